From an optimization exercise on the open Yosys and OpenROAD flow, aimed at small area, a short achievable clock period and few clock cycles; shortcuts taken in it are not production practice. The RTL was checked by simulation tests, not by an equivalence proof against the original design. Order is by start time. A run may have started before the one above it ended, and the first run may already hold edits. Not every run is shown, and edits may drop behaviour that the tests do not exercise. Power and IR drop assume default switching activity.

<file path="flow/run.sh">
#!/bin/bash
# synth_recipe.tcl (not shown) runs the flow's synth.tcl, then flattens the netlist and writes it again
# the make line also repeats each setting of config.mk as NAME=value (left out here)
make -C /OpenROAD-flow-scripts/flow DESIGN_CONFIG=/design/flow/config.mk WORK_HOME=/design/flow/orfs CLKGATE_MAP_FILE= SYNTH_SCRIPT=/design/flow/synth_recipe.tcl finish
</file>
<file path="flow/config.mk">
export PLATFORM = sky130hd
export DESIGN_NAME = CPU
export DESIGN_NICKNAME = CPU
export VERILOG_FILES = /design/flow/design.v
export SDC_FILE = /design/flow/constraint.sdc
export NUM_CORES = 4
export LEC_CHECK = 0
export CAP_MARGIN = 20
export CORE_MARGIN = 2
export CORE_UTILIZATION = 40
export SLEW_MARGIN = 20
</file>
<file path="flow/constraint.sdc">
create_clock -name core_clock -period 8.5 [get_ports {clk_i}]
set_input_delay 1.7000 -clock core_clock [delete_from_list [all_inputs] [get_ports {clk_i}]]
set_output_delay 1.7000 -clock core_clock [all_outputs]
set_load 0.01 [all_outputs]
</file>
<file path="flow/design.v">
`timescale 1ns/100ps
module PC(clk_i, rst_n_i, keep_i, pc_i, pc_o);
  input clk_i;
  input rst_n_i;
  input keep_i;
  input [32 - 1:0] pc_i;
  output reg [32 - 1:0] pc_o;
  always@(posedge clk_i)begin
    if(~rst_n_i)begin
	  pc_o <= 32'b0;
    end
    else if(keep_i)begin
      pc_o <= pc_o;
    end
    else begin
      pc_o <= pc_i;
    end	
  end
endmodule
`timescale 1ns/100ps
module adder(src1_i, src2_i, result_o);
  input [32 - 1:0] src1_i;
  input [32 - 1:0] src2_i;
  output [32 - 1:0] result_o;
  assign result_o = src1_i + src2_i;
endmodule
`timescale 1ns/100ps
module MUX_32(a, b, s, o);
  input [31:0] a;
  input [31:0] b;
  input s;
  output [31:0] o;
  assign o = (s)?b:a;
endmodule
`timescale 1ns/100ps
module MUX_pc(a, b, c, s, o);
  input [31:0] a;
  input [31:0] b;
  input [31:0] c;
  input [5:0] s;
  output [31:0] o;
  assign o = (s==6'b000100)?b:
             (s==6'b000010)?c:
			 a;
endmodule
`timescale 1ns/100ps
module IF_ID_reg(clk_i, rst_n_i, keep_d, next_addr_d, ins_d, flush_d, sign_extention_d,
                 next_addr_q, ins_q, sign_extention_q);
  input clk_i;
  input rst_n_i;
  input keep_d;
  input [32 - 1:0] next_addr_d;
  input [32 - 1:0] ins_d;
  input flush_d;
  input [32 - 1:0] sign_extention_d;
  output reg [32 - 1:0] next_addr_q;
  output reg [32 - 1:0] ins_q;
  output reg [32 - 1:0] sign_extention_q;
  always@(posedge clk_i)begin
    if(~rst_n_i)begin
      next_addr_q <= 32'b0;
	  ins_q <= {6'b000000, 26'b0}; 
	  sign_extention_q <= 32'd0;
    end
	else if(keep_d)begin
	  next_addr_q <= next_addr_q;
	  ins_q <= ins_q;
	  sign_extention_q <= sign_extention_q;
	end
	else if(flush_d)begin
      next_addr_q <= 32'b0;
	  ins_q <= {6'b000000, 26'b0}; 
	  sign_extention_q <= sign_extention_d;
    end
	else begin
	  next_addr_q <= next_addr_d;
	  ins_q <= ins_d;
	  sign_extention_q <= sign_extention_d;
	end
  end
endmodule
`timescale 1ns/100ps
module regfile(clk_i, rst_n_i, write_d, read_addr1_d, read_addr2_d, write_addr_d, write_data_d, read_data1_q, read_data2_q);
  input clk_i;
  input rst_n_i;
  input write_d;
  input [5 - 1:0] read_addr1_d;
  input [5 - 1:0] read_addr2_d;
  input [5 - 1:0] write_addr_d;
  input [32 - 1:0] write_data_d;
  output reg [32 - 1:0] read_data1_q;
  output reg [32 - 1:0] read_data2_q;
  reg [32 - 1:0] REGFILE [0:32 - 1];
  always@(posedge clk_i)begin
    if(~rst_n_i)
	    REGFILE[0] <= 32'b0;
	else if(write_d)
	  REGFILE[write_addr_d] <= write_data_d;
  end
  always@(*)begin
	read_data1_q = (write_d && write_addr_d==read_addr1_d) ? write_data_d : REGFILE[read_addr1_d];
	read_data2_q = (write_d && write_addr_d==read_addr2_d) ? write_data_d : REGFILE[read_addr2_d];
  end
endmodule
`timescale 1ns/100ps
module sign_extend(in_i, out_o);
  input [16 - 1:0] in_i;
  output [32 - 1:0] out_o;
  assign out_o = (in_i[15])?{16'b1111111111111111, in_i}
                           :{16'b0000000000000000, in_i};
endmodule
`timescale 1ns/100ps
module compare(data1_i, data2_i, equal_o);
  input [32 - 1:0] data1_i;
  input [32 - 1:0] data2_i;
  output equal_o;
  assign equal_o = (data1_i==data2_i)?1'b1:1'b0;
endmodule
`timescale 1ns/100ps
module MUX_8(a, b, s, o);
  input [7:0] a;
  input [7:0] b;
  input s;
  output [7:0] o;
  assign o = (s)?b:a;
endmodule
`timescale 1ns/100ps
module controller(opcode_i, equal_i, predic_incorrect, all_ctrl_o);
  input [6 - 1:0] opcode_i;
  input equal_i;
  output predic_incorrect;
  output [8 - 1:0] all_ctrl_o;
  reg RegWrite;
  reg MemtoReg;
  reg MemWrite;
  reg MemRead;
  reg ALUsrc;
  reg [2 - 1:0] ALUOp;
  reg RegDst;
  assign predic_incorrect = (~equal_i) & (opcode_i==6'b000100);
  assign all_ctrl_o = {RegWrite,
                       MemtoReg,
					   MemWrite,
					   MemRead,
					   ALUsrc,
					   ALUOp,
					   RegDst};
  always@(*)begin
	RegWrite = (opcode_i==6'b000000)?1'b1: 
	           (opcode_i==6'b100011)?1'b1: 
			   (opcode_i==6'b001000)?1'b1: 
			   1'b0; 
	MemtoReg = (opcode_i==6'b000000)?1'b1: 
	           (opcode_i==6'b100011)?1'b0: 
			   (opcode_i==6'b001000)?1'b1: 
			   1'b0; 
	MemWrite = (opcode_i==6'b101011)?1'b1: 
			   1'b0; 
	MemRead = (opcode_i==6'b100011)?1'b1: 
	          1'b0; 
	ALUsrc = (opcode_i==6'b000000)?1'b0: 
	         (opcode_i==6'b100011)?1'b1: 
			 (opcode_i==6'b101011)?1'b1: 
			 (opcode_i==6'b001000)?1'b1: 
			 1'b0; 
    ALUOp = (opcode_i==6'b000000)?2'b10: 
	        (opcode_i==6'b100011)?2'b00: 
			(opcode_i==6'b101011)?2'b00: 
			(opcode_i==6'b001000)?2'b00: 
			(opcode_i==6'b000100)?2'b01: 
			2'b11;
	RegDst = (opcode_i==6'b000000)?1'b1: 
	         (opcode_i==6'b100011)?1'b0: 
			 (opcode_i==6'b001000)?1'b0: 
			 1'b0; 
  end
endmodule
`timescale 1ns/100ps
module hazard_detection_unit(ID_rs_i, ID_rt_i, EX_rt_i, EX_mem_read_i,
                             pc_keep_o, IF_ID_keep_o, ID_EX_zero_o);
  input [5 - 1:0] ID_rs_i;
  input [5 - 1:0] ID_rt_i;
  input [5 - 1:0] EX_rt_i;
  input EX_mem_read_i;
  output reg pc_keep_o;
  output reg IF_ID_keep_o;
  output reg ID_EX_zero_o;
  always@(*)begin
    if((EX_mem_read_i && ((EX_rt_i==ID_rs_i) || (EX_rt_i==ID_rt_i))))begin
	  pc_keep_o = 1'b1;
	  IF_ID_keep_o = 1'b1;
	  ID_EX_zero_o = 1'b1;
	end
	else begin
	  pc_keep_o = 1'b0;
	  IF_ID_keep_o = 1'b0;
	  ID_EX_zero_o = 1'b0;
	end
  end
endmodule
`timescale 1ns/100ps
module ID_EX_reg (clk_i, rst_n_i, WB_ctrl_d, MEM_ctrl_d, EX_ctrl_d, data1_d, data2_d, extended_d, rt_d, rd_d,
                  WB_ctrl_q, MEM_ctrl_q, EX_ctrl_q,  data1_q, data2_q, extended_q, rt_q, rd_q);
  input clk_i;
  input rst_n_i;
  input [2-1:0] WB_ctrl_d;
  input [2-1:0] MEM_ctrl_d;
  input [4-1:0] EX_ctrl_d;
  input [32-1:0] data1_d;
  input [32-1:0] data2_d;
  input [32-1:0] extended_d;
  input [5-1:0] rt_d;
  input [5-1:0] rd_d;
  output reg [2-1:0] WB_ctrl_q;
  output reg [2-1:0] MEM_ctrl_q;
  output reg [4-1:0] EX_ctrl_q;
  output reg [32-1:0] data1_q;
  output reg [32-1:0] data2_q;
  output reg [32-1:0] extended_q;
  output reg [5-1:0] rt_q;
  output reg [5-1:0] rd_q;
  always@(posedge clk_i)begin
    if(~rst_n_i)begin
	  WB_ctrl_q <= 2'b0;
      MEM_ctrl_q <= 2'b0;
      EX_ctrl_q <= 4'b0;
      data1_q <= 32'b0;
      data2_q <= 32'b0;
      extended_q <= 32'b0;
      rt_q <= 5'b0;
      rd_q <= 5'b0;
	end
	else begin
	  WB_ctrl_q <= WB_ctrl_d;
      MEM_ctrl_q <= MEM_ctrl_d;
      EX_ctrl_q <= EX_ctrl_d;
      data1_q <= data1_d;
      data2_q <= data2_d;
      extended_q <= extended_d;
      rt_q <= rt_d;
      rd_q <= rd_d;
	end
  end
endmodule
`timescale 1ns/100ps
module MUX4_32(a, b, c, d, s, o);
  input [31:0] a;
  input [31:0] b;
  input [31:0] c;
  input [31:0] d;
  input [2:0] s;
  output [31:0] o;
  reg [31:0] o;
  always@(*)begin
    case(s)
      3'b000:  o = a;
	  3'b001:  o = b;
      3'b010:  o = c;
      3'b011:  o = d;
	  default:o = 32'b0;
    endcase	
  end
endmodule
`timescale 1ns/100ps
module ALU(src1_i, src2_i, ALU_control_i, result_o);
  input signed [32 - 1:0] src1_i;
  input signed [32 - 1:0] src2_i;
  input [4 - 1:0] ALU_control_i;
  output reg [32 - 1:0] result_o;
  always@(*)begin
    case(ALU_control_i)
      4'b0010:
	    result_o = src1_i + src2_i;
	  4'b0110:
	    result_o = src1_i - src2_i;
	  4'b0000:
	    result_o = src1_i & src2_i;
	  4'b0001:
	    result_o = src1_i | src2_i;
	  4'b0111:
        result_o = ((src1_i-src2_i)<0)?32'd1:32'b0;
	  4'b1000:
	    result_o = (src2_i << src1_i);
	  default:
	    result_o = 32'b0;
    endcase
  end
endmodule
`timescale 1ns/100ps
module ALUcontrol(func_i, ALUOp_i, ALU_control_o);
  input [6 - 1:0] func_i;
  input [2 - 1:0] ALUOp_i;
  output reg [4 - 1:0] ALU_control_o;
  always@(*)begin
      case(ALUOp_i)
	    2'b00: 
		  ALU_control_o = 4'b0010;
		2'b01: 
		  ALU_control_o = 4'b0110;
		2'b10:begin
          case(func_i)
		    6'b100000: 
			  ALU_control_o = 4'b0010;
			6'b100010: 
			  ALU_control_o = 4'b0110;
			6'b100100: 
			  ALU_control_o = 4'b0000;
			6'b100101: 
			  ALU_control_o = 4'b0001;
			6'b101010: 
			  ALU_control_o = 4'b0111;
			6'b010100: 
			  ALU_control_o = 4'b1000;
			default:
			  ALU_control_o = 4'b1111;
		  endcase
        end
        default:
          ALU_control_o = 4'b1111;		
	  endcase
  end
endmodule
`timescale 1ns/100ps
module MUX_5(a, b, s, o);
  input [4:0] a;
  input [4:0] b;
  input s;
  output [4:0] o;
  assign o = (s)?b:a;
endmodule
`timescale 1ns/100ps
module forwarding_unit(MEM_rd_i, EX_rd_i, ID_rs_i, ID_rt_i, MEM_reg_write_i, EX_reg_write_i, MEM_mem_read_i, forwardingA_o, forwardingB_o);
  input [5 - 1:0] MEM_rd_i;
  input [5 - 1:0] EX_rd_i;
  input [5 - 1:0] ID_rs_i;
  input [5 - 1:0] ID_rt_i;
  input MEM_reg_write_i;
  input EX_reg_write_i;
  input MEM_mem_read_i;
  output [2:0] forwardingA_o;
  output [2:0] forwardingB_o;
  assign RS_mem_hazard = (MEM_reg_write_i && MEM_rd_i!=5'b0 && (ID_rs_i==MEM_rd_i));
  assign RS_ex_hazard = (EX_reg_write_i && EX_rd_i!=5'b0 && (ID_rs_i==EX_rd_i));
  assign RS_wb_hazard = RS_mem_hazard && MEM_mem_read_i;
  assign RT_mem_hazard = (MEM_reg_write_i && MEM_rd_i!=5'b0 && (ID_rt_i==MEM_rd_i));
  assign RT_ex_hazard = (EX_reg_write_i && EX_rd_i!=5'b0 && (ID_rt_i==EX_rd_i));
  assign RT_wb_hazard = RT_mem_hazard && MEM_mem_read_i;
  assign forwardingA_o = (RS_ex_hazard)?3'b001:
						 (RS_wb_hazard)?3'b011:
                         (RS_mem_hazard)?3'b010:
						 3'b00;
  assign forwardingB_o = (RT_ex_hazard)?3'b001:
						 (RT_wb_hazard)?3'b011:
                         (RT_mem_hazard)?3'b010:
						 3'b00;
endmodule
`timescale 1ns/100ps
module EX_MEM_reg(clk_i, rst_n_i, MEM_ctrl_d, WB_ctrl_d, result_d, src2_d, rd_d,
                  MEM_ctrl_q, WB_ctrl_q, result_q, src2_q, rd_q);
  input clk_i;
  input rst_n_i;
  input [2-1:0]MEM_ctrl_d;
  input [2-1:0]WB_ctrl_d;
  input [32 - 1:0] result_d;
  input [32 - 1:0] src2_d;
  input [5 - 1:0] rd_d;
  output reg [2-1:0]MEM_ctrl_q;
  output reg [2-1:0]WB_ctrl_q;
  output reg [32 - 1:0] result_q;
  output reg [32 - 1:0] src2_q;
  output reg [5 - 1:0] rd_q;
  always@(posedge clk_i)begin
    if(~rst_n_i)begin
	  MEM_ctrl_q <= 2'b0;
	  WB_ctrl_q <= 2'b0;
	  result_q <= 32'b0;
	  src2_q <= 32'b0;
	  rd_q <= 5'b0;
	end
	else begin
	  MEM_ctrl_q <= MEM_ctrl_d;
	  WB_ctrl_q <= WB_ctrl_d;
	  result_q <= result_d;
	  src2_q <= src2_d;
	  rd_q <= rd_d;
	end
  end
endmodule
`timescale 1ns/100ps
module MEM_WB_reg(clk_i, rst_n_i,
                  WB_ctrl_d, read_data_d, result_d, rd_d,
                  WB_ctrl_q, read_data_q, result_q, rd_q);
  input clk_i;
  input rst_n_i;
  input [2 - 1:0] WB_ctrl_d;
  input [32 - 1:0] read_data_d;
  input [32 - 1:0] result_d;
  input [5 - 1:0] rd_d;
  output reg [2 - 1:0] WB_ctrl_q;
  output reg [32 - 1:0] read_data_q;
  output reg [32 - 1:0] result_q;
  output reg [5 - 1:0] rd_q;
  always@(posedge clk_i)begin
    if(~rst_n_i)begin
	  WB_ctrl_q <= 2'b0;
	  read_data_q <= 32'b0;
	  result_q <= 32'b0;
	  rd_q <= 5'b0;
	end
	else begin
	  WB_ctrl_q <= WB_ctrl_d;
	  read_data_q <= read_data_d;
	  result_q <= result_d;
	  rd_q <= rd_d;
	end
  end
endmodule
`timescale 1ns/100ps
module CPU(clk_i, rst_n_i, ins_i, pc_o, data_from_mem_i, MEM_ctrl_o, mem_write_addr_o, mem_write_data_o);
  input clk_i;
  input rst_n_i;
  input [32 - 1:0] ins_i;
  input [32 - 1:0] data_from_mem_i;
  output [32 - 1:0] pc_o; 
  output [2 - 1:0] MEM_ctrl_o; 
  output [32 - 1:0] mem_write_addr_o; 
  output [32 - 1:0] mem_write_data_o; 
  wire pc_keep;
  wire [32 - 1:0] correct_pc;
  wire [32 - 1:0] predict_pc;
  wire [32 - 1:0] new_pc;
  wire [32 - 1:0] next_addr_mem;
  wire [32 - 1:0] branch_addr;
  wire predic_incorrect;
  wire equal;
  wire IF_ID_keep;
  wire [32 - 1:0] IF_ID_addr;
  wire [32 - 1:0] IF_ID_ins;
  wire [2 - 1:0] EX_ctrl_WB;
  wire [2 - 1:0] MEM_ctrl_WB;
  wire [2 - 1:0] WB_ctrl_WB;
  wire [5 - 1:0] reg_write;
  wire [32 - 1:0] write_reg_data;
  wire [32 - 1:0] read_data1;
  wire [32 - 1:0] read_data2;
  wire [32 - 1:0] sign_extention_i;
  wire [32 - 1:0] sign_extention_o;
  wire [8 - 1:0] all_ctrl;
  wire ID_EX_zero_ctrl;
  wire [8 - 1:0] new_all_ctrl;
  wire [5 - 1:0] EX_rt;
  wire [5 - 1:0] EX_rd_new;
  wire [4 - 1:0] EX_ctrl;
  wire [32 - 1:0] EX_data_1;
  wire [32 - 1:0] EX_data_2;
  wire [32 - 1:0] EX_extention;
  wire [5 - 1:0] EX_rd;
  wire [3 - 1:0] forwardA;
  wire [3 - 1:0] forwardB;
  wire [32 - 1:0] after_forwardA;
  wire [32 - 1:0] after_forwardB;
  wire [32 - 1:0] ALU_src2_new;
  wire [4 - 1:0] alu_control;
  wire [32 - 1:0] ALU_result;
  wire [5 - 1:0] MEM_rd;
  wire [2 - 1:0] MEM_ctrl;
  wire [32 - 1:0] WB_data;
  wire [32 - 1:0] WB_result;
  PC PC(.clk_i  (clk_i),
        .rst_n_i(rst_n_i),
		.keep_i (pc_keep),
		.pc_i   (new_pc),
		.pc_o   (pc_o));
  adder adder0(.src1_i  (pc_o),
               .src2_i  (32'd1),
			   .result_o(next_addr_mem));
  MUX_32 MUX0(.a(next_addr_mem), 
              .b(IF_ID_addr), 
			  .s(predic_incorrect),
			  .o(correct_pc));
  sign_extend sign_extend(.in_i (ins_i[15:0]),
                          .out_o(sign_extention_i));
  adder adder1(.src1_i  (next_addr_mem),
               .src2_i  (sign_extention_i),
		       .result_o(predict_pc));
  MUX_pc MUX7(.a(correct_pc),
              .b(predict_pc), 
			  .c({next_addr_mem[31:28], 2'b00, ins_i[25:0]}), 
			  .s(predic_incorrect ? 6'b0 : ins_i[31:26]), 
			  .o(new_pc));
  IF_ID_reg IF_ID_reg(.clk_i           (clk_i),
                      .rst_n_i         (rst_n_i),
					  .keep_d          (IF_ID_keep),
					  .next_addr_d     (next_addr_mem),
					  .ins_d           (ins_i),
					  .flush_d         (predic_incorrect),
					  .sign_extention_d(sign_extention_i),
                      .next_addr_q     (IF_ID_addr),
					  .ins_q           (IF_ID_ins),
					  .sign_extention_q(sign_extention_o));
  regfile regfile(.clk_i       (clk_i),
                  .rst_n_i     (rst_n_i),
				  .write_d     (WB_ctrl_WB[1]),
				  .read_addr1_d(IF_ID_ins[25:21]),
				  .read_addr2_d(IF_ID_ins[20:16]),
				  .write_addr_d(reg_write),
				  .write_data_d(write_reg_data),
				  .read_data1_q(read_data1),
				  .read_data2_q(read_data2));
  MUX4_32 MUX2(.a(read_data1),
               .b(ALU_result),
			   .c(mem_write_addr_o),
			   .d(data_from_mem_i),
			   .s(forwardA),
			   .o(after_forwardA));
  MUX4_32 MUX3(.a(read_data2),
               .b(ALU_result),
			   .c(mem_write_addr_o),
			   .d(data_from_mem_i),
			   .s(forwardB),
			   .o(after_forwardB));
  compare compare(.data1_i(after_forwardA),
                  .data2_i(after_forwardB),
				  .equal_o(equal));
  MUX_8 MUX1(.a(all_ctrl),
             .b(8'b0),
			 .s(ID_EX_zero_ctrl),
			 .o(new_all_ctrl));
  controller controller(.opcode_i        (IF_ID_ins[31:26]),
						.equal_i         (equal),
						.predic_incorrect(predic_incorrect),
						.all_ctrl_o      (all_ctrl));
  hazard_detection_unit hazard_detection_unit(.ID_rs_i      (IF_ID_ins[25:21]),
                                              .ID_rt_i      (IF_ID_ins[20:16]),
											  .EX_rt_i      (EX_rt),
											  .EX_mem_read_i(MEM_ctrl[0]),
                                              .pc_keep_o    (pc_keep),
											  .IF_ID_keep_o (IF_ID_keep),
											  .ID_EX_zero_o (ID_EX_zero_ctrl));
  ID_EX_reg ID_EX_reg(.clk_i     (clk_i),
                      .rst_n_i   (rst_n_i),
					  .WB_ctrl_d (new_all_ctrl[7:6]),
					  .MEM_ctrl_d(new_all_ctrl[5:4]),
					  .EX_ctrl_d (new_all_ctrl[3:0]),
					  .data1_d   (after_forwardA),
					  .data2_d   (after_forwardB),
					  .extended_d(sign_extention_o),
					  .rt_d      (IF_ID_ins[20:16]),
					  .rd_d      (IF_ID_ins[15:11]),
                      .WB_ctrl_q (EX_ctrl_WB),
					  .MEM_ctrl_q(MEM_ctrl),
					  .EX_ctrl_q (EX_ctrl),
					  .data1_q   (EX_data_1),
					  .data2_q   (EX_data_2),
					  .extended_q(EX_extention),
					  .rt_q      (EX_rt),
					  .rd_q      (EX_rd));
  MUX_32 MUX4(.a(EX_data_2),
              .b(EX_extention),
			  .s(EX_ctrl[3]),
			  .o(ALU_src2_new));
  ALU ALU(.src1_i       (EX_data_1),
          .src2_i       (ALU_src2_new),
		  .ALU_control_i(alu_control),
		  .result_o     (ALU_result));
  ALUcontrol ALUcontrol(.func_i       (EX_extention[5:0]),
                        .ALUOp_i      (EX_ctrl[2:1]),
						.ALU_control_o(alu_control));
  MUX_5 MUX5(.a(EX_rt),
             .b(EX_rd),
			 .s(EX_ctrl[0]),
			 .o(EX_rd_new));
  forwarding_unit forwarding_unit(.MEM_rd_i       (MEM_rd),
                                  .EX_rd_i        (EX_rd_new),
								  .ID_rs_i        (IF_ID_ins[25:21]),
								  .ID_rt_i        (IF_ID_ins[20:16]),
								  .MEM_reg_write_i(MEM_ctrl_WB[1]),
								  .EX_reg_write_i (EX_ctrl_WB[1]),
								  .MEM_mem_read_i (MEM_ctrl_o[0]),
								  .forwardingA_o  (forwardA),
								  .forwardingB_o  (forwardB));
  EX_MEM_reg EX_MEM_reg(.clk_i     (clk_i),
                        .rst_n_i   (rst_n_i),
						.MEM_ctrl_d(MEM_ctrl),
						.WB_ctrl_d (EX_ctrl_WB),
						.result_d  (ALU_result),
						.src2_d    (EX_data_2),
						.rd_d      (EX_rd_new),
                        .MEM_ctrl_q(MEM_ctrl_o),
						.WB_ctrl_q (MEM_ctrl_WB),
						.result_q  (mem_write_addr_o),
						.src2_q    (mem_write_data_o),
						.rd_q      (MEM_rd));
  MEM_WB_reg MEM_WB_reg(.clk_i      (clk_i),
                        .rst_n_i    (rst_n_i),
                        .WB_ctrl_d  (MEM_ctrl_WB),
						.read_data_d(data_from_mem_i),
						.result_d   (mem_write_addr_o),
						.rd_d       (MEM_rd),
                        .WB_ctrl_q  (WB_ctrl_WB),
						.read_data_q(WB_data),
						.result_q   (WB_result),
						.rd_q       (reg_write));
  MUX_32 MUX6(.a(WB_data),
              .b(WB_result),
			  .s(WB_ctrl_WB[0]),
			  .o(write_reg_data));
endmodule
</file>
==> run summary, run 1 <==
setup bufs post-CTS=0; Initial DRT Pass Iterations=6; worst skew pair latency=between 0.8 and 0.9 ns; IO Pins=164; die height=431 µm; critical path required time=9.21 ns; Die ar.=about 190,000 µm²; count leader, synth=edfxtp_1; Synthesis Warnings=17; Tot GR Track Use=29.0%; setup TNS=0 ns; top post-synthesis cells by count=edfxtp_1, mux4_2, nor2_1, dfxtp_1, mux2i_1; remaining antenna violation count=0; arrival time at the worst endpoint=slightly above 8 ns; Clock Skew=0.0478 ns; DRC violations left=0; f_max=135 MHz; Hold Path Class=reg2reg; net switching power=0.00483 W; post-synth top area share=42.2%; HPWL after detailed placement=182 mm; Cell variety after synth=between 90 and 100; ys flop type=edfxtp_1; pwr/cell area=206 nW/µm²; Switching Share=28.5%; vias=53,200; clock power share=about 40%; RSZ-0062 raised after global routing=false; fillers=16,100; CTS clock-pin slew for the worst setup and hold paths=approximately 0.060 ns; Async SR Flop Fraction=0%; first-pass GRT wire length=387 mm; Hold Violations, Final=0; Iter 0 DRT Violations=6,756; Post-synth EDFFs=around 1,000; Final Hold Slack=0.435 ns; CTS tree=done; Crit. End Element=flip-flop; Slew HR=15.3%; status=timing/DRC/antenna clean; Pleak=between 20 and 25 nW; Sink Count=1,377; delay-heaviest family, CP=compound AO/OA/AOI/OAI gates; sequential share of the synthesized area=52.0%; root buffer cell=clkbuf_16; slowest stage delay, CP=0.70 ns; row cnt=156; CP bufs+invs=2; CTS Hold Buffers Added=0; type of origin of the critical path=flip-flop; Power Internal=between 0.01 and 0.015 W; post-synthesis net count=5,827; # Max-Cap Violations=0; Slew @ Worst Pin=1.26 ns; part of the power in registers=between 40% and 50%; FF+latch count, synth=1,377; peak supply drop=0.000208 V; IO buf count=163; grt total ovfl=0; Crit Path Max Fanout=27; nets@finish=5,911; Initial Util=40.3%; die width=431 µm; synthesized instance count=5,627; post-synth top area cell=edfxtp_1; largest net degree at the start of global routing=92; Total Power=0.0170 W; Tmin final=about 7.4 ns; critical-path cell list=buf_4 -> mux2i_1 -> inv_1 -> ha_1 -> fa_1 -> a211oi_1 -> o21ai_0 -> a2111o_1 -> a31oi_1 -> o32a_1 -> o311ai_1 -> a21boi_0 -> xnor2_1 -> a21oi_1 -> xnor2_1 -> a21oi_1 -> or3_1 -> nor3_1 -> nand3_4 -> a21oi_4 -> nand2_2 -> o31ai_1; Placed Cells=7,926; type of the worst setup path=reg2reg; core area=181,000 µm²; Routed WL per cell=33.4 µm; Combinational Power Share=15.9%; final WL=274 mm; initial antenna violation count=12; Synth area leaders=edfxtp_1, mux4_2, dfxtp_1, mux2i_1, ha_1; area grow syn2layout=13.3%; number of buffers created by CTS=about 150; Placer Congestion=0.982; Final Cycle Share=87.0%; H-tree depth=4; Vias/cell=6.48; mean post-synth cell area=~13 µm²; fraction of layout instances using a drive strength above 1=18.3%; mapped cell area=72,800 µm²; vias in the first global route=roughly 52,000; slowest cell on the critical path=dfxtp_2; post-CTS sizing=0; Final Setup Violations=0; Clock Tree Buf Depth=3; Post-Layout Cell Count=8,202; Slew Limit Fails=0
[sequential cells by signal, summed over array words and instances (netlist names), 16 cells and up, named ones only]
name	cells
regfile.REGFILE	1024
EX_MEM_reg.result_q	32
EX_MEM_reg.src2_q	32
ID_EX_reg.data1_q	32
ID_EX_reg.data2_q	32
IF_ID_reg.next_addr_q	32
MEM_WB_reg.read_data_q	32
MEM_WB_reg.result_q	32
PC.pc_o	32
IF_ID_reg.ins_q	21
ID_EX_reg.extended_q	16
IF_ID_reg.sign_extention_q	16
[routing by layer]
metal | global-route usage (%) | part of all wire, % | up-vias | wire (µm)
li1 | - | - | 22200 | -
met1 | 37.7 | 38 | 27200 | 105000
met2 | 46.1 | 46 | 3137 | 127000
met3 | 6.08 | 9.8 | 625 | 26800
met4 | 14.6 | 5.5 | 6 | 15100
met5 | 0 | 0.016 | - | 43
[cell families (layout without fill, tap and decap cells)]
| logic type | after synthesis | in the layout | share of synthesized area, % |
|---|---|---|---|
| DFF | 1377 | 1377 | 52.0 |
| buffers and inverters | 576 | 777 | 3.34 |
| other | 0 | 4 | 0 |
| xor gates and xnor gates | 137 | 137 | 1.65 |
| muxes | 894 | 894 | 20.9 |
| AOI/OAI and AO/OA | 1115 | 1115 | 10.5 |
| and+or+nand+nor | 1394 | 1394 | 9.33 |
| adders and majority gates | 134 | 134 | 2.33 |
[per-stage QoR]
| stage | area (µm²) | util [%] | worst slack [ns] |
|---|---|---|---|
| floorplan | 72800 | - | 1.96 |
| global placement | 77400 | 42.8 | 1.55 |
| detailed placement | 77400 | 42.8 | 1.31 |
| CTS | 82400 | 45.6 | 1.22 |
| global route | 82500 | 45.6 | 0.637 |
| finish | 82500 | 45.6 | 1.10 |
[power by group through the flow]
stage	clock, W	sequential [W]	combinational (W)
4_1_cts	0.00679	0.00753	0.00265
3_5_place_dp	0	0.00767	0.00263
3_3_place_gp	0	0.00767	0.00264
6_report	0.00673	0.00753	0.00271
2_1_floorplan	0	0.00752	0.00169
5_1_grt	0.00707	0.00754	0.00285
[layout by cell type (no fill, tap or decap), types with 26 or more instances in the layout]
cell | Yosys | layout
edfxtp_1 | 1024 | 1024
mux4_2 | 495 | 495
nor2_1 | 396 | 352
mux2i_1 | 352 | 352
dfxtp_1 | 353 | 338
nand2_1 | 323 | 318
a21oi_1 | 238 | 236
buf_4 | 20 | 170
and2_1 | 171 | 165
clkdlybuf4s50_1 | 0 | 162
o21ai_0 | 162 | 161
inv_1 | 159 | 158
clkbuf_16 | 0 | 155
ha_1 | 131 | 131
a22oi_1 | 115 | 115
nand3_1 | 106 | 106
a211oi_1 | 102 | 100
nor3_1 | 93 | 93
xnor2_1 | 76 | 76
xor2_1 | 61 | 61
nor2b_1 | 59 | 56
o22ai_1 | 49 | 49
o211ai_1 | 48 | 48
mux2_2 | 47 | 47
and3_1 | 44 | 44
nand4_1 | 41 | 41
nor2_4 | 0 | 40
o31ai_1 | 41 | 40
a22o_1 | 35 | 35
o221ai_1 | 34 | 34
nand2b_1 | 33 | 33
clkbuf_1 | 228 | 32
nor4_1 | 28 | 28
a221oi_1 | 27 | 27
or3_1 | 26 | 26
[cell type report]
class	instances	area, µm²	share of cell area [%]
sequential	1377	37900	45.9
multi-input combinational	3674	32900	39.9
clock buffer	198	4140	5.02
timing repair buffer	342	3090	3.75
tap	2370	2970	3.60
clock inverter	74	887	1.08
inverter	163	614	0.745
antenna	4	10.0	0.0121
[path summary, 6_finish.rpt]
kind         cells after the start  slack [ns]                   start                 endpoint
max reg2reg                     22        1.10  ID_EX_reg.EX_ctrl_q[3]              PC.pc_o[24]
min                              1        0.43  ID_EX_reg.WB_ctrl_q[0]  EX_MEM_reg.WB_ctrl_q[0]
max                             22        1.10  ID_EX_reg.EX_ctrl_q[3]              PC.pc_o[24]
min reg2reg                      1        0.43  ID_EX_reg.WB_ctrl_q[0]  EX_MEM_reg.WB_ctrl_q[0]
[worst reg2reg max path, cell delays in order (launching register included)]
cell and delay, ns:
dfxtp_2 0.70, buf_4 0.37, mux2i_1 0.32, inv_1 0.12, ha_1 0.25, fa_1 0.45
a211oi_1 0.27, o21ai_0 0.27, a2111o_1 0.52, a31oi_1 0.40, o32a_1 0.32, o311ai_1 0.29
a21boi_0 0.34, xnor2_1 0.14, a21oi_1 0.35, xnor2_1 0.16, a21oi_1 0.08, or3_1 0.32
nor3_1 0.31, nand3_4 0.27, a21oi_4 0.22, nand2_2 0.41, o31ai_1 0.42
==> run 2, diff against run 1 <==
==> flow/design.v (replaced) <==
`timescale 1ns/100ps
module CPU(clk_i, rst_n_i, ins_i, pc_o, data_from_mem_i, MEM_ctrl_o, mem_write_addr_o, mem_write_data_o);
  input clk_i;
  input rst_n_i;
  input [32 - 1:0] ins_i;
  input [32 - 1:0] data_from_mem_i;
  output [32 - 1:0] pc_o;
  output [2 - 1:0] MEM_ctrl_o;
  output [32 - 1:0] mem_write_addr_o;
  output [32 - 1:0] mem_write_data_o;
  integer i;
  reg  [31:0] pc;
  wire [31:0] pc1 = pc + 32'd1;
  wire [31:0] if_target = pc1 + {{16{ins_i[15]}}, ins_i[15:0]};
  wire if_beq = (ins_i[31:26] == 6'b000100);
  wire if_j   = (ins_i[31:26] == 6'b000010);
  wire        mispredict;
  wire [31:0] ex_fall;
  always @(posedge clk_i) begin
    if (~rst_n_i)        pc <= 32'd0;
    else if (mispredict) pc <= ex_fall;
    else if (if_beq)     pc <= if_target;
    else if (if_j)       pc <= {pc1[31:28], 2'b00, ins_i[25:0]};
    else                 pc <= pc1;
  end
  assign pc_o = pc;
  reg        id_valid;
  reg [31:0] id_ins;
  reg [31:0] id_pc1;
  reg [31:1] id_rs_oh;
  reg [31:1] id_rt_oh;
  always @(posedge clk_i) begin
    id_valid <= rst_n_i & ~mispredict;
    id_ins   <= ins_i;
    id_pc1   <= pc1;
    for (i = 1; i < 32; i = i + 1) begin
      id_rs_oh[i] <= (ins_i[25:21] == i);
      id_rt_oh[i] <= (ins_i[20:16] == i);
    end
  end
  wire [5:0] id_op   = id_ins[31:26];
  wire [4:0] id_rs   = id_ins[25:21];
  wire [4:0] id_rt   = id_ins[20:16];
  wire [4:0] id_rd   = id_ins[15:11];
  wire [5:0] id_fn   = id_ins[5:0];
  wire       is_r    = (id_op == 6'b000000);
  wire       is_addi = (id_op == 6'b001000);
  wire       is_lw   = (id_op == 6'b100011);
  wire       is_sw   = (id_op == 6'b101011);
  wire       is_beq  = (id_op == 6'b000100);
  wire       is_imm  = is_addi | is_lw | is_sw;
  wire       r_shl = ~id_fn[5];
  wire       r_slt = id_fn[5] & id_fn[3];
  wire       r_log = id_fn[5] & ~id_fn[3] & id_fn[2];
  wire       r_and = r_log & ~id_fn[0];
  wire       r_or  = r_log & id_fn[0];
  wire       r_sub = id_fn[5] & ~id_fn[3] & ~id_fn[2] & id_fn[1];
  wire       r_add = id_fn[5] & ~id_fn[3] & ~id_fn[2] & ~id_fn[1];
  wire [4:0] id_dest = is_r ? id_rd : id_rt;
  wire       id_rw   = (is_r | is_addi | is_lw) & (id_dest != 5'd0);
  wire       id_sub  = is_beq | (is_r & (r_sub | r_slt));
  reg [31:0] rf [1:31];
  reg [31:0] rf_a, rf_b;
  always @(*) begin
    rf_a = 32'd0;
    rf_b = 32'd0;
    for (i = 1; i < 32; i = i + 1) begin
      rf_a = rf_a | ({32{id_rs_oh[i]}} & rf[i]);
      rf_b = rf_b | ({32{id_rt_oh[i]}} & rf[i]);
    end
  end
  reg        ex_rw, ex_lw, ex_sw, ex_beq;
  reg        ex_add, ex_and, ex_or, ex_slt, ex_shl, ex_cin;
  reg  [4:0] ex_dest;
  reg [31:0] ex_a, ex_x, ex_b;
  wire [31:0] ex_res;
  wire fwd_a = ex_rw & (ex_dest == id_rs);
  wire fwd_b = ex_rw & (ex_dest == id_rt);
  wire [31:0] opa = fwd_a ? ex_res : rf_a;
  wire [31:0] opb = fwd_b ? ex_res : rf_b;
  wire id_go = id_valid & rst_n_i & ~mispredict;
  always @(posedge clk_i) begin
    ex_rw  <= id_go & id_rw;
    ex_lw  <= id_go & is_lw;
    ex_sw  <= id_go & is_sw;
    ex_beq <= id_go & is_beq;
    ex_add <= is_imm | (is_r & (r_add | r_sub));
    ex_and <= is_r & r_and;
    ex_or  <= is_r & r_or;
    ex_slt <= is_r & r_slt;
    ex_shl <= is_r & r_shl;
    ex_cin <= id_sub;
    ex_dest <= id_dest;
    ex_a <= opa;
    ex_x <= is_imm ? {{16{id_ins[15]}}, id_ins[15:0]} : (opb ^ {32{id_sub}});
    ex_b <= is_beq ? id_pc1 : opb;
  end
  wire [31:0] sum = ex_a + ex_x + {31'd0, ex_cin};
  wire [31:0] shl = (|ex_a[31:5]) ? 32'd0 : (ex_x << ex_a[4:0]);
  wire [31:0] alu = ({32{ex_add}} & sum)
                  | ({32{ex_and}} & (ex_a & ex_x))
                  | ({32{ex_or}}  & (ex_a | ex_x))
                  | ({32{ex_slt}} & {31'd0, sum[31]})
                  | ({32{ex_shl}} & shl);
  assign ex_res = ex_lw ? data_from_mem_i : alu;
  assign mispredict = ex_beq & (sum != 32'd0);
  assign ex_fall    = ex_b;
  always @(posedge clk_i) begin
    for (i = 1; i < 32; i = i + 1)
      if (ex_rw && ex_dest == i) rf[i] <= ex_res;
  end
  assign MEM_ctrl_o       = {ex_sw, ex_lw};
  assign mem_write_addr_o = sum;
  assign mem_write_data_o = ex_b;
endmodule
==> run 2 against run 1 <==
- still clean
- global-route usage grew 7.6 points
- clock skew shrank 0.0092 ns
- via count shrank 9.1%
- sequential share of layout area grew 8.4 points
- count of clock-buffer cells in the layout shrank 48
- non-clock buffer count shrank 32
- critical path depth shrank 13
- combinational power shrank 23%
- area after synthesis shrank 23%
- register-to-register slack gained 1.7 ns
- first-iteration DRC count grew 70%
- largest cell class unchanged
- highest routed layer unchanged
==> run summary, run 2 <==
net switching power=0.00403 W (-17%); ys flop type=edfxtp_1; nets@finish=4,645 (-21%); Die ar.=144,000 µm² (-23%); Synth area leaders=edfxtp_1, dfxtp_1, a221oi_1, a22o_1, a22oi_1; Tmin final=6.65 ns (-0.746 ns); # Max-Cap Violations=0 (unchanged); FF+latch count, synth=1,262 (-8.4%); delay-heaviest family, CP=compound AO/OA/AOI/OAI gates; initial antenna violation count=19 (+7); Async SR Flop Fraction=0% (unchanged); final WL=271 mm (-1.3%); Vias/cell=7.47 (+15%); Power Internal=0.0108 W (-11%); Iter 0 DRT Violations=11,500 (+70%); Clock Tree Buf Depth=3 (unchanged); reg2reg end=ex_x[24]; post-synthesis net count=4,517 (-22%); Placer Congestion=0.950 (-3.2%); RSZ-0062 raised after global routing=false; Tot GR Track Use=36.6% (+7.6 points); post-synth top area cell=edfxtp_1; mean post-synth cell area=12.9 µm² (about the same); Reg2Reg Setup Slack=2.84 ns (+1.74 ns); area grow syn2layout=15.5%; Crit Path Max Fanout=40 (+48%); vias=48,300 (-9.1%); H-tree depth=3 (-1); Sink Count=1,262 (-8.4%); Finished Core Util=46.6% (+0.93 points); synthesized instance count=4,351 (-23%); IO Pins=164 (unchanged); first-pass GRT wire length=362 mm (-6.4%); arrival time at the worst endpoint=4.95 ns (-3.16 ns); Pleak=22.2 nW (-11%); worst skew pair latency=0.78 ns (-0.04 ns); number of buffers created by CTS=121 (-21%); worst r2r src=ex_a[1]; Initial Util=40.3% (+0.046 points); root buffer cell=clkbuf_16; sequential share of the synthesized area=62.6% (+11 points); Final Setup Violations=0 (unchanged); row cnt=137 (-12%); die height=379 µm (-12%); CTS tree=done; DRC violations left=0 (unchanged); Hold Path Class=reg2reg; peak supply drop=0.000186 V (-11%); Clock Skew=0.0386 ns (-0.00921 ns); vias in the first global route=44,000 (-15%); Synthesis Warnings=2 (-15); Reg2Reg Depth=14 (-36%); clock power share=39.1% (-0.6 points); Final Cycle Share=78.3% (-8.8 points); Slew @ Worst Pin=1.30 ns (+0.0394 ns); critical path required time=6.80 ns (-2.41 ns); worst-case hold path end point=ex_b[19]; count leader, synth=edfxtp_1; largest net degree at the start of global routing=66 (-28%); CTS clock-pin slew for the worst setup and hold paths=0.07 ns (about the same); Crit. End Element=output port; remaining antenna violation count=0 (unchanged); type of origin of the critical path=flip-flop; slowest stage delay, CP=0.92 ns (+0.22 ns); HPWL after detailed placement=148 mm (-19%); Initial DRT Pass Iterations=12 (+6); Slew Limit Fails=0 (unchanged); CTS Hold Buffers Added=0 (unchanged); Combinational Power Share=14.1% (-1.8 points); post-synth top area share=53.0% (+11 points); largest reg by FF count=rf; slowest cell on the critical path=dfxtp_2; critical-path cell list=inv_1 -> fa_1 -> nand2b_1 -> a2111oi_0 -> o21a_1 -> o2111ai_1 -> a41o_1 -> a211oi_1 -> clkdlybuf4s50_1; die width=379 µm (-12%); post-CTS sizing=0 (unchanged); HP Start=id_pc1[19]; top post-synthesis cells by count=edfxtp_1, a221oi_1, a22o_1, dfxtp_1, a22oi_1; IO buf count=163 (unchanged); setup bufs post-CTS=0 (unchanged); status=timing/DRC/antenna clean; Routed WL per cell=41.8 µm (+25%); fraction of layout instances using a drive strength above 1=11.9% (-6.3 points); CP bufs+invs=2 (unchanged); setup TNS=0 ns (unchanged); core area=140,000 µm² (-23%); grt total ovfl=0 (unchanged); Post-synth EDFFs=992 (-3.1%); part of the power in registers=46.8% (+2.4 points); max FFs per register=992 (-3.1%); pwr/cell area=228 nW/µm² (+11%); mapped cell area=56,300 µm² (-23%); Min-Delay Path Depth=2 (+1); Hold Violations, Final=0 (unchanged); Switching Share=27.2% (-1.3 points); f_max=150 MHz (+11%); most frequent cells in the layout=edfxtp_1, a221oi_1, a22o_1, a22oi_1, dfxtp_1; Slew HR=13.3% (-2.0 points); Cell variety after synth=75 (-23%); type of the worst setup path=reg2out; commonest non-fill, non-tap cell in the layout=edfxtp_1
## run 2: how the worst max path moves through the flow
| stage | startpoint | end | cells past startpoint |
|---|---|---|---|
| 2_1_floorplan | ex_a[1] | ex_x[30] | 15 |
| 3_3_place_gp | ex_a[1] | mem_write_addr_o[30] | 9 |
| 3_5_place_dp | ex_a[1] | mem_write_addr_o[30] | 9 |
| 4_1_cts | ex_a[1] | mem_write_addr_o[30] | 9 |
| 5_1_grt | ex_a[1] | mem_write_addr_o[30] | 9 |
| 6_report | ex_a[1] | mem_write_addr_o[30] | 9 |
## run 2: cell families (layout without fill, tap and decap cells)
family                     Yosys count  in the layout  share of synthesized area [%]
AOI/OAI and AO/OA                 1489           1489                           20.5
DFF                               1262           1262                           62.6
other                                0             12                              0
adders and majority gates          100            100                           2.26
and+or+nand+nor                    866            866                           7.53
buffers and inverters              419            654                           2.86
xor gates and xnor gates           116            116                           1.81
muxes                               99             99                           2.43
## run 2: layout make-up
| cell class | instances | area [µm²] |
|---|---|---|
| fill | 12500 | 74600 |
| sequential | 1262 | 35300 |
| multi-input combinational | 2670 | 19900 |
| clock buffer | 150 | 3290 |
| timing repair buffer | 310 | 2740 |
| tap | 1876 | 2350 |
| clock inverter | 80 | 917 |
| inverter | 114 | 428 |
| antenna | 12 | 30.0 |
## run 2: metrics by stage
step / instance area [µm²] / std cells / hold WS, ns / setup slack [ns] / total power [W]
finish: 65000 / 6474 / 0.419 / 1.85 / 0.0148
global route: 64900 / 6462 / 0.444 / 1.63 / 0.0151
CTS: 64900 / 6461 / 0.424 / 1.86 / 0.0147
detailed placement: 60700 / 6231 / 0.410 / 2.68 / 0.00907
global placement: 60700 / 6231 / 0.411 / 2.71 / 0.00907
floorplan: 56300 / 4351 / 0.401 / 3.48 / 0.00810
## run 2: power groups by stage
stage / sequential, W / clock [W] / combinational, W
3_3_place_gp: 0.00706 / 0 / 0.00201
6_report: 0.00694 / 0.00580 / 0.00209
4_1_cts: 0.00693 / 0.00578 / 0.00202
3_5_place_dp: 0.00706 / 0 / 0.00201
2_1_floorplan: 0.00695 / 0 / 0.00115
5_1_grt: 0.00694 / 0.00601 / 0.00220
## run 2: routing by layer
metal / GRT usage, % / wire length, µm
met5: 0 / 185
met4: 23.9 / 23400
met3: 16.1 / 46700
met2: 52.6 / 110000
met1: 44.5 / 89900
## run 2: worst reg2reg max path, delay by kind of cell, from the launching register on
family | cells | cell delay (ns)
AO/OA/AOI/OAI | 8 | 2.93
XOR/XNOR | 2 | 0.40
adder cells (fa/ha/maj) | 1 | 0.52
buffers and inverters | 2 | 0.51
flip-flops | 1 | 0.92
AND/OR/NAND/NOR | 1 | 0.22
Testbench counts for the RTL of run 2, summed over its fixed seeds: cycles 112,812.
==> run 3, diff against run 2 <==
==> flow/design.v (replaced) <==
`timescale 1ns/100ps
module adder(a_i, b_i, c_i, s_o);
  input  [31:0] a_i;
  input  [31:0] b_i;
  input         c_i;
  output [31:0] s_o;
  reg [31:0] p, g, gn, pn;
  integer l, k, j;
  always @(*) begin
    p = a_i ^ b_i;
    g = a_i & b_i;
    g[0] = g[0] | (p[0] & c_i);    
    pn = p;
    for (l = 0; l < 5; l = l + 1) begin
      gn = g;
      for (k = 0; k < 32; k = k + 1)
        if ((k >> l) & 1) begin
          j = ((k >> l) << l) - 1;
          gn[k] = g[k] | (pn[k] & g[j]);
        end
      for (k = 31; k >= 0; k = k - 1)
        if ((k >> l) & 1) begin
          j = ((k >> l) << l) - 1;
          pn[k] = pn[k] & pn[j];
        end
      g = gn;
    end
  end
  assign s_o = p ^ {g[30:0], c_i};
endmodule
`timescale 1ns/100ps
module CPU(clk_i, rst_n_i, ins_i, pc_o, data_from_mem_i, MEM_ctrl_o, mem_write_addr_o, mem_write_data_o);
  input clk_i;
  input rst_n_i;
  input [32 - 1:0] ins_i;
  input [32 - 1:0] data_from_mem_i;
  output [32 - 1:0] pc_o;
  output [2 - 1:0] MEM_ctrl_o;
  output [32 - 1:0] mem_write_addr_o;
  output [32 - 1:0] mem_write_data_o;
  integer i;
  reg  [31:0] pc;
  wire [31:0] pc1 = pc + 32'd1;
  wire [31:0] if_target;
  adder target_adder(.a_i(pc1), .b_i({{16{ins_i[15]}}, ins_i[15:0]}), .c_i(1'b0), .s_o(if_target));
  wire if_beq = (ins_i[31:26] == 6'b000100);
  wire if_j   = (ins_i[31:26] == 6'b000010);
  wire        mispredict;
  reg  [31:0] id_pc1;
  always @(posedge clk_i) begin
    if (~rst_n_i)        pc <= 32'd0;
    else if (mispredict) pc <= id_pc1;
    else if (if_beq)     pc <= if_target;
    else if (if_j)       pc <= {pc1[31:28], 2'b00, ins_i[25:0]};
    else                 pc <= pc1;
  end
  assign pc_o = pc;
  reg        id_valid;
  wire [4:0] id_dest;
  wire       id_rw_go;
  reg [31:0] id_ins;
  reg [31:1] id_rs_oh;
  reg [31:1] id_rt_oh;
  reg  id_fwd_a, id_fwd_b;
  wire nx_fwd_a = id_rw_go & (id_dest == ins_i[25:21]);
  wire nx_fwd_b = id_rw_go & (id_dest == ins_i[20:16]);
  always @(posedge clk_i) begin
    id_valid <= rst_n_i & ~mispredict;
    id_ins   <= ins_i;
    id_pc1   <= pc1;
    id_fwd_a <= nx_fwd_a;
    id_fwd_b <= nx_fwd_b;
    for (i = 1; i < 32; i = i + 1) begin
      id_rs_oh[i] <= (ins_i[25:21] == i) & ~nx_fwd_a;
      id_rt_oh[i] <= (ins_i[20:16] == i) & ~nx_fwd_b;
    end
  end
  wire [5:0] id_op   = id_ins[31:26];
  wire [4:0] id_rs   = id_ins[25:21];
  wire [4:0] id_rt   = id_ins[20:16];
  wire [4:0] id_rd   = id_ins[15:11];
  wire [5:0] id_fn   = id_ins[5:0];
  wire       is_r    = (id_op == 6'b000000);
  wire       is_addi = (id_op == 6'b001000);
  wire       is_lw   = (id_op == 6'b100011);
  wire       is_sw   = (id_op == 6'b101011);
  wire       is_beq  = (id_op == 6'b000100);
  wire       is_imm  = is_addi | is_lw | is_sw;
  wire       id_go   = id_valid & rst_n_i;
  wire       r_shl = ~id_fn[5];
  wire       r_slt = id_fn[5] & id_fn[3];
  wire       r_log = id_fn[5] & ~id_fn[3] & id_fn[2];
  wire       r_and = r_log & ~id_fn[0];
  wire       r_or  = r_log & id_fn[0];
  wire       r_sub = id_fn[5] & ~id_fn[3] & ~id_fn[2] & id_fn[1];
  wire       r_add = id_fn[5] & ~id_fn[3] & ~id_fn[2] & ~id_fn[1];
  assign     id_dest = is_r ? id_rd : id_rt;
  wire       id_rw   = (is_r | is_addi | is_lw) & (id_dest != 5'd0);
  assign     id_rw_go = id_go & id_rw;
  wire       id_sub  = is_r & (r_sub | r_slt);
  wire       sel_add = is_imm | (is_r & (r_add | r_sub));
  wire       sel_and = is_r & r_and;
  wire       sel_or  = is_r & r_or;
  wire       sel_slt = is_r & r_slt;
  wire       sel_shl = is_r & r_shl;
  reg [31:0] rf [1:31];
  reg [31:0] rf_a, rf_b;
  always @(*) begin
    rf_a = 32'd0;
    rf_b = 32'd0;
    for (i = 1; i < 32; i = i + 1) begin
      rf_a = rf_a | ({32{id_rs_oh[i]}} & rf[i]);
      rf_b = rf_b | ({32{id_rt_oh[i]}} & rf[i]);
    end
  end
  reg        wb_rw, wb_lw, wb_sw;
  reg  [4:0] wb_dest;
  reg [31:0] wb_alu, wb_sd;
  wire [31:0] wb_res = wb_lw ? data_from_mem_i : wb_alu;
  wire [31:0] opa = rf_a | ({32{id_fwd_a}} & wb_res);
  wire [31:0] opb = rf_b | ({32{id_fwd_b}} & wb_res);
  wire [31:0] srcb = is_imm ? {{16{id_ins[15]}}, id_ins[15:0]} : opb;
  wire [31:0] sum;
  adder alu_adder(.a_i(opa), .b_i(srcb ^ {32{id_sub}}), .c_i(id_sub), .s_o(sum));
  wire [31:0] shl  = (|opa[31:5]) ? 32'd0 : (opb << opa[4:0]);
  wire [31:0] alu  = ({32{sel_add}} & sum)
                   | ({32{sel_and}} & (opa & opb))
                   | ({32{sel_or}}  & (opa | opb))
                   | ({32{sel_slt}} & {31'd0, sum[31]})
                   | ({32{sel_shl}} & shl);
  assign mispredict = id_valid & is_beq & (opa != opb);
  always @(posedge clk_i) begin
    wb_rw   <= id_rw_go;
    wb_lw   <= id_go & is_lw;
    wb_sw   <= id_go & is_sw;
    wb_dest <= id_dest;
    wb_alu  <= alu;
    wb_sd   <= opb;
  end
  always @(posedge clk_i) begin
    for (i = 1; i < 32; i = i + 1)
      if (wb_rw && wb_dest == i) rf[i] <= wb_res;
  end
  assign MEM_ctrl_o       = {wb_sw, wb_lw};
  assign mem_write_addr_o = wb_alu;
  assign mem_write_data_o = wb_sd;
endmodule
--- a/flow/config.mk
+++ b/flow/config.mk
@@ -10,2 +10,3 @@
 export CORE_UTILIZATION = 40
+export SETUP_SLACK_MARGIN = 5
 export SLEW_MARGIN = 20
==> run 3 against run 2 <==
- register-to-register slack gained 0.66 ns
- critical path type is now reg2reg
- area after synthesis shrank 3.3%
- largest cell class unchanged
- synthesized cell count shrank 6.4%
==> run summary, run 3 <==
die width=373 µm (-1.7%); f_max=200 MHz (+33%); vias=48,000 (-0.63%); critical path required time=9.20 ns (+2.40 ns); Reg2Reg Setup Slack=3.50 ns (+0.66 ns); post-synthesis net count=4,272 (-5.4%); mapped cell area=54,400 µm² (-3.3%); part of the power in registers=46.9% (about the same); Area after DPL=58,700 µm² (-3.2%); Crit Path Max Fanout=19 (-53%); RSZ-0062 raised after global routing=true; Initial Util=40.2% (-0.069 points); Clock Skew=0.0433 ns (+0.00474 ns); reg2reg end=wb_alu[28]; pwr/cell area=211 nW/µm² (-7.4%); Sink Count=1,220 (-3.3%); met3 Use GR=19.4% (+3.3 points); Cell variety after synth=81 (+8.0%); number of buffers created by CTS=119 (-1.7%); Routed WL per cell=44.8 µm (+7.3%); # Max-Cap Violations=0 (unchanged); clock power share=38.7% (-0.4 points); Top Usage Layer GRT=met2; nets@finish=4,634 (-0.24%); Slew HR=15.8% (+2.5 points); Slew Limit Fails=0 (unchanged); HPWL after detailed placement=154 mm (+4.3%); Slew @ Worst Pin=1.26 ns (-0.0368 ns); HP Start=id_pc1[12]; Setup crit start=id_rs_oh[7]; core area=135,000 µm² (-3.2%); most frequent cells in the layout=edfxtp_1, a22oi_1, buf_4, nand4_1, nor2_1; Clock Tree Buf Depth=3 (unchanged); post-synth top area share=54.8% (+1.8 points); Reg2Reg Depth=22 (+8); Hold Path Class=reg2reg; final WL=284 mm (+4.8%); grt total ovfl=0 (unchanged); peak supply drop=0.000189 V (+1.7%); type of origin of the critical path=flip-flop; met2 global-route usage=53.0% (+0.40 points); Pleak=23.1 nW (+4.0%); Synth area leaders=edfxtp_1, a22oi_1, dfxtp_1, ha_1, mux2i_1; largest reg by FF count=rf; synthesized instance count=4,071 (-6.4%); count leader, synth=edfxtp_1; net switching power=0.00377 W (-6.4%); Placer Congestion=1.02 (+7.8%); Post-synth EDFFs=992 (unchanged); vias in the first global route=44,100 (+0.27%); initial antenna violation count=15 (-4); largest net degree at the start of global routing=60 (-9.1%); Finished Core Util=49.2% (+2.6 points); area grow syn2layout=22.2%; Final Setup Violations=0 (unchanged); remaining antenna violation count=0 (unchanged); post-synth top area cell=edfxtp_1; fillers=11,700 (-6.4%); CTS Hold Buffers Added=0 (unchanged); met1 usage=47.3% (+2.8 points); CTS tree=done; first-pass GRT wire length=370 mm (+2.1%); IO Pins=164 (unchanged); Tot GR Track Use=38.6% (+2.0 points); crit path capture=wb_alu[28]; Switching Share=26.9% (-0.34 points); Total Power=0.0140 W (-5.2%); max FFs per register=992 (unchanged); Hold Violations, Final=0 (unchanged); IO buf count=163 (unchanged); commonest non-fill, non-tap cell in the layout=edfxtp_1; sequential share of the synthesized area=63.2% (+0.60 points); H-tree depth=3 (unchanged); worst skew pair latency=0.80 ns (+0.02 ns); Iter 0 DRT Violations=12,200 (+6.8%); row cnt=135 (-1.5%); Combinational Power Share=14.4% (+0.3 points); Async SR Flop Fraction=0% (unchanged); Tmin final=5.00 ns (-1.65 ns); worst r2r src=id_rs_oh[7]; status=timing/DRC/antenna clean; type of the worst setup path=reg2reg; DRC violations left=0 (unchanged); Power Internal=0.0103 W (-4.8%); mean post-synth cell area=13.4 µm² (+3.3%); post-route cell area=66,500 µm² (+2.3%); Synthesis Warnings=3 (+1); worst slack, placed=1.75 ns (-0.933 ns); top post-synthesis cells by count=edfxtp_1, a22oi_1, dfxtp_1, nand4_1, clkbuf_1; fraction of layout instances using a drive strength above 1=21.2% (+9.3 points); ys flop type=edfxtp_1; Vias/cell=7.60 (+1.7%); FF+latch count, synth=1,220 (-3.3%); CTS clock-pin slew for the worst setup and hold paths=0.07 ns (about the same); root buffer cell=clkbuf_16; Crit. End Element=flip-flop; setup TNS=0 ns (unchanged); die height=373 µm (-1.7%); arrival time at the worst endpoint=5.71 ns (+0.76 ns); Initial DRT Pass Iterations=13 (+1); final worst slack=3.50 ns (+1.65 ns); Die ar.=139,000 µm² (-3.3%); Final Cycle Share=58.9% (-19 points)
## run 3: cell count changes after synthesis, sizes merged, moves of 56 or more
cell / delta
o21ai: -56
clkbuf: -87
a21oi: -92
a22oi: +391
a221oi: -210
nor3: -63
buf: +60
a22o: -197
mux2i: +64
## run 3: layout make-up
cell class	instances	area, µm²	area share [%]
Multi-Input combinational cell	2475	20600	31.0
Sequential cell	1220	34600	52.0
Inverter	120	475	0.715
Clock inverter	72	649	0.977
Clock buffer	152	3270	4.92
Timing Repair inverter	2	10.0	0.0151
Tap cell	1781	2230	3.35
Timing Repair Buffer	495	4630	6.97
Antenna cell	7	17.5	0.0264
## run 3: through the flow
| stage | std cells | hold WS [ns] |
|---|---|---|
| 2_1_floorplan | 4071 | 0.450 |
| 3_3_place_gp | 5883 | 0.454 |
| 3_5_place_dp | 5883 | 0.462 |
| 4_1_cts | 6202 | 0.470 |
| 5_1_grt | 6317 | 0.486 |
| 6_report | 6324 | 0.465 |
## run 3: cells by family (layout without fill, tap and decap cells)
logic type,Yosys count,count (layout),synth area share [%]
compound gates,1318,1319,18.6
xor+xnor,118,118,1.90
fa+ha+maj,135,135,3.24
buf+inv,398,841,2.92
flops,1220,1220,63.2
mux,157,178,3.03
other cells,0,7,0
simple gates,725,725,7.10
## run 3: power by group through the flow
stage / clock [W] / sequential [W] / combinational (W)
3_3_place_gp: 0 / 0.00671 / 0.00152
2_1_floorplan: 0 / 0.00666 / 0.000915
3_5_place_dp: 0 / 0.00671 / 0.00152
5_1_grt: 0.00562 / 0.00658 / 0.00207
4_1_cts: 0.00540 / 0.00658 / 0.00168
6_report: 0.00544 / 0.00658 / 0.00202
## run 3: worst min-delay path by stage
stage | to | slack (ns) | cells after the start
after floorplan | pc[17] | 0.45 | 1
after global placement | pc[5] | 0.45 | 1
after detailed placement | pc[23] | 0.46 | 1
after CTS | pc[12] | 0.47 | 2
after global routing | pc[23] | 0.49 | 1
final | pc[12] | 0.46 | 2
## run 3: repair_timing
item | in CTS | in global routing
resized for setup | 213 | 318
cloned | 11 | 15
pin swaps | 65 | 110
endpoints found under the setup margin | 102 | 111
setup buffers | 84 | 99
## run 3: worst max-delay path, cell delays in order, from the launching register on
cell,delay (ns)
dfxtp_2,0.83
buf_6,0.48
a22oi_1,0.13
nand4_1,0.24
a2111oi_4,0.07
nand2_2,0.20
clkinv_4,0.11
nor2_1,0.13
a21oi_2,0.06
fa_2,0.40
nand2b_4,0.18
a21oi_4,0.22
o41ai_4,0.08
buf_4,0.17
a311o_1,0.32
a211oi_2,0.34
buf_4,0.19
o31ai_4,0.06
buf_6,0.13
a21oi_2,0.14
xor2_1,0.19
nand2_1,0.09
o2111ai_2,0.10
## run 3: per-layer routing
layer  vias up  wire length (µm)
met1     23100             91600
li1      17500                 -
met2      5722            110000
met3      1730             53300
met4        20             28200
met5         -               299
Testbench counts for the RTL of run 3, summed over its fixed seeds: cycles 107,105.
==> run 4, diff against run 3 <==
==> flow/design.v (replaced) <==
`timescale 1ns/100ps
module adder(a_i, b_i, c_i, s_o, c_o);
  parameter W = 32;
  input  [W-1:0] a_i;
  input  [W-1:0] b_i;
  input          c_i;
  output [W-1:0] s_o;
  output         c_o;
  reg [W-1:0] p, g, gn, pn;
  integer l, k, j;
  always @(*) begin
    p = a_i ^ b_i;
    g = a_i & b_i;
    g[0] = g[0] | (p[0] & c_i);    
    pn = p;
    for (l = 0; (1 << l) < W; l = l + 1) begin
      gn = g;
      for (k = 0; k < W; k = k + 1)
        if ((k >> l) & 1) begin
          j = ((k >> l) << l) - 1;
          gn[k] = g[k] | (pn[k] & g[j]);
        end
      for (k = W - 1; k >= 0; k = k - 1)
        if ((k >> l) & 1) begin
          j = ((k >> l) << l) - 1;
          pn[k] = pn[k] & pn[j];
        end
      g = gn;
    end
  end
  assign s_o = p ^ {g[W-2:0], c_i};
  assign c_o = g[W-1];
endmodule
`timescale 1ns/100ps
module CPU(clk_i, rst_n_i, ins_i, pc_o, data_from_mem_i, MEM_ctrl_o, mem_write_addr_o, mem_write_data_o);
  input clk_i;
  input rst_n_i;
  input [32 - 1:0] ins_i;
  input [32 - 1:0] data_from_mem_i;
  output [32 - 1:0] pc_o;
  output [2 - 1:0] MEM_ctrl_o;
  output [32 - 1:0] mem_write_addr_o;
  output [32 - 1:0] mem_write_data_o;
  integer i;
  reg        wb_rw, wb_lw, wb_sw;
  reg  [4:0] wb_dest;
  reg [31:0] wb_alu, wb_sd;
  wire [31:0] wb_res = wb_lw ? data_from_mem_i : wb_alu;
  reg [31:0] rf [1:31];
  reg  [31:0] pc;
  wire [31:0] pc1 = pc + 32'd1;
  wire [15:0] tgt_lo;
  wire        tgt_c;
  adder #(.W(16)) target_adder(.a_i(pc1[15:0]), .b_i(ins_i[15:0]), .c_i(1'b0), .s_o(tgt_lo), .c_o(tgt_c));
  wire [15:0] pc1_hi   = pc1[31:16];
  wire [15:0] pc1_hi_p = pc1_hi + 16'd1;
  wire [15:0] pc1_hi_m = ~((~pc1_hi) + 16'd1);
  wire [15:0] tgt_hi   = (tgt_c == ins_i[15]) ? pc1_hi : (tgt_c ? pc1_hi_p : pc1_hi_m);
  wire [31:0] if_target = {tgt_hi, tgt_lo};
  wire if_beq = (ins_i[31:26] == 6'b000100);
  wire if_j   = (ins_i[31:26] == 6'b000010);
  wire [4:0] if_rs = ins_i[25:21];
  wire [4:0] if_rt = ins_i[20:16];
  wire        mispredict;
  wire        stall;
  reg  [31:0] id_pc1;
  always @(posedge clk_i) begin
    if (~rst_n_i)        pc <= 32'd0;
    else if (mispredict) pc <= id_pc1;
    else if (stall)      pc <= pc;
    else if (if_beq)     pc <= if_target;
    else if (if_j)       pc <= {pc1[31:28], 2'b00, ins_i[25:0]};
    else                 pc <= pc1;
  end
  assign pc_o = pc;
  reg [31:0] rf_a, rf_b;
  always @(*) begin
    rf_a = 32'd0;
    rf_b = 32'd0;
    for (i = 1; i < 32; i = i + 1) begin
      rf_a = rf_a | ({32{if_rs == i}} & rf[i]);
      rf_b = rf_b | ({32{if_rt == i}} & rf[i]);
    end
  end
  wire byp_a = wb_rw & (wb_dest == if_rs);
  wire byp_b = wb_rw & (wb_dest == if_rt);
  wire [4:0] id_dest;
  wire       id_rw_go;
  wire nx_fwd_a = id_rw_go & (id_dest == if_rs);
  wire nx_fwd_b = id_rw_go & (id_dest == if_rt);
  wire id_lw_go;
  wire if_use_rt = (ins_i[31:26] == 6'b000000) | (ins_i[31:26] == 6'b101011) | if_beq;
  wire nx_lu = id_lw_go & ((nx_fwd_a & ~if_j) | (nx_fwd_b & if_use_rt));
  wire [5:0] if_op   = ins_i[31:26];
  wire [5:0] if_fn   = ins_i[5:0];
  wire       if_r    = (if_op == 6'b000000);
  wire       if_imm  = (if_op == 6'b001000) | (if_op == 6'b100011) | (if_op == 6'b101011);
  wire       f_slt   = if_fn[5] & if_fn[3];
  wire       f_log   = if_fn[5] & ~if_fn[3] & if_fn[2];
  wire       f_as    = if_fn[5] & ~if_fn[3] & ~if_fn[2];
  wire [6:0] if_ctl  = {if_imm,                           
                        if_r & (f_slt | (f_as & if_fn[1])),  
                        if_imm | (if_r & f_as),           
                        if_r & f_log & ~if_fn[0],         
                        if_r & f_log & if_fn[0],          
                        if_r & f_slt,                     
                        if_r & ~if_fn[5]};                
  reg        id_valid;
  reg  [6:0] id_ctl;
  reg [31:0] id_ins;
  reg [31:0] id_a, id_b;
  reg        id_fwd_a, id_fwd_b, id_lu;
  always @(posedge clk_i) begin
    id_valid <= rst_n_i & (stall | ~mispredict);
    if (stall) begin
      id_fwd_a <= 1'b0;
      id_fwd_b <= 1'b0;
      id_lu    <= 1'b0;
      id_a     <= id_fwd_a ? wb_res : id_a;
      id_b     <= id_fwd_b ? wb_res : id_b;
    end else begin
      id_ins   <= ins_i;
      id_ctl   <= if_ctl;
      id_pc1   <= pc1;
      id_fwd_a <= nx_fwd_a;
      id_fwd_b <= nx_fwd_b;
      id_lu    <= nx_lu;
      id_a     <= byp_a ? wb_res : rf_a;
      id_b     <= byp_b ? wb_res : rf_b;
    end
  end
  wire [5:0] id_op   = id_ins[31:26];
  wire [4:0] id_rt   = id_ins[20:16];
  wire [4:0] id_rd   = id_ins[15:11];
  wire [5:0] id_fn   = id_ins[5:0];
  wire       is_r    = (id_op == 6'b000000);
  wire       is_addi = (id_op == 6'b001000);
  wire       is_lw   = (id_op == 6'b100011);
  wire       is_sw   = (id_op == 6'b101011);
  wire       is_beq  = (id_op == 6'b000100);
  wire       is_imm  = is_addi | is_lw | is_sw;
  wire       id_go   = id_valid & rst_n_i;
  assign     id_dest  = is_r ? id_rd : id_rt;
  wire       id_rw    = (is_r | is_addi | is_lw) & (id_dest != 5'd0);
  assign     id_rw_go = id_go & id_rw;
  assign     id_lw_go = id_go & is_lw;
  assign     stall    = id_valid & id_lu;
  wire       b_imm    = id_ctl[6];
  wire       id_sub   = id_ctl[5];
  wire       sel_add  = id_ctl[4];
  wire       sel_and  = id_ctl[3];
  wire       sel_or   = id_ctl[2];
  wire       sel_slt  = id_ctl[1];
  wire       sel_shl  = id_ctl[0];
  wire [31:0] opa = id_fwd_a ? wb_alu : id_a;
  wire [31:0] opb = id_fwd_b ? wb_alu : id_b;
  wire [31:0] srcb = b_imm ? {{16{id_ins[15]}}, id_ins[15:0]} : opb;
  wire [31:0] sum;
  adder alu_adder(.a_i(opa), .b_i(srcb ^ {32{id_sub}}), .c_i(id_sub), .s_o(sum), .c_o());
  wire [31:0] shl  = (|opa[31:5]) ? 32'd0 : (opb << opa[4:0]);
  wire [31:0] alu  = ({32{sel_add}} & sum)
                   | ({32{sel_and}} & (opa & opb))
                   | ({32{sel_or}}  & (opa | opb))
                   | ({32{sel_slt}} & {31'd0, sum[31]})
                   | ({32{sel_shl}} & shl);
  assign mispredict = id_valid & ~id_lu & is_beq & (opa != opb);
  always @(posedge clk_i) begin
    wb_rw   <= id_rw_go & ~stall;
    wb_lw   <= id_lw_go & ~stall;
    wb_sw   <= id_go & is_sw & ~stall;
    wb_dest <= id_dest;
    wb_alu  <= alu;
    wb_sd   <= opb;
  end
  always @(posedge clk_i) begin
    for (i = 1; i < 32; i = i + 1)
      if (wb_rw && wb_dest == i) rf[i] <= wb_res;
  end
  assign MEM_ctrl_o       = {wb_sw, wb_lw};
  assign mem_write_addr_o = wb_alu;
  assign mem_write_data_o = wb_sd;
endmodule
==> run 4 against run 3 <==
- die area increased by 5.5%
- clock power increased by 12%
- largest power group unchanged
- critical path type unchanged
- area after synthesis increased by 5.6%
- clock skew down 0.0054 ns
- still clean
- first-iteration DRC count shrank 0.56%
- critical path depth is 8 lower
- sequential share of layout area is 1.6 points lower
- register-to-register slack gained 1.1 ns
- final cell count up 8.2%
- non-clock buffer count rose by 94
- fmax is 30% higher
- count of clock-buffer cells in the layout increased by 9
==> run summary, run 4 <==
Final Cycle Share=45.4% (-14 points); Sink Count=1,230 (+0.82%); type of origin of the critical path=flip-flop; Initial Util=40.1% (-0.12 points); worst r2r src=id_b[10]; DRC violations left=0 (unchanged); largest reg by FF count=rf; Routed WL per cell=42.0 µm (-6.3%); HPWL after detailed placement=153 mm (-0.51%); Cell variety after synth=80 (-1.2%); # Max-Cap Violations=0 (unchanged); number of buffers created by CTS=132 (+11%); pwr/cell area=209 nW/µm² (-1.1%); Async SR Flop Fraction=0% (unchanged); final WL=288 mm (+1.4%); largest net degree at the start of global routing=67 (+12%); met3 wire length=50.2 mm (-5.8%); mapped cell area=57,400 µm² (+5.6%); area grow syn2layout=24.5%; top post-synthesis cells by count=edfxtp_1, a22oi_1, nor2_1, clkbuf_1, a221oi_1; synthesized instance count=4,415 (+8.5%); slowest cell on the critical path=edfxtp_1; post-synth top area cell=edfxtp_1; RSZ-0062 raised after global routing=true; mean post-synth cell area=13.0 µm² (-2.6%); nets@finish=5,009 (+8.1%); HP Start=id_lu; Synthesis Warnings=4 (+1); met1 wire length=93.5 mm (+2.1%); fillers=12,100 (+3.3%); Synth area leaders=edfxtp_1, a22oi_1, a221oi_1, dfxtp_1, a22o_1; root buffer cell=clkbuf_16; part of the power in registers=45.8% (-1.1 points); grt total ovfl=0 (unchanged); Die ar.=147,000 µm² (+5.5%); Initial DRT Pass Iterations=14 (+1); top sig layer=met5; Placed Cells=6,300 (+7.1%); post-synthesis net count=4,602 (+7.7%); Clock Skew=0.0380 ns (-0.00536 ns); Clock Tree Buf Depth=3 (unchanged); ys flop type=edfxtp_1; die width=383 µm (+2.7%); row cnt=139 (+3.0%); Placer Congestion=0.978 (-4.5%); Slew Limit Fails=0 (unchanged); Final Hold Slack=0.497 ns (+0.0321 ns); post-synth top area share=58.7% (+3.9 points); max FFs per register=992 (unchanged); first-pass GRT wire length=384 mm (+3.9%); peak supply drop=0.000224 V (+18%); Slew HR=19.6% (+3.9 points); worst skew pair latency=0.82 ns (+0.02 ns); Final Setup Violations=0 (unchanged); Setup crit start=id_b[10]; setup TNS=0 ns (unchanged); slowest stage delay, CP=0.60 ns (-0.23 ns); clock power share=40.9% (+2.2 points); CTS clock-pin slew for the worst setup and hold paths=0.07 ns (about the same); IO Pins=164 (unchanged); Slew @ Worst Pin=1.21 ns (-0.0581 ns); sequential share of the synthesized area=62.4% (-0.74 points); Crit. End Element=flip-flop; Post-synth EDFFs=1,122 (+13%); Power Internal=0.0110 W (+7.0%); fraction of layout instances using a drive strength above 1=22.7% (+1.5 points); critical path required time=9.16 ns (-0.04 ns); type of the worst setup path=reg2reg; remaining antenna violation count=0 (unchanged); f_max=259 MHz (+30%); Post-Layout Cell Count=6,844 (+8.2%); final worst slack=4.64 ns (+1.15 ns); vias=51,200 (+6.6%); wire length on met2=114 mm (+3.4%); arrival time at the worst endpoint=4.52 ns (-1.19 ns); Pleak=24.6 nW (+6.5%); Tot GR Track Use=37.8% (-0.77 points); IO buf count=163 (unchanged); Tmin final=3.86 ns (-1.15 ns); net switching power=0.00395 W (+4.7%); die height=383 µm (+2.7%); core area=143,000 µm² (+5.9%); vias in the first global route=47,500 (+7.6%); Iter 0 DRT Violations=12,200 (-0.56%); Hold Violations, Final=0 (unchanged); Vias/cell=7.48 (-1.5%); most frequent cells in the layout=edfxtp_1, a22oi_1, buf_4, a22o_1, a221oi_1; initial antenna violation count=11 (-4); Hold Path Class=reg2reg; Combinational Power Share=13.3% (-1.1 points); critical-path cell list=mux2_4 -> mux2i_1 -> xnor2_1 -> ha_1 -> and3_4 -> or3b_4 -> o21a_4 -> o21ai_4 -> a21oi_4 -> fa_2 -> xor2_2 -> o221ai_2 -> a21oi_1 -> o21ai_1; Crit Path Max Fanout=3 (-16); worst slack, placed=3.08 ns (+1.33 ns); FF+latch count, synth=1,230 (+0.82%); status=timing/DRC/antenna clean; H-tree depth=4 (+1); Total Power=0.0149 W (+6.4%); CTS tree=done; commonest non-fill, non-tap cell in the layout=edfxtp_1; Switching Share=26.4% (-0.43 points); CTS Hold Buffers Added=0 (unchanged); count leader, synth=edfxtp_1
-- run 4: final cells by class --
type,instances,area (µm²),share of cell area [%]
clock inverters,83,1070,1.50
flip-flops and latches,1230,36000,50.4
multi-input cells,2750,22400,31.3
well taps,1903,2380,3.33
inverters,119,482,0.674
repair buffers,589,5650,7.91
diodes,9,22.5,0.0315
clock buffers,161,3460,4.84
-- run 4: power by group through the flow --
stage / clock network (W) / registers [W] / logic [W]
finish: 0.00611 / 0.00685 / 0.00199
global route: 0.00632 / 0.00684 / 0.00207
CTS: 0.00609 / 0.00682 / 0.00175
detailed placement: 0 / 0.00696 / 0.00151
global placement: 0 / 0.00696 / 0.00150
floorplan: 0 / 0.00688 / 0.000918
-- run 4: cell families (layout without fill, tap and decap cells) --
family / Yosys count / in the layout / share of synthesized area [%]
AOI/OAI and AO/OA: 1442 / 1442 / 19.2
xor gates and xnor gates: 107 / 107 / 1.66
adders and majority gates: 121 / 121 / 2.75
buffers and inverters: 437 / 952 / 2.92
DFF: 1230 / 1230 / 62.4
muxes: 170 / 170 / 3.07
other: 0 / 9 / 0
and+or+nand+nor: 908 / 910 / 7.96
-- run 4: path summary, 6_finish.rpt --
check	end	slack [ns]	depth (start not counted)
min	wb_lw	0.50	1
max	wb_alu[17]	4.64	14
min reg2reg	wb_lw	0.50	1
max reg2reg	wb_alu[17]	4.64	14
-- run 4: metrics by stage --
| stage | cell area (µm²) | util [%] |
|---|---|---|
| after global placement | 62200 | 43.4 |
| final | 71500 | 50.0 |
| after global routing | 71500 | 50.0 |
| after floorplan | 57800 | - |
| after CTS | 70000 | 48.9 |
| after detailed placement | 62200 | 43.4 |
-- run 4: timing repair --
item	CTS	global route
resized for setup	444	211
buffers inserted	194	86
endpoints found under the setup margin	193	116
pin swaps	125	87
cloned	11	0
-- run 4: metal layers --
layer  vias up  global-route usage, %
li1      19000                      -
met1     24400                   45.2
met2      5899                   53.5
met3      1920                   17.3
met4        19                   27.0
met5         -                   2.25
-- run 4: critical path: cells and delay by family (launching register included) --
| kind | cells | cell delay [ns] |
|---|---|---|
| multiplexers | 2 | 0.53 |
| AND/OR/NAND/NOR | 2 | 0.58 |
| flip-flops | 1 | 0.60 |
| XOR/XNOR | 2 | 0.29 |
| AO/OA/AOI/OAI | 6 | 0.98 |
| adder cells (fa/ha/maj) | 2 | 0.75 |
Testbench counts for the RTL of run 4, summed over its fixed seeds: cycles 112,057.
==> run 5, diff against run 4 <==
--- a/flow/config.mk
+++ b/flow/config.mk
@@ -9,4 +9,5 @@
 export CORE_MARGIN = 2
-export CORE_UTILIZATION = 40
+export CORE_UTILIZATION = 30
 export SETUP_SLACK_MARGIN = 5
 export SLEW_MARGIN = 20
+export TNS_END_PERCENT = 5
==> run 5 against run 4 <==
- worst hold slack improved by 0.0047 ns
- area after synthesis did not move
- register-to-register slack got worse by 0.13 ns
- fmax fell by 3.2%
- sequential power barely moved
- combinational power fell by 12%
- synthesized cell count did not move
- clock skew rose by 0.0064 ns
- die area rose by 33%
- sequential cell count did not move
- clock power fell by 1%
- critical path type unchanged
- critical endpoint is now pc[18]
==> run summary, run 5 <==
status=timing/DRC/antenna clean; Routed WL per cell=38.4 µm (-8.5%); slowest cell on the critical path=edfxtp_1; worst skew pair latency=0.80 ns (-0.02 ns); Reg2Reg Depth=11 (-3); Storage cell area=35,900 µm² (-0.40%); Post-synth EDFFs=1,122 (unchanged); WP depth=11 (-3); Final Hold Slack=0.502 ns (+0.00471 ns); type of origin of the critical path=flip-flop; Tot GR Track Use=27.8% (-10 points); top post-synthesis cells by count=edfxtp_1, a22oi_1, nor2_1, clkbuf_1, a221oi_1; HPWL after detailed placement=156 mm (+1.8%); largest reg by FF count=rf; IO buf count=163 (unchanged); delay-heaviest family, CP=simple AND/OR/NAND/NOR gates; Sink Count=1,230 (unchanged); die width=442 µm (+15%); CP bufs+invs=1 (+1); IO Pins=164 (unchanged); ys flop type=edfxtp_1; HP Start=pc[9]; f_max=251 MHz (-3.2%); Initial DRT Pass Iterations=20 (+6); slowest stage delay, CP=0.56 ns (-0.04 ns); post-synth top area share=58.7% (unchanged); Post-Layout Cell Count=7,332 (+7.1%); Slew HR=23.9% (+4.3 points); Clock Tree Buf Depth=3 (unchanged); type of the worst setup path=reg2reg; first-pass GRT wire length=378 mm (-1.8%); Async SR Flop Fraction=0% (unchanged); pwr/cell area=209 nW/µm² (+0.26%); Crit Path Max Fanout=16 (+13); Tmin final=3.98 ns (+0.127 ns); peak supply drop=0.000214 V (-4.3%); final WL=282 mm (-2.0%); commonest non-fill, non-tap cell in the layout=edfxtp_1; Pleak=23.4 nW (-5.1%); fillers=18,000 (+49%); # Max-Cap Violations=0 (unchanged); CTS clock-pin slew for the worst setup and hold paths=0.06 ns (about the same); vias=49,800 (-2.7%); arrival time at the worst endpoint=4.62 ns (+0.10 ns); largest net degree at the start of global routing=72 (+7.5%); nets@finish=4,902 (-2.1%); Final Setup Violations=0 (unchanged); Placed Cells=6,918 (+9.8%); CTS tree=done; Clock Skew=0.0444 ns (+0.00636 ns); H-tree depth=4 (unchanged); Iter 0 DRT Violations=12,700 (+4.5%); Vias/cell=6.80 (-9.2%); Min-Delay Path Depth=2 (+1); mapped cell area=57,400 µm² (unchanged); fraction of layout instances using a drive strength above 1=17.8% (-5.0 points); Hold Violations, Final=0 (unchanged); synthesized instance count=4,415 (unchanged); grt total ovfl=0 (unchanged); Finished Core Util=36.8% (-13 points); area grow syn2layout=21.7%; post-route cell area=69,900 µm² (-2.3%); die height=442 µm (+15%); Area after DPL=63,000 µm² (+1.3%); critical path required time=9.14 ns (-0.02 ns); count leader, synth=edfxtp_1; Top cell by count, worst path=nor2_1; row cnt=160 (+15%); remaining antenna violation count=0 (unchanged); setup TNS=0 ns (unchanged); area of the multi-input gates=21,600 µm² (-3.7%); most frequent cells in the layout=edfxtp_1, a22oi_1, buf_4, a221oi_1, a22o_1; core area=190,000 µm² (+33%); DRC violations left=0 (unchanged); initial antenna violation count=10 (-1); Slew @ Worst Pin=1.14 ns (-0.0645 ns); Synthesis Warnings=4 (unchanged); post-synthesis net count=4,602 (unchanged); FF+latch count, synth=1,230 (unchanged); Die ar.=195,000 µm² (+33%); Placer Congestion=0.978 (unchanged); RSZ-0062 raised after global routing=true; critical-path cell list=mux2i_1 -> ha_1 -> nor4_2 -> nand4_1 -> nor2_4 -> nor2_1 -> buf_4 -> a221o_1 -> a21oi_1 -> a2bb2oi_1 -> nor2_1; Hold Path Class=reg2reg; worst r2r src=id_a[16]; vias in the first global route=46,300 (-2.6%); sequential share of the synthesized area=62.4% (unchanged); Crit. End Element=flip-flop; Synth area leaders=edfxtp_1, a22oi_1, a221oi_1, dfxtp_1, a22o_1; root buffer cell=clkbuf_16; Cell variety after synth=80 (unchanged); number of buffers created by CTS=131 (-0.76%); Setup crit start=id_a[16]; mean post-synth cell area=13.0 µm² (unchanged); post-synth top area cell=edfxtp_1; Slew Limit Fails=0 (unchanged); max FFs per register=992 (unchanged); CTS Hold Buffers Added=0 (unchanged); Initial Util=30.2% (-9.9 points); Final Cycle Share=46.8% (+1.5 points)
==> run 5: cell count changes in the layout (fill, tap and decap cells not counted), moves of 16 or more <==
cell and change:
buf_4 -50, buf_6 -33, dfxtp_1 +46, dfxtp_4 -34, buf_12 -16, o21ai_0 +24, clkdlybuf4s50_1 +40, dlygate4sd2_1 -25
==> run 5: metrics by stage <==
step | setup slack, ns | power [W]
3_3_place_gp | 3.01 | 0.00846
6_report | 4.52 | 0.0146
5_1_grt | 4.49 | 0.0149
4_1_cts | 4.65 | 0.0145
3_5_place_dp | 3.01 | 0.00846
2_1_floorplan | 4.38 | 0.00778
==> run 5: path summary, 6_finish.rpt <==
check / endpoint / slack, ns
worst max-delay path: pc[18] / 4.52
worst min register to register: pc[9] / 0.50
worst min-delay path: pc[9] / 0.50
worst max register to register: pc[18] / 4.52
==> run 5: final cells by class <==
| class | instances | area share [%] |
|---|---|---|
| inverters | 119 | 0.662 |
| well taps | 2511 | 4.49 |
| diodes | 5 | 0.0179 |
| repair buffers | 483 | 6.24 |
| clock inverters | 76 | 1.41 |
| flip-flops and latches | 1230 | 51.4 |
| multi-input cells | 2750 | 30.9 |
| clock buffers | 158 | 4.95 |
==> run 5: where the power goes <==
part / switching [W] / internal [W]
Clock: 0.00251 / 0.00353
Combinational: 0.00110 / 0.000657
Sequential: 0.000147 / 0.00670
Total: 0.00376 / 0.0109
==> run 5: kinds of logic after synthesis <==
logic type	share of synthesized area (%)
AND/OR/NAND/NOR	7.96
XOR/XNOR	1.66
buffers and inverters	2.92
adder cells (fa/ha/maj)	2.75
flip-flops	62.4
multiplexers	3.07
AO/OA/AOI/OAI	19.2
==> run 5: metal layers <==
layer | part of all wire (%) | vias up | GRT usage (%)
met1 | 34 | 23700 | 33.4
met3 | 17 | 1747 | 12.4
met5 | 0.081 | - | 0.440
met4 | 9.0 | 16 | 18.3
met2 | 41 | 5597 | 40.0
li1 | - | 18700 | -
==> run 5: worst reg2reg max path, cell delays in order (launching register included) <==
cell	delay, ns
edfxtp_1	0.56
mux2i_1	0.50
ha_1	0.36
nor4_2	0.45
nand4_1	0.39
nor2_4	0.36
nor2_1	0.14
buf_4	0.26
a221o_1	0.35
a21oi_1	0.22
a2bb2oi_1	0.20
nor2_1	0.05
==> run 5: timing repair <==
action,in CTS,in global routing
cloned,7,0
gates resized for setup,211,88
setup buffers,105,63
pin swaps,69,44
endpoints found under the setup margin,185,178
==> run 6, diff against run 5 <==
==> flow/design.v (replaced) <==
`timescale 1ns/100ps
module adder(a_i, b_i, c_i, s_o, c_o);
  parameter W = 32;
  input  [W-1:0] a_i;
  input  [W-1:0] b_i;
  input          c_i;
  output [W-1:0] s_o;
  output         c_o;
  reg [W-1:0] p, g, gn, pn;
  integer l, k, j;
  always @(*) begin
    p = a_i ^ b_i;
    g = a_i & b_i;
    g[0] = g[0] | (p[0] & c_i);    
    pn = p;
    for (l = 0; (1 << l) < W; l = l + 1) begin
      gn = g;
      for (k = 0; k < W; k = k + 1)
        if ((k >> l) & 1) begin
          j = ((k >> l) << l) - 1;
          gn[k] = g[k] | (pn[k] & g[j]);
        end
      for (k = W - 1; k >= 0; k = k - 1)
        if ((k >> l) & 1) begin
          j = ((k >> l) << l) - 1;
          pn[k] = pn[k] & pn[j];
        end
      g = gn;
    end
  end
  assign s_o = p ^ {g[W-2:0], c_i};
  assign c_o = g[W-1];
endmodule
`timescale 1ns/100ps
module CPU(clk_i, rst_n_i, ins_i, pc_o, data_from_mem_i, MEM_ctrl_o, mem_write_addr_o, mem_write_data_o);
  input clk_i;
  input rst_n_i;
  input [32 - 1:0] ins_i;
  input [32 - 1:0] data_from_mem_i;
  output [32 - 1:0] pc_o;
  output [2 - 1:0] MEM_ctrl_o;
  output [32 - 1:0] mem_write_addr_o;
  output [32 - 1:0] mem_write_data_o;
  integer i;
  reg        wb_rw, wb_lw, wb_sw;
  reg  [4:0] wb_dest;
  reg [31:0] wb_alu, wb_sd;
  wire [31:0] wb_res = wb_lw ? data_from_mem_i : wb_alu;
  reg [31:0] rf [1:31];
  wire        mispredict;
  wire        stall;
  reg  [31:0] pc;
  wire [31:0] pc1 = pc + 32'd1;
  wire [15:0] tgt_lo;
  wire        tgt_c;
  adder #(.W(16)) target_adder(.a_i(pc1[15:0]), .b_i(ins_i[15:0]), .c_i(1'b0), .s_o(tgt_lo), .c_o(tgt_c));
  wire [15:0] pc1_hi   = pc1[31:16];
  wire [15:0] pc1_hi_p = pc1_hi + 16'd1;
  wire [15:0] pc1_hi_m = ~((~pc1_hi) + 16'd1);
  wire [15:0] tgt_hi   = (tgt_c == ins_i[15]) ? pc1_hi : (tgt_c ? pc1_hi_p : pc1_hi_m);
  wire [31:0] if_target = {tgt_hi, tgt_lo};
  wire if_beq = (ins_i[31:26] == 6'b000100);
  wire if_j   = (ins_i[31:26] == 6'b000010);
  reg  [31:0] id_c;    
  always @(posedge clk_i) begin
    if (~rst_n_i)        pc <= 32'd0;
    else if (mispredict) pc <= id_c;
    else if (stall)      pc <= pc;
    else if (if_beq)     pc <= if_target;
    else if (if_j)       pc <= {pc1[31:28], 2'b00, ins_i[25:0]};
    else                 pc <= pc1;
  end
  assign pc_o = pc;
  reg        id_valid;
  reg [31:0] id_ins;
  wire [31:0] s_ins = stall ? id_ins : ins_i;
  wire [5:0]  s_op  = s_ins[31:26];
  wire [5:0]  s_fn  = s_ins[5:0];
  wire [4:0]  s_rs  = s_ins[25:21];
  wire [4:0]  s_rt  = s_ins[20:16];
  wire        s_r   = (s_op == 6'b000000);
  wire        s_beq = (s_op == 6'b000100);
  wire        s_imm = (s_op == 6'b001000) | (s_op == 6'b100011) | (s_op == 6'b101011);
  wire        f_slt = s_fn[5] & s_fn[3];
  wire        f_log = s_fn[5] & ~s_fn[3] & s_fn[2];
  wire        f_as  = s_fn[5] & ~s_fn[3] & ~s_fn[2];
  wire        s_sub = s_r & (f_slt | (f_as & s_fn[1]));
  wire [5:0]  s_ctl = {s_sub,                     
                       s_imm | (s_r & f_as),      
                       s_r & f_log & ~s_fn[0],    
                       s_r & f_log & s_fn[0],     
                       s_r & f_slt,               
                       s_r & ~s_fn[5]};           
  reg [31:0] rf_a, rf_b;
  always @(*) begin
    rf_a = 32'd0;
    rf_b = 32'd0;
    for (i = 1; i < 32; i = i + 1) begin
      rf_a = rf_a | ({32{s_rs == i}} & rf[i]);
      rf_b = rf_b | ({32{s_rt == i}} & rf[i]);
    end
  end
  wire byp_a = wb_rw & (wb_dest == s_rs);
  wire byp_b = wb_rw & (wb_dest == s_rt);
  wire [31:0] val_a = byp_a ? wb_res : rf_a;
  wire [31:0] val_b = byp_b ? wb_res : rf_b;
  wire [4:0] id_dest;
  wire       id_rw_go, id_lw_go;
  wire nx_fwd_a  = id_rw_go & (id_dest == ins_i[25:21]);
  wire nx_fwd_b  = id_rw_go & (id_dest == ins_i[20:16]);
  wire if_use_rt = (ins_i[31:26] == 6'b000000) | (ins_i[31:26] == 6'b101011) | if_beq;
  wire nx_lu     = id_lw_go & ((nx_fwd_a & ~if_j) | (nx_fwd_b & if_use_rt));
  reg  [5:0] id_ctl;
  reg [31:0] id_a, id_bx;
  reg        id_fwd_a, id_fwd_b, id_fwd_bx, id_lu;
  always @(posedge clk_i) begin
    id_valid  <= rst_n_i & (stall | ~mispredict);
    id_ins    <= s_ins;
    id_ctl    <= s_ctl;
    id_lu     <= ~stall & nx_lu;
    id_fwd_a  <= ~stall & nx_fwd_a;
    id_fwd_b  <= ~stall & nx_fwd_b;
    id_fwd_bx <= ~stall & nx_fwd_b & ~s_imm;
    id_a      <= val_a;
    id_bx     <= (s_imm ? {{16{s_ins[15]}}, s_ins[15:0]} : val_b) ^ {32{s_sub}};
    if (s_beq) begin
      if (~stall) id_c <= pc1;
    end else
      id_c <= val_b;
  end
  wire [5:0] id_op   = id_ins[31:26];
  wire [4:0] id_rt   = id_ins[20:16];
  wire [4:0] id_rd   = id_ins[15:11];
  wire       is_r    = (id_op == 6'b000000);
  wire       is_addi = (id_op == 6'b001000);
  wire       is_lw   = (id_op == 6'b100011);
  wire       is_sw   = (id_op == 6'b101011);
  wire       is_beq  = (id_op == 6'b000100);
  wire       id_go   = id_valid & rst_n_i;
  assign     id_dest  = is_r ? id_rd : id_rt;
  wire       id_rw    = (is_r | is_addi | is_lw) & (id_dest != 5'd0);
  assign     id_rw_go = id_go & id_rw;
  assign     id_lw_go = id_go & is_lw;
  assign     stall    = id_valid & id_lu;
  wire       id_sub   = id_ctl[5];
  wire       sel_add  = id_ctl[4];
  wire       sel_and  = id_ctl[3];
  wire       sel_or   = id_ctl[2];
  wire       sel_slt  = id_ctl[1];
  wire       sel_shl  = id_ctl[0];
  wire [31:0] opa  = id_fwd_a ? wb_alu : id_a;
  wire [31:0] srcb = id_fwd_bx ? (wb_alu ^ {32{id_sub}}) : id_bx;
  wire [31:0] sum;
  adder alu_adder(.a_i(opa), .b_i(srcb), .c_i(id_sub), .s_o(sum), .c_o());
  wire [31:0] shl  = (|opa[31:5]) ? 32'd0 : (srcb << opa[4:0]);
  wire [31:0] alu  = ({32{sel_add}} & sum)
                   | ({32{sel_and}} & (opa & srcb))
                   | ({32{sel_or}}  & (opa | srcb))
                   | ({32{sel_slt}} & {31'd0, sum[31]})
                   | ({32{sel_shl}} & shl);
  assign mispredict = id_valid & ~id_lu & is_beq & (opa != srcb);
  always @(posedge clk_i) begin
    wb_rw   <= id_rw_go & ~stall;
    wb_lw   <= id_lw_go & ~stall;
    wb_sw   <= id_go & is_sw & ~stall;
    wb_dest <= id_dest;
    wb_alu  <= alu;
    wb_sd   <= id_fwd_b ? wb_alu : id_c;
  end
  always @(posedge clk_i) begin
    for (i = 1; i < 32; i = i + 1)
      if (wb_rw && wb_dest == i) rf[i] <= wb_res;
  end
  assign MEM_ctrl_o       = {wb_sw, wb_lw};
  assign mem_write_addr_o = wb_alu;
  assign mem_write_data_o = wb_sd;
endmodule
--- a/flow/config.mk
+++ b/flow/config.mk
@@ -10,2 +10,4 @@
 export CORE_UTILIZATION = 30
+export CTS_BUF_LIST = sky130_fd_sc_hd__clkbuf_8
+export CTS_CLUSTER_SIZE = 24
 export SETUP_SLACK_MARGIN = 5
==> run 6 against run 5 <==
- largest cell class unchanged
- sequential power is essentially flat
- critical endpoint is now id_c[22]
- die area rose by 1.8%
- critical path depth unchanged
- sequential share of layout area is 2.9 points lower
- via count up 8.5%
- combinational power increased by 12%
- first-iteration DRC count rose by 4.8%
- area after synthesis is 1.8% higher
- largest power group unchanged
- wire length up 12%
- worst hold slack worse by 0.064 ns
- clock power down 14%
==> run summary, run 6 <==
critical path required time=9.27 ns (+0.13 ns); Tot GR Track Use=30.3% (+2.6 points); core area=194,000 µm² (+2.2%); met3 wire length=53.2 mm (+12%); sequential share of the synthesized area=59.8% (-2.6 points); Setup crit start=ins_i[20]; Synth Area in Adders=2.12% (-0.64 points); first-pass GRT wire length=417 mm (+10%); Placer Congestion=0.989 (+1.2%); Sink Count=1,235 (+0.41%); CTS clock-pin slew for the worst setup and hold paths=0.06 ns (about the same); worst skew pair latency=1.01 ns (+0.21 ns); top sig layer=met5; Hold Path Class=reg2reg; Synthesis Warnings=4 (unchanged); Pleak=25.2 nW (+8.1%); vias in the first global route=50,100 (+8.2%); Vias/cell=6.79 (about the same); IO buf count=163 (unchanged); largest net degree at the start of global routing=58 (-19%); post-synthesis net count=4,930 (+7.1%); number of buffers created by CTS=198 (+51%); post-synth top area cell=edfxtp_1; grt total ovfl=0 (unchanged); RSZ-0062 raised after global routing=true; top post-synthesis cells by count=edfxtp_1, a22oi_1, nand2_1, nor2_1, dfxtp_1; initial antenna violation count=31 (+21); CTS tree=done; H-tree depth=4 (unchanged); main combinational cell family by area after synthesis=compound AO/OA/AOI/OAI gates; Crit. End Element=flip-flop; Final Setup Violations=0 (unchanged); mapped cell area=58,500 µm² (+1.8%); Reg2Reg Depth=16 (+5); remaining antenna violation count=0 (unchanged); Area after DPL=63,800 µm² (+1.3%); # Max-Cap Violations=0 (unchanged); Slew HR=14.6% (-9.3 points); pwr/cell area=194 nW/µm² (-7.3%); worst r2r src=id_ctl[5]; Final Cycle Share=47.9% (+1.0 points); root buffer cell=clkbuf_8; wire length on met2=126 mm (+10%); type of the worst setup path=in2reg; f_max=246 MHz (-2.1%); peak supply drop=0.000162 V (-24%); die width=445 µm (+0.90%); type of origin of the critical path=primary input; ys flop type=edfxtp_1; met1 wire length=103 mm (+8.5%); Die ar.=198,000 µm² (+1.8%); CTS Hold Buffers Added=0 (unchanged); vias=54,100 (+8.5%); IO Pins=164 (unchanged); post-synth top area share=52.6% (-6.1 points); Slew @ Worst Pin=1.28 ns (+0.137 ns); die height=445 µm (+0.90%); Iter 0 DRT Violations=13,300 (+4.8%); row cnt=162 (+1.3%); crit path capture=id_c[22]; status=timing/DRC/antenna clean; nets@finish=5,385 (+9.9%); FF+latch count, synth=1,235 (+0.41%); Reg2Reg Setup Slack=4.57 ns (+0.05 ns); compound-gate portion of the synthesized area=18.6% (-0.58 points); Slew Limit Fails=0 (unchanged); fraction of layout instances using a drive strength above 1=22.1% (+4.4 points); reg2reg end=pc[26]; most frequent cells in the layout=edfxtp_1, a22oi_1, buf_4, nand2_1, clkbuf_8; synthesized instance count=4,771 (+8.1%); Clock Tree Buf Depth=3 (unchanged); arrival time at the worst endpoint=4.83 ns (+0.21 ns); Post-synth EDFFs=1,024 (-8.7%); final WL=315 mm (+12%); count leader, synth=edfxtp_1; mean post-synth cell area=12.3 µm² (-5.8%); Cell variety after synth=103 (+29%); setup TNS=0 ns (unchanged); Clock Skew=0.0841 ns (+0.0397 ns); Tmin final=4.07 ns (+0.0860 ns); Initial Util=30.1% (-0.12 points); Initial DRT Pass Iterations=14 (-30%); Synth area leaders=edfxtp_1, a22oi_1, dfxtp_1, mux2i_1, nand2_1; XOR/XNOR Fraction of Synth Area=1.85% (+0.19 points); commonest non-fill, non-tap cell in the layout=edfxtp_1; Crit Path Max Fanout=21 (+5); DRC violations left=0 (unchanged); HPWL after detailed placement=180 mm (+15%); multiplexer share of the synthesized area=4.50% (+1.4 points); Async SR Flop Fraction=0% (unchanged); Hold Violations, Final=0 (unchanged); post-synthesis simple-gate area fraction=9.63% (+1.7 points); Routed WL per cell=39.5 µm (+2.9%); area grow syn2layout=23.6%; max FFs per register=992 (unchanged); largest reg by FF count=rf; HP Start=id_ins[8]; post-route cell area=72,300 µm² (+3.4%)
==> run 6: per-stage QoR <==
step | cells | worst slack, ns | util (%) | total power [W] | hold WS, ns
after floorplan | 4771 | 4.55 | - | 0.00781 | 0.411
after global placement | 7297 | 2.25 | 32.8 | 0.00857 | 0.421
after detailed placement | 7299 | 2.19 | 32.8 | 0.00858 | 0.427
after CTS | 7899 | 4.51 | 36.8 | 0.0139 | 0.440
after global routing | 7941 | 4.51 | 37.2 | 0.0143 | 0.472
final | 7962 | 4.43 | 37.2 | 0.0140 | 0.438
==> run 6: final cells by class <==
| cell class | count | area, µm² |
|---|---|---|
| antenna | 28 | 70.1 |
| clock buffer | 215 | 2960 |
| clock inverter | 151 | 985 |
| fill | 18500 | 122000 |
| inverter | 121 | 478 |
| multi-input combinational | 3082 | 23800 |
| sequential | 1235 | 35100 |
| tap | 2542 | 3180 |
| timing repair buffer | 588 | 5740 |
==> run 6: cells by family (layout without fill, tap and decap cells) <==
kind of cell / count (synthesis) / count (layout)
fa+ha+maj: 93 / 93
mux: 249 / 249
flops: 1235 / 1235
xor+xnor: 122 / 122
compound gates: 1463 / 1463
buf+inv: 468 / 1075
other cells: 0 / 28
simple gates: 1141 / 1155
==> run 6: worst min path at each step <==
stage | endpoint | slack (ns) | cells past startpoint
2_1_floorplan | id_ins[10] | 0.41 | 2
3_3_place_gp | id_ins[8] | 0.42 | 2
6_report | id_ins[8] | 0.44 | 2
4_1_cts | id_ins[8] | 0.44 | 2
5_1_grt | id_ins[10] | 0.47 | 2
3_5_place_dp | id_ins[8] | 0.43 | 2
==> run 6: per-layer routing <==
layer,GRT usage [%],vias up
met3,14.1,1989
met1,35.2,25800
met5,1.07,-
li1,-,20100
met2,43.4,6152
met4,23.0,35
==> run 6: report_power, final <==
| part | internal, W | switching [W] | total [W] |
|---|---|---|---|
| clock | 0.00259 | 0.00264 | 0.00522 |
| combinational | 0.000735 | 0.00125 | 0.00198 |
| sequential | 0.00667 | 0.000165 | 0.00683 |
==> run 6: worst max-delay path, stage by stage <==
cell             delay, ns
clkdlybuf4s15_2       0.31
a21oi_4               0.32
buf_4                 0.39
and3_4                0.64
buf_4                 0.37
a22o_1                0.19
a221oi_1              0.05
and4_1                0.19
a31oi_2               0.40
nand2_1               0.12
o21ai_0               0.10
==> run 6: what timing repair did <==
| action | 4_1_cts | 5_1_grt |
|---|---|---|
| resized for setup | 374 | 70 |
| gates cloned | 19 | 2 |
| pin swaps | 82 | 26 |
| buffers inserted | 215 | 33 |
| setup endpoints to repair | 281 | 253 |
Testbench counts for the RTL of run 6, summed over its fixed seeds: cycles 112,057.
==> run 7, diff against run 6 <==
==> flow/design.v: back to that of run 4 <==
==> flow/flow/run.sh (new file) <==
#!/bin/bash
# The standard layout, with the ports buffered by a plain buffer cell
# instead of the delay cell buffer_ports picks by default.
set -euo pipefail
export BUFFER_PORTS_ARGS="-buffer_cell sky130_fd_sc_hd__buf_2"
bash standard.sh > standard_flow.log 2>&1
==> flow/standard.sh (new file) <==
#!/bin/bash
# synth_recipe.tcl (not shown) runs the flow's synth.tcl, then flattens the netlist and writes it again
# the make line also repeats each setting of config.mk as NAME=value (left out here)
make -C /OpenROAD-flow-scripts/flow DESIGN_CONFIG=/design/flow/config.mk WORK_HOME=/design/flow/orfs CLKGATE_MAP_FILE= SYNTH_SCRIPT=/design/flow/synth_recipe.tcl "${@:-finish}"
--- a/flow/config.mk
+++ b/flow/config.mk
@@ -10,4 +10,2 @@
 export CORE_UTILIZATION = 30
-export CTS_BUF_LIST = sky130_fd_sc_hd__clkbuf_8
-export CTS_CLUSTER_SIZE = 24
 export SETUP_SLACK_MARGIN = 5
removed: flow/run.sh
==> run 7 against run 6 <==
- clock power rose by 12%
- worst hold slack improved by 0.064 ns
- clock skew fell by 0.040 ns
- critical path depth fell by 1
- count of clock-buffer cells in the layout fell by 55
- first-iteration DRC count fell by 6.1%
- via count fell by 8.1%
- setup slack got worse by 0.079 ns
- highest routed layer unchanged
- core utilization fell by 0.98 points
==> run summary, run 7 <==
type of origin of the critical path=primary input; Routed WL per cell=38.2 µm (-3.3%); row cnt=160 (-1.2%); Crit Path Max Fanout=13 (-38%); Hold Violations, Final=0 (unchanged); Initial DRT Pass Iterations=15 (+1); CTS Hold Buffers Added=0 (unchanged); die width=442 µm (-0.89%); final WL=280 mm (-11%); most frequent cells in the layout=edfxtp_1, a22oi_1, buf_4, a221oi_1, a22o_1; first-pass GRT wire length=373 mm (-10%); CTS tree=done; root buffer cell=clkbuf_16; nets@finish=4,893 (-9.1%); Top cell by count, worst path=buf_4; Placed Cells=6,910 (-5.3%); RSZ-0062 raised after global routing=true; Tmin final=4.15 ns (+0.0791 ns); Iter 0 DRT Violations=12,500 (-6.1%); clock power share=40.7% (+3.5 points); vias=49,700 (-8.1%); CP bufs+invs=3 (unchanged); CTS clock-pin slew for the worst setup and hold paths=0.06 ns (about the same); type of the worst setup path=in2reg; slowest stage delay, CP=0.57 ns (-0.07 ns); post-synth top area cell=edfxtp_1; sequential share of the synthesized area=62.4% (+2.6 points); # Max-Cap Violations=0 (unchanged); Area after DPL=62,100 µm² (-2.7%); Tot GR Track Use=27.4% (-2.9 points); Synthesis Warnings=4 (unchanged); delay-heaviest family, CP=simple AND/OR/NAND/NOR gates; H-tree depth=4 (unchanged); DRC violations left=0 (unchanged); post-synthesis net count=4,602 (-6.7%); Hold Path Class=reg2reg; Slew @ Worst Pin=1.22 ns (-0.0559 ns); IO buf count=163 (unchanged); top post-synthesis cells by count=edfxtp_1, a22oi_1, nor2_1, clkbuf_1, a221oi_1; critical path required time=9.12 ns (-0.15 ns); remaining antenna violation count=0 (unchanged); worst slack, placed=3.14 ns (+0.948 ns); mean post-synth cell area=13.0 µm² (+6.1%); fraction of layout instances using a drive strength above 1=20.9% (-1.2 points); synthesized instance count=4,415 (-7.5%); number of buffers created by CTS=132 (-33%); peak supply drop=0.000164 V (+1.3%); worst skew pair latency=0.81 ns (-0.20 ns); status=timing/DRC/antenna clean; arrival time at the worst endpoint=4.77 ns (-0.06 ns); Clock Tree Buf Depth=3 (unchanged); largest reg by FF count=rf; count leader, synth=edfxtp_1; slowest cell on the critical path=nor2_4; Final Hold Slack=0.502 ns (+0.0637 ns); post-synth top area share=58.7% (+6.1 points); FF+latch count, synth=1,230 (-0.40%); IO Pins=164 (unchanged); Cell variety after synth=80 (-22%); Combinational Power Share=12.0% (-2.1 points); area grow syn2layout=19.9%; mapped cell area=57,400 µm² (-1.8%); Crit. End Element=flip-flop; die height=442 µm (-0.89%); Async SR Flop Fraction=0% (unchanged); part of the power in registers=47.3% (-1.4 points); Placer Congestion=0.998 (+0.88%); Final Cycle Share=48.8% (+0.93 points); Vias/cell=6.78 (-0.13%); setup TNS=0 ns (unchanged); Post-Layout Cell Count=7,323 (-8.0%); Slew Limit Fails=0 (unchanged); initial antenna violation count=7 (-77%); Synth area leaders=edfxtp_1, a22oi_1, a221oi_1, dfxtp_1, a22o_1; Power Internal=0.0105 W (+5.2%); HPWL after detailed placement=155 mm (-14%); Post-synth EDFFs=1,122 (+9.6%); Clock Skew=0.0445 ns (-0.0396 ns); critical-path cell list=buf_2 -> or3_1 -> nor2_4 -> buf_4 -> buf_4 -> a22o_1 -> a221oi_1 -> nand4_1 -> nor3_1 -> a21oi_1; post-route cell area=68,900 µm² (-4.7%); Pleak=23.4 nW (-7.3%); largest net degree at the start of global routing=65 (+12%); Initial Util=30.2% (+0.12 points); pwr/cell area=209 nW/µm² (+7.7%); vias in the first global route=45,800 (-8.6%); Die ar.=195,000 µm² (-1.8%); ys flop type=edfxtp_1; max FFs per register=992 (unchanged); core area=190,000 µm² (-2.2%); commonest non-fill, non-tap cell in the layout=edfxtp_1; Final Setup Violations=0 (unchanged); Sink Count=1,230 (-0.40%); net switching power=0.00390 W (-3.8%); Slew HR=18.6% (+3.9 points); grt total ovfl=0 (unchanged); final worst slack=4.35 ns (-0.0791 ns); Switching Share=27.0% (-1.8 points); f_max=241 MHz (-1.9%)
run 7: cell types whose count changed after synthesis, sizes merged, moves of 98 or more:
cell / delta
a221oi: +167
nand2: -200
a22oi: -330
edfxtp: +98
a22o: +151
buf: -139
clkbuf: +110
dfxtp: -103
run 7: area by class of cell:
class                      instances  area (µm²)
multi-input combinational       2751       21500
clock inverter                    78         903
antenna                            2        5.00
tap                             2511        3140
sequential                      1230       35900
clock buffer                     160        3440
fill                           18100      121000
inverter                         119         477
timing repair buffer             472        3480
run 7: per-stage QoR:
| step | util [%] | total power (W) |
|---|---|---|
| after global placement | 32.6 | 0.00840 |
| after CTS | 35.7 | 0.0143 |
| after detailed placement | 32.6 | 0.00841 |
| after global routing | 36.2 | 0.0147 |
| after floorplan | - | 0.00778 |
| final | 36.2 | 0.0144 |
run 7: what timing repair did:
action	4_1_cts	5_1_grt
setup buffers	83	81
pin swaps	45	52
gates cloned	7	2
gates resized for setup	147	85
endpoints found under the setup margin	130	124
run 7: cells by family after synthesis:
group	after synthesis	synth area share (%)
muxes	170	3.07
and+or+nand+nor	908	7.96
xor gates and xnor gates	107	1.66
AOI/OAI and AO/OA	1442	19.2
buffers and inverters	437	2.92
adders and majority gates	121	2.75
DFF	1230	62.4
run 7: layer usage:
| metal | share of wire, % | global-route usage (%) | wire length [µm] |
|---|---|---|---|
| met3 | 17 | 12.4 | 47200 |
| met1 | 33 | 32.7 | 92800 |
| met2 | 41 | 39.7 | 114000 |
| met5 | 0.14 | 0.367 | 381 |
| met4 | 9.1 | 17.9 | 25400 |
run 7: worst min-delay path, delay by kind of cell (launching register included):
kind | cells | cell delay (ns)
and+or+nand+nor | 1 | 0.06
AOI/OAI and AO/OA | 1 | 0.05
DFF | 1 | 0.36
run 7: worst paths after layout:
check        startpoint          to  slack [ns]  cells past startpoint
max           ins_i[24]    id_a[20]        4.35                     10
min               pc[6]       pc[6]        0.50                      2
max reg2reg    id_fwd_b  wb_alu[16]        4.62                     15
min reg2reg       pc[6]       pc[6]        0.50                      2
run 7: power groups by stage:
| stage | Sequential [W] | Combinational [W] | Clock (W) |
|---|---|---|---|
| global placement | 0.00693 | 0.00147 | 0 |
| CTS | 0.00681 | 0.00160 | 0.00585 |
| finish | 0.00682 | 0.00172 | 0.00586 |
| detailed placement | 0.00693 | 0.00148 | 0 |
| global route | 0.00682 | 0.00181 | 0.00609 |
| floorplan | 0.00687 | 0.000908 | 0 |
Testbench counts for the RTL of run 7, summed over its fixed seeds: cycles 112,057.
==> run 8, diff against run 7 <==
==> flow/run.sh (new file) <==
#!/bin/bash
# synth_recipe.tcl (not shown) runs the flow's synth.tcl, then flattens the netlist and writes it again
# the make line also repeats each setting of config.mk as NAME=value (left out here)
make -C /OpenROAD-flow-scripts/flow DESIGN_CONFIG=/design/flow/config.mk WORK_HOME=/design/flow/orfs CLKGATE_MAP_FILE= SYNTH_SCRIPT=/design/flow/synth_recipe.tcl finish
--- a/flow/config.mk
+++ b/flow/config.mk
@@ -10,2 +10,4 @@
 export CORE_UTILIZATION = 30
+export CTS_CLUSTER_DIAMETER = 100
+export CTS_CLUSTER_SIZE = 24
 export SETUP_SLACK_MARGIN = 5
removed: flow/flow/run.sh
removed: flow/standard.sh
==> run 8 against run 7 <==
- sequential cell count unchanged
- die area unchanged
- critical path depth up 2
- highest routed layer unchanged
- setup slack better by 0.22 ns
- core utilization down 0.95 points
- still clean on timing, DRC and antenna
- first-iteration DRC count down 1.3%
- fmax up 5.7%
- synthesized cell count unchanged
- area after synthesis unchanged
- largest power group unchanged
- register-to-register slack worse by 0.04 ns
- wire length about the same
- final cell count down 1.9%
==> run summary, run 8 <==
Post-synth EDFFs=1,122 (unchanged); # Max-Cap Violations=0 (unchanged); vias=49,600 (-0.093%); ys flop type=edfxtp_1; compound-gate portion of the synthesized area=19.2% (unchanged); post-synthesis simple-gate area fraction=7.96% (unchanged); H-tree depth=2 (-2); Synth Area in Adders=2.75% (unchanged); row cnt=160 (unchanged); Min-Delay Path Depth=2 (unchanged); Reg2Reg Depth=12 (-3); die height=442 µm (unchanged); remaining antenna violation count=0 (unchanged); first-pass GRT wire length=375 mm (+0.35%); Top cell by count, worst path=nor2_1; Hold Path Class=reg2reg; largest reg by FF count=rf; core area=190,000 µm² (unchanged); DRC violations left=0 (unchanged); clock power share=27.7% (-13 points); fraction of layout instances using a drive strength above 1=15.7% (-5.2 points); Clock Skew=0.0236 ns (-0.0209 ns); number of buffers created by CTS=59 (-55%); vias in the first global route=45,600 (-0.40%); arrival time at the worst endpoint=4.53 ns (-0.24 ns); peak supply drop=0.000180 V (+9.3%); status=timing/DRC/antenna clean; mean post-synth cell area=13.0 µm² (unchanged); largest net degree at the start of global routing=72 (+11%); post-route cell area=67,100 µm² (-2.6%); Crit Path Max Fanout=16 (+3); multiplexer share of the synthesized area=3.07% (unchanged); IO buf count=163 (unchanged); Die ar.=195,000 µm² (unchanged); post-synthesis net count=4,602 (unchanged); Crit. End Element=flip-flop; Initial Util=30.2% (unchanged); critical-path cell list=buf_12 -> mux2i_1 -> ha_1 -> nor4_2 -> nand4_1 -> nor2_4 -> nor2_1 -> buf_4 -> a221o_1 -> a21oi_1 -> a2bb2oi_1 -> nor2_1; post-synth top area cell=edfxtp_1; Switching Share=27.1% (+0.10 points); CTS tree=done; synthesized instance count=4,415 (unchanged); Power Internal=0.00867 W (-18%); part of the power in registers=57.4% (+10 points); Placer Congestion=0.978 (-2.0%); FF+latch count, synth=1,230 (unchanged); pwr/cell area=177 nW/µm² (-15%); Initial DRT Pass Iterations=22 (+7); max FFs per register=992 (unchanged); commonest non-fill, non-tap cell in the layout=edfxtp_1; type of origin of the critical path=flip-flop; Slew HR=22.7% (+4.2 points); CTS clock-pin slew for the worst setup and hold paths=0.10 ns (+0.04 ns); Sink Count=1,230 (unchanged); setup TNS=0 ns (unchanged); Post-Layout Cell Count=7,184 (-1.9%); Synthesis Warnings=4 (unchanged); count leader, synth=edfxtp_1; Pleak=22.0 nW (-5.9%); Final Cycle Share=46.2% (-2.6 points); Routed WL per cell=39.0 µm (+1.9%); Slew Limit Fails=0 (unchanged); most frequent cells in the layout=edfxtp_1, a22oi_1, buf_4, a221oi_1, a22o_1; type of the worst setup path=reg2reg; IO Pins=164 (unchanged); slowest stage delay, CP=0.47 ns (-0.10 ns); area grow syn2layout=16.8%; Iter 0 DRT Violations=12,300 (-1.3%); worst skew pair latency=0.75 ns (-0.06 ns); Area after DPL=63,000 µm² (+1.5%); Final Setup Violations=0 (unchanged); root buffer cell=clkbuf_16; initial antenna violation count=7 (unchanged); Slew @ Worst Pin=1.16 ns (-0.0627 ns); HPWL after detailed placement=156 mm (+0.62%); Cell variety after synth=80 (unchanged); grt total ovfl=0 (unchanged); Vias/cell=6.91 (+1.8%); die width=442 µm (unchanged); main combinational cell family by area after synthesis=compound AO/OA/AOI/OAI gates; slowest cell on the critical path=mux2i_1; critical path required time=9.11 ns (about the same); Clock Tree Buf Depth=3 (unchanged); top post-synthesis cells by count=edfxtp_1, a22oi_1, nor2_1, clkbuf_1, a221oi_1; final WL=280 mm (about the same); net switching power=0.00323 W (-17%); Tmin final=3.92 ns (-0.223 ns); Total Power=0.0119 W (-17%); f_max=255 MHz (+5.7%); CTS Hold Buffers Added=0 (unchanged); Async SR Flop Fraction=0% (unchanged); Synth area leaders=edfxtp_1, a22oi_1, a221oi_1, dfxtp_1, a22o_1; RSZ-0062 raised after global routing=true; Combinational Power Share=14.9% (+2.9 points); mapped cell area=57,400 µm² (unchanged); nets@finish=4,836 (-1.2%); XOR/XNOR Fraction of Synth Area=1.66% (unchanged); post-synth top area share=58.7% (unchanged); Placed Cells=6,918 (+0.12%); Hold Violations, Final=0 (unchanged); sequential share of the synthesized area=62.4% (unchanged); Tot GR Track Use=27.5% (+0.10 points)
run 8: cell counts after synthesis:
Identical to the previous run, type by type.
run 8: area by class of cell:
| class | instances | area (µm²) |
|---|---|---|
| Fill cell | 18200 | 123000 |
| Sequential cell | 1230 | 35900 |
| Multi-Input combinational cell | 2750 | 21500 |
| Timing Repair Buffer | 489 | 4370 |
| Tap cell | 2511 | 3140 |
| Clock buffer | 70 | 1560 |
| Inverter | 119 | 463 |
| Clock inverter | 9 | 97.6 |
| Antenna cell | 6 | 15.0 |
run 8: cells by family (layout without fill, tap and decap cells):
logic type,after synthesis,count (layout)
other,0,6
AND/OR/NAND/NOR,908,910
buffers and inverters,437,687
multiplexers,170,170
AO/OA/AOI/OAI,1442,1442
adder cells (fa/ha/maj),121,121
flip-flops,1230,1230
XOR/XNOR,107,107
run 8: timing repair:
action	4_1_cts	5_1_grt
setup buffers	110	65
pin swaps	74	42
endpoints found under the setup margin	183	176
resized for setup	207	93
cloned	6	0
run 8: power groups by stage:
stage	Sequential [W]	Clock, W	Combinational, W
after detailed placement	0.00695	0	0.00151
after global routing	0.00683	0.00347	0.00185
after CTS	0.00682	0.00328	0.00166
after global placement	0.00695	0	0.00151
final	0.00683	0.00329	0.00177
after floorplan	0.00687	0	0.000908
run 8: final timing paths:
path                            slack, ns      to      from
worst min-delay path                 0.50   pc[5]     pc[5]
worst max-delay path                 4.58  pc[18]  id_fwd_a
worst max register to register       4.58  pc[18]  id_fwd_a
worst min register to register       0.50   pc[5]     pc[5]
run 8: per-layer routing:
metal / part of all wire (%) / GRT usage (%)
met5: 0.066 / 0
met4: 9.2 / 17.8
met3: 17 / 11.9
met2: 40 / 39.7
met1: 33 / 33.4
run 8: worst max-delay path, delay by kind of cell (launching register included):
family	cells	cell delay, ns
AO/OA/AOI/OAI	3	0.74
adder cells (fa/ha/maj)	1	0.35
buffers and inverters	2	0.44
flip-flops	1	0.45
multiplexers	1	0.47
AND/OR/NAND/NOR	5	1.31
run 8: per-stage QoR:
stage	worst slack [ns]	utilization, %	hold slack, ns
after floorplan	4.38	-	0.419
after global placement	3.01	33.1	0.500
after detailed placement	3.01	33.1	0.501
after CTS	4.63	34.9	0.506
after global routing	4.48	35.3	0.528
final	4.58	35.3	0.503
==> run 9, diff against run 8 <==
--- a/flow/config.mk
+++ b/flow/config.mk
@@ -9,3 +9,3 @@
 export CORE_MARGIN = 2
-export CORE_UTILIZATION = 30
+export CORE_UTILIZATION = 40
 export CTS_CLUSTER_DIAMETER = 100
@@ -14,2 +14 @@
 export SLEW_MARGIN = 20
-export TNS_END_PERCENT = 5
==> run 9 against run 8 <==
- total power increased by 2.3%
- clock power increased by 4%
- sequential share of layout area decreased by 0.75 points
- non-clock buffer count increased by 64
- final cell count decreased by 7.3%
- sequential cell count unchanged
- synthesized cell count unchanged
- via count increased by 1.5%
- clock skew increased by 0.033 ns
- critical endpoint is now wb_alu[0]
- largest power group unchanged
- highest routed layer unchanged
==> run summary, run 9 <==
slowest cell on the critical path=edfxtp_1; arrival time at the worst endpoint=4.54 ns (about the same); count leader, synth=edfxtp_1; synthesized instance count=4,415 (unchanged); remaining antenna violation count=0 (unchanged); Routed WL per cell=42.7 µm (+9.6%); Tmin final=3.85 ns (-0.0714 ns); Clock Tree Buf Depth=3 (unchanged); FF+latch count, synth=1,230 (unchanged); setup TNS=0 ns (unchanged); Pleak=22.9 nW (+3.9%); Die ar.=147,000 µm² (-25%); Post-synth EDFFs=1,122 (unchanged); ys flop type=edfxtp_1; post-synthesis net count=4,602 (unchanged); Min-Delay Path Depth=1 (-1); most frequent cells in the layout=edfxtp_1, a22oi_1, buf_4, a22o_1, a221oi_1; Post-Layout Cell Count=6,659 (-7.3%); Initial DRT Pass Iterations=14 (-36%); largest reg by FF count=rf; Synthesis Warnings=4 (unchanged); initial antenna violation count=6 (-1); f_max=260 MHz (+1.9%); sequential share of the synthesized area=62.4% (unchanged); IO buf count=163 (unchanged); worst slack, placed=3.08 ns (+0.0612 ns); die height=383 µm (-13%); final worst slack=4.65 ns (+0.0714 ns); HP Start=id_lu; Crit. End Element=flip-flop; first-pass GRT wire length=381 mm (+1.7%); Final Cycle Share=45.3% (-0.84 points); part of the power in registers=56.2% (-1.2 points); critical path required time=9.19 ns (+0.08 ns); max FFs per register=992 (unchanged); CP bufs+invs=2 (unchanged); final WL=284 mm (+1.6%); DRC violations left=0 (unchanged); post-synth top area share=58.7% (unchanged); Cell variety after synth=80 (unchanged); Total Power=0.0122 W (+2.3%); number of buffers created by CTS=61 (+3.4%); Slew Limit Fails=0 (unchanged); Placed Cells=6,300 (-8.9%); post-synth top area cell=edfxtp_1; mapped cell area=57,400 µm² (unchanged); # Max-Cap Violations=0 (unchanged); area grow syn2layout=18.8%; Tot GR Track Use=37.4% (+9.9 points); type of origin of the critical path=flip-flop; Initial Util=40.1% (+9.9 points); top post-synthesis cells by count=edfxtp_1, a22oi_1, nor2_1, clkbuf_1, a221oi_1; pwr/cell area=178 nW/µm² (+0.48%); CTS clock-pin slew for the worst setup and hold paths=0.11 ns (about the same); Area after DPL=62,200 µm² (-1.3%); vias=50,400 (+1.5%); post-route cell area=68,200 µm² (+1.8%); type of the worst setup path=reg2reg; Reg2Reg Depth=14 (+2); Combinational Power Share=15.6% (+0.7 points); worst-case hold path end point=wb_lw; worst skew pair latency=0.79 ns (+0.04 ns); HPWL after detailed placement=153 mm (-1.8%); Crit Path Max Fanout=4 (-12); RSZ-0062 raised after global routing=true; CTS tree=done; largest net degree at the start of global routing=67 (-6.9%); root buffer cell=clkbuf_16; core area=143,000 µm² (-25%); Synth area leaders=edfxtp_1, a22oi_1, a221oi_1, dfxtp_1, a22o_1; slowest stage delay, CP=0.59 ns (+0.12 ns); Placer Congestion=0.978 (unchanged); vias in the first global route=46,800 (+2.7%); Reg2Reg Setup Slack=4.65 ns (+0.07 ns); grt total ovfl=0 (unchanged); status=timing/DRC/antenna clean; reg2reg end=wb_alu[0]; fraction of layout instances using a drive strength above 1=19.8% (+4.0 points); delay-heaviest family, CP=simple AND/OR/NAND/NOR gates; die width=383 µm (-13%); Slew HR=10.6% (-12 points); Iter 0 DRT Violations=12,500 (+1.6%); row cnt=139 (-13%); critical-path cell list=mux2_4 -> mux2i_1 -> xnor2_1 -> ha_1 -> and3_1 -> or3b_4 -> o21a_4 -> buf_4 -> o31ai_4 -> a21boi_2 -> or3_1 -> nand4_1 -> buf_6 -> a21o_1; Hold Violations, Final=0 (unchanged); IO Pins=164 (unchanged); area of the multi-input gates=22,200 µm² (+3.1%); fillers=12,300 (-32%); Clock Skew=0.0563 ns (+0.0327 ns); clock power share=28.2% (+0.5 points); Final Setup Violations=0 (unchanged); Vias/cell=7.56 (+9.5%); peak supply drop=0.000182 V (+1.4%); Hold Path Class=reg2reg; Async SR Flop Fraction=0% (unchanged); H-tree depth=2 (unchanged); nets@finish=4,903 (+1.4%); Power Internal=0.00879 W (+1.4%); Sink Count=1,230 (unchanged); Slew @ Worst Pin=1.34 ns (+0.181 ns); Switching Share=27.7% (+0.60 points); Storage cell area=36,000 µm² (+0.34%); mean post-synth cell area=13.0 µm² (unchanged); commonest non-fill, non-tap cell in the layout=edfxtp_1; net switching power=0.00338 W (+4.5%); worst r2r src=id_b[10]; Setup crit start=id_b[10]
-- run 9: cell counts after synthesis --
Identical to the previous run, type by type.
-- run 9: stage by stage --
stage          utilization (%)  hold slack (ns)
2_1_floorplan                -            0.419
3_3_place_gp              43.4            0.482
3_5_place_dp              43.4            0.477
4_1_cts                   46.9            0.505
5_1_grt                   47.7            0.536
6_report                  47.7            0.503
-- run 9: final cells by class --
class / count / area share, %
clock buffers: 77 / 2.34
diodes: 13 / 0.0477
inverters: 119 / 0.699
well taps: 1903 / 3.49
clock inverters: 13 / 0.268
multi-input cells: 2751 / 32.5
repair buffers: 553 / 7.89
flip-flops and latches: 1230 / 52.8
-- run 9: worst reg2reg max path: stages (launching register included) --
cell and delay, ns:
edfxtp_1 0.59, mux2_4 0.36, mux2i_1 0.16, xnor2_1 0.11, ha_1 0.35, and3_1 0.17
or3b_4 0.39, o21a_4 0.28, buf_4 0.16, o31ai_4 0.29, a21boi_2 0.14, or3_1 0.38
nand4_1 0.11, buf_6 0.16, a21o_1 0.14
-- run 9: worst max path at each step --
stage          slack [ns]    endpoint  cells after the start
5_1_grt              4.59   wb_alu[0]                     15
2_1_floorplan        4.38      pc[27]                     11
3_3_place_gp         3.16    id_a[26]                      9
6_report             4.65   wb_alu[0]                     14
4_1_cts              4.73  wb_alu[16]                     14
3_5_place_dp         3.08    id_b[30]                      9
-- run 9: cells by family (layout without fill, tap and decap cells) --
group	Yosys count	count (layout)	share of synthesized area, %
muxes	170	170	3.07
adders and majority gates	121	121	2.75
DFF	1230	1230	62.4
AOI/OAI and AO/OA	1442	1442	19.2
and+or+nand+nor	908	911	7.96
xor gates and xnor gates	107	107	1.66
buffers and inverters	437	762	2.92
other	0	13	0
-- run 9: repair_timing --
action / CTS / global route
endpoints found under the hold margin: 0 / 0
hold buffers: 0 / 0
gates cloned: 11 / 0
pin swaps: 116 / 81
buffers inserted: 188 / 57
setup endpoints to repair: 183 / 122
resized for setup: 420 / 156
-- run 9: power by group through the flow --
stage	Combinational (W)	Sequential, W	Clock [W]
5_1_grt	0.00197	0.00684	0.00360
2_1_floorplan	0.000918	0.00688	0
6_report	0.00189	0.00684	0.00343
3_3_place_gp	0.00150	0.00696	0
3_5_place_dp	0.00151	0.00696	0
4_1_cts	0.00174	0.00682	0.00340
-- run 9: layer usage --
metal	global-route usage, %	wire, µm
met4	25.8	27800
met2	53.0	114000
met1	45.1	93300
met3	16.9	49000
met5	1.36	314
==> run 10, diff against run 9 <==
--- a/flow/config.mk
+++ b/flow/config.mk
@@ -9,6 +9,7 @@
 export CORE_MARGIN = 2
-export CORE_UTILIZATION = 40
+export CORE_UTILIZATION = 30
 export CTS_CLUSTER_DIAMETER = 100
-export CTS_CLUSTER_SIZE = 24
+export CTS_CLUSTER_SIZE = 18
 export SETUP_SLACK_MARGIN = 5
 export SLEW_MARGIN = 20
+export TNS_END_PERCENT = 5
==> run 10 against run 9 <==
- via count decreased by 1.5%
- setup slack got worse by 0.16 ns
- clock power increased by 14%
- fmax decreased by 4.0%
- first-iteration DRC count increased by 1.2%
- critical path type is now in2reg
- area after synthesis unchanged
- die area increased by 33%
- sequential share of layout area increased by 0.37 points
- core utilization decreased by 12 points
==> run summary, run 10 <==
Hold Violations, Final=0 (unchanged); fraction of layout instances using a drive strength above 1=16.0% (-3.8 points); max FFs per register=992 (unchanged); worst slack, placed=3.01 ns (-0.0612 ns); Min-Delay Path Depth=2 (+1); largest net degree at the start of global routing=72 (+7.5%); pwr/cell area=185 nW/µm² (+3.9%); Synth area leaders=edfxtp_1, a22oi_1, a221oi_1, dfxtp_1, a22o_1; Combinational Power Share=14.1% (-1.5 points); final worst slack=4.49 ns (-0.162 ns); Initial Util=30.2% (-9.9 points); grt total ovfl=0 (unchanged); die width=442 µm (+15%); Reg2Reg Depth=13 (-1); largest reg by FF count=rf; Cell variety after synth=80 (unchanged); arrival time at the worst endpoint=4.44 ns (-0.10 ns); CP bufs+invs=5 (+3); Slew HR=22.2% (+12 points); Tot GR Track Use=27.6% (-9.7 points); IO buf count=163 (unchanged); commonest non-fill, non-tap cell in the layout=edfxtp_1; Crit Path Max Fanout=21 (+17); Tmin final=4.01 ns (+0.162 ns); reg2reg end=pc[18]; HP Start=pc[6]; post-synth top area share=58.7% (unchanged); setup TNS=0 ns (unchanged); peak supply drop=0.000166 V (-8.8%); Synthesis Warnings=4 (unchanged); mapped cell area=57,400 µm² (unchanged); top post-synthesis cells by count=edfxtp_1, a22oi_1, nor2_1, clkbuf_1, a221oi_1; RSZ-0062 raised after global routing=true; worst-case hold path end point=pc[6]; root buffer cell=clkbuf_16; count leader, synth=edfxtp_1; Vias/cell=6.89 (-8.8%); vias=49,600 (-1.5%); post-synth top area cell=edfxtp_1; Sink Count=1,230 (unchanged); initial antenna violation count=7 (+1); critical path required time=8.93 ns (-0.26 ns); status=timing/DRC/antenna clean; Slew Limit Fails=0 (unchanged); CTS Hold Buffers Added=0 (unchanged); # Max-Cap Violations=0 (unchanged); net switching power=0.00336 W (-0.31%); vias in the first global route=45,700 (-2.4%); Final Setup Violations=0 (unchanged); Final Hold Slack=0.502 ns (-0.000987 ns); number of buffers created by CTS=79 (+30%); slowest cell on the critical path=nor3_2; Pleak=22.2 nW (-2.8%); Placer Congestion=0.978 (unchanged); Crit. End Element=flip-flop; CTS tree=done; sequential share of the synthesized area=62.4% (unchanged); Routed WL per cell=39.0 µm (-8.6%); Iter 0 DRT Violations=12,700 (+1.2%); DRC violations left=0 (unchanged); mean post-synth cell area=13.0 µm² (unchanged); Hold Path Class=reg2reg; nets@finish=4,830 (-1.5%); worst r2r src=id_fwd_a; row cnt=160 (+15%); Slew @ Worst Pin=1.17 ns (-0.172 ns); slowest stage delay, CP=0.45 ns (-0.14 ns); Area after DPL=63,000 µm² (+1.3%); remaining antenna violation count=0 (unchanged); Die ar.=195,000 µm² (+33%); ys flop type=edfxtp_1; Clock Tree Buf Depth=3 (unchanged); synthesized instance count=4,415 (unchanged); FF+latch count, synth=1,230 (unchanged); Switching Share=26.9% (-0.84 points); Final Cycle Share=47.2% (+1.9 points); part of the power in registers=54.6% (-1.6 points); area grow syn2layout=17.6%; IO Pins=164 (unchanged); core area=190,000 µm² (+33%); Top cell by count, worst path=buf_4; post-synthesis net count=4,602 (unchanged); die height=442 µm (+15%); Post-synth EDFFs=1,122 (unchanged); type of the worst setup path=in2reg; Async SR Flop Fraction=0% (unchanged); Power Internal=0.00914 W (+4.0%); first-pass GRT wire length=376 mm (-1.4%); clock power share=31.3% (+3.1 points); type of origin of the critical path=primary input; H-tree depth=3 (+1); CTS clock-pin slew for the worst setup and hold paths=0.09 ns (-0.02 ns); most frequent cells in the layout=edfxtp_1, a22oi_1, buf_4, a221oi_1, a22o_1; final WL=281 mm (-1.3%); critical-path cell list=clkdlybuf4s15_2 -> nand3b_1 -> buf_4 -> buf_4 -> nor2_4 -> buf_4 -> buf_4 -> a221oi_1 -> nand4_1 -> nor3_2 -> a21oi_1; Clock Skew=0.0494 ns (-0.00698 ns); delay-heaviest family, CP=buffers and inverters; Reg2Reg Setup Slack=4.62 ns (-0.03 ns); f_max=249 MHz (-4.0%); Finished Core Util=35.5% (-12 points); worst skew pair latency=0.74 ns (-0.05 ns); Initial DRT Pass Iterations=14 (unchanged); post-route cell area=67,500 µm² (-1.0%); HPWL after detailed placement=156 mm (+1.8%)
[run 10: cell types whose count changed in the layout (fill, tap and decap cells not counted), sizes merged, moves of 7 or more]
cell / delta
buf: -95
clkbuf: +24
clkdlybuf4s15: +7
clkdlybuf4s50: +11
dlygate4sd2: -8
inv: -7
[run 10: power by group through the flow]
stage	clock, W	sequential [W]	combinational (W)
after floorplan	0	0.00687	0.000908
after global placement	0	0.00695	0.00151
after detailed placement	0	0.00695	0.00151
after CTS	0.00387	0.00681	0.00164
after global routing	0.00408	0.00683	0.00185
final	0.00391	0.00683	0.00177
[run 10: cells by family after synthesis]
| family | synth area share [%] |
|---|---|
| buffers and inverters | 2.92 |
| and+or+nand+nor | 7.96 |
| AOI/OAI and AO/OA | 19.2 |
| adders and majority gates | 2.75 |
| muxes | 3.07 |
| xor gates and xnor gates | 1.66 |
| DFF | 62.4 |
[run 10: stage by stage]
stage               total power, W  cells
floorplan                  0.00778   4415
global placement           0.00846   6918
detailed placement         0.00846   6918
CTS                         0.0123   7140
global route                0.0128   7183
finish                      0.0125   7192
[run 10: worst max path at each step]
stage / from / to / depth (start not counted)
after global routing: id_fwd_b / wb_alu[16] / 15
after global placement: ins_i[21] / id_a[1] / 9
after detailed placement: ins_i[21] / id_a[1] / 9
final: ins_i[24] / id_a[1] / 11
after floorplan: ins_i[0] / pc[27] / 11
after CTS: id_fwd_b / wb_alu[16] / 15
[run 10: cell type report]
type,count,area (µm²)
Sequential cell,1230,35900
Clock inverter,6,63.8
Timing Repair Buffer,463,4170
Inverter,119,463
Multi-Input combinational cell,2750,21600
Clock buffer,102,2170
Antenna cell,11,27.5
Fill cell,18200,123000
Tap cell,2511,3140
[run 10: repair_timing]
action                                  in CTS  in global routing
setup buffers                              108                 41
endpoints found under the setup margin     177                176
gates cloned                                 6                  0
gates resized for setup                    211                 83
pin swaps                                   62                 44
[run 10: per-layer routing]
metal | vias to the layer above | track usage, % | part of all wire (%)
met2 | 5607 | 39.7 | 40
met3 | 1810 | 11.6 | 17
met5 | - | 0 | 0.048
li1 | 18500 | - | -
met4 | 12 | 18.6 | 9.4
met1 | 23700 | 33.6 | 34
[run 10: worst register-to-register path: cells and delay by family (launching register included)]
family / cells / cell delay [ns]
flops: 1 / 0.44
mux: 1 / 0.39
buf+inv: 3 / 0.56
fa+ha+maj: 1 / 0.35
compound gates: 3 / 0.77
simple gates: 5 / 1.26
==> run 11, diff against run 10 <==
==> flow/flow/run.sh (new file) <==
#!/bin/bash
# The standard layout, with the ports buffered by a plain buffer cell
# instead of the delay cell buffer_ports picks by default.
set -euo pipefail
export BUFFER_PORTS_ARGS="-buffer_cell sky130_fd_sc_hd__buf_2"
bash standard.sh > standard_flow.log 2>&1
==> flow/standard.sh (new file) <==
#!/bin/bash
# synth_recipe.tcl (not shown) runs the flow's synth.tcl, then flattens the netlist and writes it again
# the make line also repeats each setting of config.mk as NAME=value (left out here)
make -C /OpenROAD-flow-scripts/flow DESIGN_CONFIG=/design/flow/config.mk WORK_HOME=/design/flow/orfs CLKGATE_MAP_FILE= SYNTH_SCRIPT=/design/flow/synth_recipe.tcl "${@:-finish}"
--- a/flow/config.mk
+++ b/flow/config.mk
@@ -11,3 +11,3 @@
 export CTS_CLUSTER_DIAMETER = 100
-export CTS_CLUSTER_SIZE = 18
+export CTS_CLUSTER_SIZE = 24
 export SETUP_SLACK_MARGIN = 5
removed: flow/run.sh
==> run 11 against run 10 <==
- critical path type unchanged
- largest power group unchanged
- final cell count is 0.44% lower
- clock skew down 0.0057 ns
- register-to-register slack worse by 0.06 ns
- global-route usage is 0.50 points lower
==> run summary, run 11 <==
status=timing/DRC/antenna clean; # Max-Cap Violations=0 (unchanged); Sink Count=1,230 (unchanged); max FFs per register=992 (unchanged); H-tree depth=2 (-1); reg2reg end=wb_alu[16]; Area after DPL=62,100 µm² (-1.5%); Synthesis Warnings=4 (unchanged); remaining antenna violation count=0 (unchanged); mean post-synth cell area=13.0 µm² (unchanged); Crit Path Max Fanout=15 (-29%); Hold Path Class=reg2reg; net switching power=0.00329 W (-2.2%); Initial Util=30.2% (unchanged); HPWL after detailed placement=155 mm (-0.62%); vias=49,000 (-1.2%); post-synthesis net count=4,602 (unchanged); Synth area leaders=edfxtp_1, a22oi_1, a221oi_1, dfxtp_1, a22o_1; initial antenna violation count=12 (+5); CTS Hold Buffers Added=0 (unchanged); most frequent cells in the layout=edfxtp_1, a22oi_1, buf_4, a221oi_1, a22o_1; Placer Congestion=0.998 (+2.1%); post-synth top area share=58.7% (unchanged); Final Setup Violations=0 (unchanged); Slew HR=18.2% (-3.9 points); Cell variety after synth=80 (unchanged); die height=442 µm (unchanged); count leader, synth=edfxtp_1; Min-Delay Path Depth=2 (unchanged); final WL=278 mm (-1.2%); Post-synth EDFFs=1,122 (unchanged); type of origin of the critical path=primary input; RSZ-0062 raised after global routing=true; clock power share=28.3% (-3.0 points); first-pass GRT wire length=370 mm (-1.4%); Reg2Reg Depth=16 (+3); CTS tree=done; largest net degree at the start of global routing=65 (-9.7%); post-synth top area cell=edfxtp_1; Iter 0 DRT Violations=12,600 (-0.94%); Async SR Flop Fraction=0% (unchanged); Combinational Power Share=14.6% (+0.5 points); worst r2r src=id_fwd_b; synthesized instance count=4,415 (unchanged); CTS clock-pin slew for the worst setup and hold paths=0.10 ns (about the same); Die ar.=195,000 µm² (unchanged); Pleak=22.0 nW (-0.80%); type of the worst setup path=in2reg; area grow syn2layout=15.1%; fraction of layout instances using a drive strength above 1=18.0% (+2.0 points); Reg2Reg Setup Slack=4.56 ns (-0.06 ns); FF+latch count, synth=1,230 (unchanged); Vias/cell=6.84 (-0.74%); Clock Tree Buf Depth=3 (unchanged); pwr/cell area=180 nW/µm² (-2.5%); Switching Share=27.6% (+0.70 points); top post-synthesis cells by count=edfxtp_1, a22oi_1, nor2_1, clkbuf_1, a221oi_1; Crit. End Element=flip-flop; Final Cycle Share=49.9% (+2.7 points); Routed WL per cell=38.8 µm (-0.71%); grt total ovfl=0 (unchanged); root buffer cell=clkbuf_16; post-route cell area=66,100 µm² (-2.2%); ys flop type=edfxtp_1; DRC violations left=0 (unchanged); part of the power in registers=57.1% (+2.5 points); number of buffers created by CTS=60 (-24%); Tmin final=4.24 ns (+0.225 ns); mapped cell area=57,400 µm² (unchanged); setup TNS=0 ns (unchanged); largest reg by FF count=rf; fillers=18,400 (+0.97%); f_max=236 MHz (-5.3%); core area=190,000 µm² (unchanged); sequential share of the synthesized area=62.4% (unchanged); worst-case hold path end point=pc[4]; row cnt=160 (unchanged); HP Start=pc[4]; critical path required time=9.05 ns (+0.12 ns); Power Internal=0.00863 W (-5.6%); commonest non-fill, non-tap cell in the layout=edfxtp_1; Hold Violations, Final=0 (unchanged); nets@finish=4,811 (-0.39%); worst skew pair latency=0.79 ns (+0.05 ns); peak supply drop=0.000150 V (-9.9%); vias in the first global route=45,100 (-1.4%); Clock Skew=0.0436 ns (-0.00574 ns); IO buf count=163 (unchanged); IO Pins=164 (unchanged); arrival time at the worst endpoint=4.79 ns (+0.35 ns); die width=442 µm (unchanged); Slew Limit Fails=0 (unchanged); Initial DRT Pass Iterations=15 (+1); Total Power=0.0119 W (-4.7%); Slew @ Worst Pin=1.23 ns (+0.0587 ns); Tot GR Track Use=27.1% (-0.50 points)
==> run 11: cell counts after synthesis <==
Identical to the previous run, type by type.
==> run 11: worst max path at each step <==
stage / startpoint / end
after CTS: ins_i[16] / id_b[17]
after global routing: pc[4] / pc[27]
after detailed placement: id_fwd_a / wb_alu[16]
final: ins_i[23] / id_a[28]
after floorplan: ins_i[0] / pc[27]
after global placement: id_fwd_a / pc[20]
==> run 11: kinds of logic after synthesis <==
kind of cell / Yosys count / share of synthesized area [%]
adders and majority gates: 121 / 2.75
AOI/OAI and AO/OA: 1442 / 19.2
DFF: 1230 / 62.4
xor gates and xnor gates: 107 / 1.66
muxes: 170 / 3.07
buffers and inverters: 437 / 2.92
and+or+nand+nor: 908 / 7.96
==> run 11: cell type report <==
class                   instances  area [µm²]  share of cell area (%)
clock buffers                  67        1550                    2.34
inverters                     119         477                   0.721
well taps                    2511        3140                    4.75
repair buffers                460        3480                    5.27
diodes                          7        17.5                  0.0265
clock inverters                13         186                   0.282
flip-flops and latches       1230       35900                    54.3
multi-input cells            2753       21300                    32.3
==> run 11: metal layers <==
metal / wire length, µm / vias up / GRT usage, %
li1: - / 18400 / -
met1: 92300 / 23500 / 32.6
met2: 113000 / 5378 / 39.3
met3: 46400 / 1659 / 11.7
met4: 25500 / 18 / 18.1
met5: 275 / - / 0.147
==> run 11: worst max-delay path, stage by stage <==
cell     delay [ns]
buf_2          0.29
or3b_2         0.61
nor2_4         0.65
buf_4          0.53
buf_4          0.33
a22oi_1        0.10
nand4_1        0.10
nor3_1         0.09
a21oi_1        0.36
==> run 11: power groups by stage <==
| stage | Sequential (W) | Clock, W | Combinational, W |
|---|---|---|---|
| after floorplan | 0.00687 | 0 | 0.000908 |
| after global placement | 0.00693 | 0 | 0.00147 |
| after detailed placement | 0.00693 | 0 | 0.00148 |
| after CTS | 0.00680 | 0.00335 | 0.00162 |
| after global routing | 0.00681 | 0.00355 | 0.00182 |
| final | 0.00681 | 0.00337 | 0.00174 |
==> run 11: metrics by stage <==
stage          util, %  setup slack [ns]  hold WS [ns]  instances
3_5_place_dp      32.6              3.14         0.499       6910
2_1_floorplan        -              4.38         0.419       4415
4_1_cts           34.4              4.58         0.503       7094
6_report          34.7              4.26         0.509       7160
5_1_grt           34.7              4.39         0.527       7156
3_3_place_gp      32.6              3.09         0.500       6909
==> run 11: repair_timing <==
item | 4_1_cts | 5_1_grt
resized for setup | 144 | 59
buffers inserted | 97 | 55
pin swaps | 44 | 33
cloned | 7 | 4
endpoints found under the setup margin | 130 | 127

## separate check: timing with driven ports
How much do the figures lean on ideal ports? The routed layouts below were timed once more, with nothing changed but the port constraints. Step 1: set_driving_cell puts a clkbuf_16 on clk_i and a buf_2 on each other input, an assumption about the parent block. Step 2 times the ports against the registers' clock, not the clock port: input delays grow and output delays shrink by t, the midpoint of the rising clock arrivals with the driver on. Slacks: ideal ports / drivers / drivers and shift; pairs: ideal ports / drivers.
run | t (ns) | setup slack, ns | latest minus earliest clock arrival (ns)
run 1 | 0.882 | 1.102 / 1.102 / 1.102 | 0.049 / 0.050
run 2 | 0.845 | 1.848 / 1.766 / 2.611 | 0.045 / 0.044
run 3 | 0.861 | 3.496 / 3.496 / 2.668 | 0.044 / 0.043
run 4 | 0.874 | 4.644 / 4.644 / 3.897 | 0.039 / 0.040
run 5 | 0.854 | 4.518 / 4.518 / 3.827 | 0.044 / 0.044
run 6 | 1.060 | 4.432 / 4.462 / 3.434 | 0.090 / 0.090
run 7 | 0.879 | 4.353 / 4.408 / 3.530 | 0.055 / 0.055
run 8 | 0.829 | 4.576 / 4.564 / 3.851 | 0.027 / 0.027
run 9 | 0.849 | 4.647 / 4.647 / 3.947 | 0.060 / 0.060
run 10 | 0.799 | 4.485 / 4.500 / 3.701 | 0.050 / 0.050
run 11 | 0.849 | 4.260 / 4.310 / 3.461 | 0.055 / 0.056
After both steps setup and hold are still met in every run listed. The setup slack of run 6, which loses most, moves by +0.030 ns with the drivers and by -0.998 ns with both steps.
